What follows belongs to an exercise in optimizing a design on an open flow for small area; a production flow would make more cautious choices. RTL that was checked went through simulation tests only; none was proved equivalent to the original. Runs are listed by start time; runs that overlapped did not see each other's results, and the first one shown may already differ from the original design. Some runs may be left out. An edit can pass the tests and still lose a function that they never use. Function not checked in runs 1 and 4: the RTL went through the layout flow alone.

**config.mk**
```make
export PLATFORM = sky130hd
export DESIGN_NAME = Pipeline
export DESIGN_NICKNAME = Pipeline
export VERILOG_FILES = /design/flow/design.v
export SDC_FILE = /design/flow/constraint.sdc
export NUM_CORES = 4
export LEC_CHECK = 0
export CAP_MARGIN = 20
export CORE_MARGIN = 2
export CORE_UTILIZATION = 45
export PLACE_DENSITY = 0.6
export SLEW_MARGIN = 20
```
**constraint.sdc**
```tcl
create_clock -name core_clock -period 8.0 [get_ports {clk}]
set_input_delay 1.6000 -clock core_clock [delete_from_list [all_inputs] [get_ports {clk}]]
set_output_delay 1.6000 -clock core_clock [all_outputs]
set_load 0.01 [all_outputs]
```
**design.v**
```verilog
module MUX_2#(parameter N = 1) (A,B,s,OUT);
	input[N - 1:0] A,B;
	input s;
	output[N - 1:0] OUT;
	assign OUT = (s)? A : B;
endmodule 
module MUX_4#(parameter N = 1) (A,B,C,D,s,OUT);
	input[N - 1:0] A,B,C,D;
	input [1:0]s;
	output[N - 1:0] OUT;
	assign OUT = (s == 2'b0)? A :
			(s == 2'b01) ? B:
			(s == 2'b10) ? C:
			(s == 2'b11) ? D:
			0;
endmodule 
module MUX_8#(parameter N = 1) (A,B,C,D,E,F,G,H,s,OUT);
	input[N - 1:0] A,B,C,D,E,F,G,H;
	input [2:0]s;
	output[N - 1:0] OUT;
	assign OUT = (s == 0)? A :
			(s == 1) ? B:
			(s == 2) ? C:
			(s == 3) ? D:
			(s == 4) ? E:
			(s == 5) ? F:
			(s == 6) ? G:
			(s == 7) ? H:
			0;
endmodule 
module Reg#(parameter N = 1)(input [N-1:0]D, input clk, enable, rst, output reg [N-1 : 0] Q);
	always@(posedge clk)begin
		if(rst) Q <= 0;
		else if(enable) Q <= D;
	end
endmodule
module RegFile(input clk, input rst, input [4:0] readReg1, readReg2, writeReg, input regwrite, input [31:0] writeData,
		output [31:0] readData1, readData2);
	reg [32*32-1:32] MemReg;
	wire wr = regwrite && writeReg != 0;
	integer index;
	always@(posedge clk)begin
		for (index=1; index < 32; index = index + 1)
			if(rst) MemReg[32*index +: 32] <= 0;
			else if(wr && writeReg == index) MemReg[32*index +: 32] <= writeData;
	end
	wire [32*32-1:0] regs = {MemReg, 32'd0};
	assign readData1 = (readReg1 == 0) ? 32'd0 : (wr && writeReg == readReg1) ? writeData : regs[32*readReg1 +: 32];
	assign readData2 = (readReg2 == 0) ? 32'd0 : (wr && writeReg == readReg2) ? writeData : regs[32*readReg2 +: 32];
endmodule
module SignExtend(A,B);
	input[15:0] A;
	output [31:0] B;
	assign B = { {16{A[15]}},A } ;
endmodule
module ALU (A, B, ALUcont, zero, out);
	input [3:0] ALUcont;
	input signed [31:0] A, B;
	output reg zero;
	output reg signed [63:0] out;
    always @(A, B, ALUcont)begin
     	out = 0;
	    zero = 0;
      	case(ALUcont)
         	4'b0000 : out = A + B;
         	4'b0001 : out = A - B;
         	4'b0010 : out = A & B;
         	4'b0011 : out = A | B;
         	4'b0100 : out = A ^ B;
		4'b0101 : out = (A < B) ? 1 : 0;
		4'b1000 : begin
			zero = ( A == B ) ? 1 : 0;
			out = 0;
		end
		4'b1001 : begin
			zero = ( A != B ) ? 1 : 0;
			out = 0;
		end
		default : out = 0;
       	endcase
     end
 endmodule
module CU(input [31:0] Inst,
		input clk,
		output reg pcwrite, RegWrite, branch, MemWrite, MemRead, j, jr, jal, 
		output reg [3:0] ALUcont,
		output reg [2:0] ALUSrc1, ALUSrc2, Mem2Reg, RegDst);
		always@(*)begin
			{pcwrite , RegWrite, branch, MemWrite, MemRead, j, jr, jal}<=8'b10000000;
   			ALUcont<=4'b0;
			ALUSrc1 <= 3'b0;
			ALUSrc2 <= 3'b0;
			Mem2Reg <= 3'b0;
			RegDst <= 3'b0;
			 case(Inst[31:26])
				6'b001000: begin 
					ALUSrc2 <= 3;
					RegWrite <= 1;
					Mem2Reg <= 1;
					RegDst <= 1;
				end
				6'b100000: begin 
					RegWrite <= 1;
					Mem2Reg <= 1;
					RegDst <= 2;
				end
				6'b100010: begin 
					ALUcont <= 4'b0001;
					RegWrite <= 1;
					Mem2Reg <= 1;
					RegDst <= 2;
				end
				6'b100100: begin 
					ALUcont <= 4'b0010;
					RegWrite <= 1;
					Mem2Reg <= 1;
					RegDst <= 2;
				end
				6'b100101: begin 
					ALUcont <= 4'b0011;
					RegWrite <= 1;
					Mem2Reg <= 1;
					RegDst <= 2;
				end
				6'b100110: begin 
					ALUcont <= 4'b0100;
					RegWrite <= 1;
					Mem2Reg <= 1;
					RegDst <= 2;
				end
				6'b101010: begin 
					RegWrite <= 1;
					Mem2Reg <= 1;
					RegDst <= 2;
					ALUcont <= 4'b0101;
				end
				6'b001010: begin 
					ALUSrc2 <= 3;
					RegWrite <= 1;
					Mem2Reg <= 1;
					RegDst <= 1;
					ALUcont <= 4'b0101;
				end
				6'b011000: begin 
				end
				6'b011010: begin 
				end
				6'b100011:begin 
					RegWrite <= 1;
					MemRead <= 1;
					ALUSrc2 <= 3;
					RegDst <= 1;
				end
				6'b101011:begin 
					MemWrite <= 1;
					ALUSrc2 <= 3;
				end
				6'b010000:begin 
					RegDst <= 0;
					RegWrite <= 1;
					Mem2Reg <= 5;
				end
				6'b010001:begin 
					RegDst <= 0;
					RegWrite <= 1;
					Mem2Reg <= 2;
				end
				6'b000010:begin 
					j <= 1;
				end
				6'b000011:begin 
					RegWrite <= 1;
					Mem2Reg <= 3;
					RegDst <= 3;
					jal <= 1;
				end
				6'b000111:begin 
					jr <= 1;
				end
				6'b000100:begin 
					branch <= 1;
					ALUcont <= 4'd8;
				end
				6'b000101:begin 
					branch <= 1;
					ALUcont <= 4'd9;
				end
				6'b001111:begin 
					RegDst <= 0;
					RegWrite <= 1;
					Mem2Reg <= 4;
				end
			endcase
		end
endmodule
module forwardUnit(input [4:0] EX_Mem_Rd, Mem_WB_Rd, ID_EX_Rs, ID_EX_Rt,
			 input EX_Mem_regwrite, Mem_WB_regwrite,
			input [1:0] ALUSrc1, ALUSrc2,
			output [1:0] ALUsrc1, ALUsrc2);
	assign ALUsrc1 = (Mem_WB_regwrite==1 && (Mem_WB_Rd==ID_EX_Rs  ) && Mem_WB_Rd != 0)?
			2'd2 : (EX_Mem_regwrite == 1 && (EX_Mem_Rd==ID_EX_Rs  ) && EX_Mem_Rd!=0)?
			2'd1 : ALUSrc1;
	assign ALUsrc2 = (Mem_WB_regwrite==1 && (  Mem_WB_Rd==ID_EX_Rt) && Mem_WB_Rd != 0)?
			2'd1 : (EX_Mem_regwrite == 1 && ( EX_Mem_Rd==ID_EX_Rt) && EX_Mem_Rd!=0)?
			2'd2 : ALUSrc2;
endmodule
module HazardDetec(input [31:0] readData1, readData2, input [5:0] IFout_opc,
			input ID_EX_memread,
			input [4:0] ID_EX_Rd, IF_ID_Rs, IF_ID_Rt,
			output IFflush,pcwrite,contsel,IFwrite );
	assign {pcwrite,contsel,IFwrite} = (ID_EX_memread==1 && (ID_EX_Rd==IF_ID_Rs || ID_EX_Rd==IF_ID_Rt))? 3'd0:3'd7;
	assign IFflush = ((IFout_opc == 6'b000100 && readData1 == readData2)||(IFout_opc == 6'b000101 && readData1 != readData2))?
		1 : 0;
endmodule
module DP(input clk, input rst, input [31:0] Inst, readData_Mem,
		input pcwrite, RegWrite, branch, MemWrite, MemRead, j, jr, jal,contsel, IFwrite, IFflush,
		input [3:0] ALUcont,
		input [2:0] ALUSrc1_CU, ALUSrc2_CU, ALUSrc1_FW, ALUSrc2_FW, Mem2Reg, RegDst,
		output [1:0] ALUsrc1, ALUsrc2,
		output [4:0] EX_Mem_Rd, Mem_WB_Rd, ID_EX_Rs, ID_EX_Rt,
		output EX_Mem_regwrite, Mem_WB_regwrite,
		output [31:0] readData1out, readData2out, 
		output [5:0] IFout_opc,
		output ID_EX_memread,
		output [4:0] ID_EX_Rd, IF_ID_Rs, IF_ID_Rt,
		output [31:0] adr_inst, adr_Mem, writeData_Mem ,Inst_CU,
		output memWrite, memRead);
	wire [31:0] hiout, lowout, jrout, plus4out, pcsrcout, jjalout,  plusbranchout, signexout, readData1, readData2,
		ALUSrc1out, ALUSrc2out, Mem2Regout;
	wire [63:0] IFout, ALUout;
	wire [22:0] contselout;
	wire [165:0] IDout;
	wire [161:0] EXout;
	wire [157:0] Memout;
	wire [4:0] RegDstout;
	wire zero, tmp, pcsrc;  
	Reg#(32) pc(jrout, clk, pcwrite, rst, adr_inst);
	Reg#(32) hi(Memout[121:90], clk, 1'b1, rst, hiout);
	Reg#(32) lo(Memout[57:26], clk, 1'b1, rst, lowout);
	Reg#(64) IF({plus4out, Inst}, clk, IFwrite, IFflush | rst, IFout); 
	Reg#(166) ID({contselout, IFout[63:32], readData1, readData2, signexout, IFout[25:21], IFout[20:16], IFout[15:11]},
			clk, 1'b1, rst, IDout);
	Reg#(162) EX({IDout[165:162], IDout[148:146], IDout[142:111], zero, ALUout, IDout[78:47], IDout[9:5], IDout[30:15],
			RegDstout}, clk, 1'b1, rst, EXout);
	Reg#(158) Mem({EXout[161], EXout[157:123], EXout[121:90], readData_Mem, EXout[89:58], EXout[25:5], EXout[4:0]},
			clk, 1'b1, rst, Memout);
	ALU EXE(ALUSrc1out, ALUSrc2out, IDout[158:155], zero, ALUout);
	MUX_2#(32) Pcsrc(plusbranchout, plus4out, pcsrc, pcsrcout);
	 MUX_2#(32) jjal( {IDout[142:139], IDout[25:0], 2'b0}, pcsrcout, (IDout[161] | IDout[159]), jjalout);
	 MUX_2#(32) Jr((IDout[110:79] << 2), jjalout, IDout[160], jrout);
	MUX_2#(23) Contsel({RegWrite, branch, MemWrite, MemRead, j, jr, jal, 
				ALUcont, ALUSrc1_CU, ALUSrc2_CU, Mem2Reg, RegDst}, 0, contsel, contselout);
	MUX_4#(32) src1(IDout[110:79],EXout[89:58],Mem2Regout, 0 , ALUSrc1_FW,ALUSrc1out);
	MUX_4#(32) src2(IDout[78:47],Mem2Regout,EXout[89:58],IDout[46:15], ALUSrc2_FW,ALUSrc2out);
	MUX_4#(5) regdst(IDout[14:10], IDout[9:5], IDout[4:0], 5'd31, IDout[144:143],RegDstout);
	MUX_8#(32) mem2reg(Memout[89:58],Memout[57:26], hiout,Memout[153:122],{{11{Memout[25]}},Memout[25:5]},lowout,0,0,Memout[156:154],Mem2Regout);
	SignExtend SE(IFout[15:0], signexout);
	RegFile RF(clk, rst, IFout[25:21], IFout[20:16], Memout[4:0], Memout[157], Mem2Regout,readData1,readData2);
	assign Inst_CU = IFout[31:0];
	assign memRead = EXout[158];
	assign memWrite = EXout[159];
	assign pcsrc = (IFout[31:26]==6'b000100)?(contselout[21] & (readData1==readData2)):
				(IFout[31:26]==6'b000101)?(contselout[21] & (readData1!=readData2)):0;
	assign plus4out = 4 + adr_inst;
	 assign plusbranchout = IFout[63:32] + (signexout << 2) ;
	assign adr_Mem = EXout[89:58];    
	assign writeData_Mem = EXout[57:26];  
	assign EX_Mem_Rd = EXout[4:0];
	assign Mem_WB_Rd = Memout[4:0];
	assign ID_EX_Rs = IDout[14:10];
	assign ID_EX_Rt = IDout[9:5];
	assign EX_Mem_regwrite = EXout[161];
	assign Mem_WB_regwrite = Memout[157];
	assign ALUsrc1 = IDout[153:152];
	assign ALUsrc2 = IDout[150:149];
	assign readData1out = readData1;
	assign readData2out = readData2;
	assign IFout_opc = IFout[31:26];
	assign ID_EX_memread = IDout[162];
	assign ID_EX_Rd = RegDstout;
	assign IF_ID_Rs = IFout[25:21]; 
	assign IF_ID_Rt = IFout[20:16];
endmodule
module Pipeline(input clk, input rst, input [31:0] Inst, readData_Mem,
		output [31:0] adr_inst, adr_Mem, writeData_Mem,
		output memWrite, memRead);
	wire pcwrite, RegWrite, branch, MemWrite, MemRead, j, jr, jal,contsel, IFwrite, IFflush ,Pcwrite;
	wire [3:0] ALUcont;
	wire [2:0] ALUSrc1_CU, ALUSrc2_CU, ALUSrc1_FW, ALUSrc2_FW, Mem2Reg, RegDst;
	wire [1:0] ALUsrc1, ALUsrc2;
	wire [4:0] EX_Mem_Rd, Mem_WB_Rd, ID_EX_Rs, ID_EX_Rt;
	wire EX_Mem_regwrite, Mem_WB_regwrite;
	wire [31:0] readData1out, readData2out, Inst_CU;
	wire [5:0] IFout_opc;
	wire ID_EX_memread;
	wire [4:0] ID_EX_Rd, IF_ID_Rs, IF_ID_Rt;
	DP dp(clk, rst, Inst, readData_Mem,
		pcwrite, RegWrite, branch, MemWrite, MemRead, j, jr, jal,contsel, IFwrite, IFflush,
		ALUcont,
		ALUSrc1_CU, ALUSrc2_CU, ALUSrc1_FW, ALUSrc2_FW, Mem2Reg, RegDst,
		ALUsrc1, ALUsrc2,
		EX_Mem_Rd, Mem_WB_Rd, ID_EX_Rs, ID_EX_Rt,
		EX_Mem_regwrite, Mem_WB_regwrite,
		readData1out, readData2out, 
		IFout_opc,
		ID_EX_memread,
		ID_EX_Rd, IF_ID_Rs, IF_ID_Rt,
		adr_inst, adr_Mem, writeData_Mem,Inst_CU,
		memWrite, memRead);
	CU cu(Inst_CU,
		clk,
		Pcwrite, RegWrite, branch, MemWrite, MemRead, j, jr, jal, 
		ALUcont,
		ALUSrc1_CU, ALUSrc2_CU, Mem2Reg, RegDst);
	forwardUnit FW(EX_Mem_Rd, Mem_WB_Rd, ID_EX_Rs, ID_EX_Rt,
			EX_Mem_regwrite, Mem_WB_regwrite,
			ALUsrc1, ALUsrc2,
			ALUSrc1_FW, ALUSrc2_FW);
	HazardDetec HD(readData1out, readData2out, IFout_opc,
			ID_EX_memread,
			ID_EX_Rd, IF_ID_Rs, IF_ID_Rt,
			IFflush,pcwrite,contsel,IFwrite );
endmodule
```
**run.sh**
```bash
#!/bin/bash
# synth_recipe.tcl (not shown) runs the flow's synth.tcl, then flattens the netlist and writes it again
# the make line also repeats each setting of config.mk as NAME=value (left out here)
make -C /OpenROAD-flow-scripts/flow DESIGN_CONFIG=/design/flow/config.mk WORK_HOME=/design/flow/orfs CLKGATE_MAP_FILE= SYNTH_SCRIPT=/design/flow/synth_recipe.tcl finish
```
==> results of run 1 <==
## routing by layer
layer  track usage  routed length, um  vias to the layer above
met3        0.0835              32800                      961
met1         0.437             117000                    32200
met2         0.526             135000                     3892
met5             0                126                        -
met4         0.207              21600                       18
li1              -                  -                    29100
## cells in the mapped netlist, drive strengths merged, types with 83 or more instances
| cell | number | area (um2) |
|---|---|---|
| clkbuf | 522 | 1960 |
| dfxtp | 1515 | 30300 |
| nor2 | 1171 | 4400 |
| a211oi | 807 | 6070 |
| inv | 133 | 499 |
| ha | 128 | 1600 |
| nor3 | 87 | 450 |
| nand2 | 833 | 3130 |
| mux2 | 83 | 935 |
| a21oi | 526 | 2640 |
| nand3 | 87 | 435 |
| mux2i | 257 | 2570 |
| nor2b | 345 | 2160 |
| buf | 338 | 2070 |
| o21ai | 177 | 886 |
| mux4 | 443 | 9980 |
## critical path, cell delays in order (launching register included)
cell and delay [ns]:
dfxtp_1 1.02, nor2_1 0.28, a21oi_1 0.53, a21o_1 0.89, a211oi_1 0.09, a211oi_1 0.56, xor2_1 0.14, nor4_1 0.59
o2111ai_1 0.32, nor4_4 0.72, a21o_1 0.30, nand2_2 0.59, or2_1 0.45, a311o_1 0.37, a311oi_2 0.23
## layout make-up
class,count,area [um2],share of cell area
Antenna cell,1,2.50,0.0000293
Sequential cell,1515,30400,0.356
Clock inverter,64,822,0.00964
Tap cell,2218,2780,0.0325
Multi-Input combinational cell,5795,42500,0.499
Inverter,136,510,0.00599
Clock buffer,238,4870,0.0571
Timing Repair Buffer,361,3410,0.0399
## stage by stage
| stage | util | setup slack, ns |
|---|---|---|
| floorplan | - | 2.87 |
| global placement | 0.469 | 1.26 |
| detailed placement | 0.469 | 1.12 |
| CTS | 0.503 | 1.13 |
| global route | 0.503 | 0.771 |
| finish | 0.503 | 0.776 |
## worst paths after layout
check             cells past startpoint  slack [ns]           end   startpoint
hold / removal                        1        0.43  dp.Mem.Q[14]  dp.EX.Q[14]
setup reg to reg                     14        0.78    dp.pc.Q[2]  dp.Mem.Q[2]
hold reg to reg                       1        0.43  dp.Mem.Q[14]  dp.EX.Q[14]
setup / recovery                     14        0.78    dp.pc.Q[2]  dp.Mem.Q[2]
## registers in the layout, indices dropped and copies added, names as in the netlist
register / count
dp.IF.Q: 64
dp.RF.MemReg: 992
dp.pc.Q: 32
dp.EX.Q: 129
dp.Mem.Q: 127
dp.lo.Q: 32
dp.ID.Q: 138
dp.hi.Q: 1
## cells in the final DEF (no fill, tap or decap), types with 83 or more instances in the layout
cell             instances
dfxtp_1               1504
nor2_1                1141
nand2_1                831
a211oi_1               804
a21oi_1                506
mux4_2                 443
nor2b_1                342
mux2i_1                257
buf_4                  176
o21ai_0                172
clkbuf_16              169
clkdlybuf4s50_1        162
inv_1                  128
ha_1                   128
nand3_1                 87
mux2_2                  83
## cells by family (layout without fill, tap and decap cells)
family          after synthesis  count (layout)
xor+xnor                    135             135
other cells                   0               1
compound gates             2008            2008
buf+inv                     996             799
fa+ha+maj                   131             131
simple gates               2738            2738
flops                      1515            1515
mux                         783             783
==> summary.txt, run 1 <==
Run status - timing/DRC/antenna clean
Crit path launch type - flop
Synthesized area - 76800 um2
Worst EP arrival - 7.95 ns
Average wire per standard cell - 29.6 um
Inst Count DP - 10000
Site row count - 151
Hold Fails Final Rpt - 0
CP Capture Type - flop
Largest family of logic cells by synthesized area - compound AO/OA/AOI/OAI gates
Port-buffer cells - 163
RSZ-0062 raised after global routing - false
Design area - 85300 um2
Clk latency of the worst-skew pair - 0.84 ns
Drt first pass iters - 9
Final setup TNS - 0 ns
Asr flop ratio synth - 0
Worst Max-Slew Pin Slew - 1.31 ns
GP Congestion - 0.999
Initial DRC Count - 8665
Worst EP required - 8.73 ns
Grt total ovfl - 0
Fillers - 15600
Placed cell area - 79600 um2
Gr usage total - 0.343
Io pins - 164
Final ANT Viol Nets - 0
Synth Area in Compound Gates - 0.177
Final setup vio count - 0
#FFs+latches synth - 1515
Largest net degree at the start of global routing - 219
Vias per std cell - 6.41
Critical path type - flop to flop
Share of post-route cells with drive strength above 1 - 0.140
EDFF count, synth - 0
Area grow syn2layout - 11.0%
F_max - 138 MHz
Register area share after synthesis - 0.395
First-pass GRT wire length - 441000 um
Multiplexer share of the synthesized area - 0.176
Crit Path Max Fanout - 40
PostCTS Resize Cnt - 0
Min Tclk post-route - 7.22 ns
Clock tree sinks - 1515
Hold slack - 0.427 ns
Vias in the first global route - 62200
Xor/xnor cell area share of the yosys netlist - 0.0154
YS warnings - 13
Fin Clk Skew - 0.0362 ns
Post-CTS Setup Bufs - 0
CTS tree - done
Syn Area/Cell - 9.25 um2
Nets - 8171
Syn Inst Count - 8306
CORE AREA - 169000 um2
Die ar. - 174000 um2
Fin crit share - 0.903
Starting Density - 0.453
Slew Limit Headroom - 0.124
Post-cts hold buffer count - 0
Adder-Cell Fraction of Synth Area - 0.0216
HPWL after detailed placement - 202000 um
Worst-path clk slew - 0.06 ns
Top_reg_cell synth - dfxtp_1
Worst Hold Class - flop to flop
Chip Height - 417 um
Distinct cells, synth - 91
Area share of and/or/nand/nor cells after synthesis - 0.156
Die Wd - 417 um
Non-filler cells, final - 10300
Clk root buf - clkbuf_16
Clock Path Buffers - 3
Via count - 66200
TritonCTS buffer count - 165
Htree depth - 4
Initial antenna violation count - 19
Max Cap Viol - 0
Final WL - 306000 um
# DRC - 0
Final slew viol count - 0
Power of run 1 is not shown: the default activity estimate is doubtful for this run.
==> run 2, diff against run 1 <==
==> design.v (replaced) <==
module aoi222(input a0, b0, a1, b1, a2, b2, output y);
	assign y = ~((a0 & b0) | (a1 & b1) | (a2 & b2));
endmodule
module oai21(input a0, a1, b, output y);
	assign y = ~((a0 | a1) & b);
endmodule
module invm(input a, output y);
	assign y = ~a;
endmodule
module nand2m(input a, b, output y);
	assign y = ~(a & b);
endmodule
module nand3m(input a, b, c, output y);
	assign y = ~(a & b & c);
endmodule
module nand4m(input a, b, c, d, output y);
	assign y = ~(a & b & c & d);
endmodule
module nor2m(input a, b, output y);
	assign y = ~(a | b);
endmodule
module or3m(input a, b, c, output y);
	assign y = a | b | c;
endmodule
module xor2m(input a, b, output y);
	assign y = a ^ b;
endmodule
module xnor2m(input a, b, output y);
	assign y = ~(a ^ b);
endmodule
module and2m(input a, b, output y);
	assign y = a & b;
endmodule
module or2m(input a, b, output y);
	assign y = a | b;
endmodule
module nand2bm(input an, b, output y);
	assign y = ~(~an & b);
endmodule
module oai22(input a0, a1, b0, b1, output y);
	assign y = ~((a0 | a1) & (b0 | b1));
endmodule
module ao21(input a0, a1, b, output y);
	assign y = (a0 & a1) | b;
endmodule
module rf_rdbit(input [31:1] s, input [31:1] d, output y);
	wire [10:0] n;
	genvar g;
	generate for (g = 0; g < 10; g = g + 1) begin : A
		aoi222 a(s[3*g+1], d[3*g+1], s[3*g+2], d[3*g+2], s[3*g+3], d[3*g+3], n[g]);
	end endgenerate
	nand2m a31(s[31], d[31], n[10]);
	wire p0, p1, p2;
	nand4m c0(n[0], n[1], n[2], n[3], p0);
	nand4m c1(n[4], n[5], n[6], n[7], p1);
	nand3m c2(n[8], n[9], n[10], p2);
	or3m c3(p0, p1, p2, y);
endmodule
module ALU(input [31:0] wbv, mema, rd1, rd2, input [15:0] imm,
		input sAw, sAm, sAr, sBw, sBm, sBi, sBr,
		input sub, selS, selXo, selAo, selSlt, selLg,
		output [31:0] lo, output hi);
	wire [32:0] c;       
	wire [31:0] px;      
	wire nselAo, nselXo;
	wire nImmHi;
	wire s32;
	invm ia(selAo, nselAo);
	invm ix(selXo, nselXo);
	nand2m ih(sBi, imm[15], nImmHi);
	assign c[0] = sub;
	genvar i;
	generate for (i = 0; i < 32; i = i + 1) begin : S
		wire nA, nB1, B;
		aoi222 ma(sAw, wbv[i], sAm, mema[i], sAr, rd1[i], nA);
		aoi222 mb(sBw, wbv[i], sBm, mema[i], sBr, rd2[i], nB1);
		if (i < 16) begin : LB
			wire nI;
			nand2m mi(sBi, imm[i], nI);
			nand2m mo(nB1, nI, B);
		end else begin : HB
			nand2m mo(nB1, nImmHi, B);
		end
		wire s;
		if (i % 2 == 0) begin : E
			wire nb, g, p, nL;
			xnor2m xb(B, sub, nb);           
			nor2m  gg(nA, nb, g);            
			nand2m pp(nA, nb, p);            
			xor2m  xx(nA, nb, px[i]);        
			oai21  cc(c[i], g, p, c[i+1]);   
			xor2m  ss(px[i], c[i], s);
			aoi222 ml(selS, s, selXo, px[i], selAo, g, nL);
			if (i == 0) begin : SLT
				wire nT;
				nand2m mt(selSlt, s32, nT);
				nand2m mo(nL, nT, lo[i]);
			end else begin : NS
				invm mo(nL, lo[i]);
			end
		end else begin : O
			wire a, b, ng, np, t;
			invm   ia(nA, a);
			xor2m  xb(B, sub, b);
			nand2m gg(a, b, ng);             
			nor2m  pp(a, b, np);             
			nand2bm xx(np, ng, px[i]);       
			oai21  cc(np, c[i], ng, c[i+1]); 
			xor2m  ss(px[i], c[i], s);
			oai22  ml(nselAo, ng, nselXo, px[i], t);
			ao21   mo(selS, s, t, lo[i]);
		end
	end endgenerate
	xnor2m sg(c[32], px[31], s32);
	assign hi = (selS & s32) | (selLg & lo[31]);
endmodule
module inc30(input [29:0] a, output [29:0] y);
	wire [30:0] t;       
	invm i0(a[0], y[0]);
	assign t[1] = a[0];
	genvar k;
	generate for (k = 1; k < 30; k = k + 1) begin : B
		if (k % 2 == 1) begin : O
			nand2m cc(t[k], a[k], t[k+1]);
			xor2m  ss(a[k], t[k], y[k]);
		end else begin : E
			wire an;
			invm   ia(a[k], an);
			nor2m  cc(t[k], an, t[k+1]);
			xnor2m ss(a[k], t[k], y[k]);
		end
	end endgenerate
endmodule
module badd30(input [29:0] a, input [15:0] imm, output [29:0] y);
	wire [16:0] c;       
	xor2m  s0(a[0], imm[0], y[0]);
	nand2m c0(a[0], imm[0], c[1]);
	genvar k;
	generate for (k = 1; k < 16; k = k + 1) begin : L
		if (k % 2 == 1) begin : O
			wire ng, np, npx;
			nand2m  gg(a[k], imm[k], ng);
			nor2m   pp(a[k], imm[k], np);
			nand2bm xx(np, ng, npx);
			oai21   cc(np, c[k], ng, c[k+1]);
			xor2m   ss(npx, c[k], y[k]);
		end else begin : E
			wire g, p, npx;
			and2m   gg(a[k], imm[k], g);
			or2m    pp(a[k], imm[k], p);
			nand2bm xx(g, p, npx);
			oai21   cc(c[k], g, p, c[k+1]);
			xnor2m  ss(npx, c[k], y[k]);
		end
	end endgenerate
	wire [30:16] t;      
	xor2m t16(imm[15], c[16], t[16]);
	generate for (k = 16; k < 30; k = k + 1) begin : H
		wire x;
		if (k % 2 == 0) begin : E
			xor2m  xs(a[k], imm[15], x);
			nand2m cc(x, t[k], t[k+1]);
			xor2m  ss(a[k], t[k], y[k]);
		end else begin : O
			xnor2m xs(a[k], imm[15], x);
			nor2m  cc(x, t[k], t[k+1]);
			xnor2m ss(a[k], t[k], y[k]);
		end
	end endgenerate
endmodule
module pcmux(input [29:0] r, j, b, n, input sr, sj, sb, sn, output [29:0] y);
	genvar k;
	generate for (k = 0; k < 30; k = k + 1) begin : B
		wire n1, n2;
		aoi222 m1(sr, r[k], sj, j[k], sn, n[k], n1);
		nand2m m2(sb, b[k], n2);
		nand2m m3(n1, n2, y[k]);
	end endgenerate
endmodule
module auxmux(input [29:0] pc4, input [4:0] rt, input [15:0] imm, input [31:0] lo, rd2,
		input sjal, slui, smflo, srd2, hbit, output [31:0] y);
	wire nh = ~hbit;
	wire nhh = ~((slui & rt[4]) | hbit);
	wire [20:0] lv = {rt, imm};
	genvar k;
	generate for (k = 0; k < 32; k = k + 1) begin : B
		wire n1, n2;
		if (k < 2) begin : L
			aoi222 m1(slui, lv[k], smflo, lo[k], srd2, rd2[k], n1);
			nand2m m3(n1, nh, y[k]);
		end else if (k < 21) begin : M
			aoi222 m1(sjal, pc4[k-2], smflo, lo[k], srd2, rd2[k], n1);
			nand2m m2(slui, lv[k], n2);
			nand3m m3(n1, n2, nh, y[k]);
		end else begin : H
			aoi222 m1(sjal, pc4[k-2], smflo, lo[k], srd2, rd2[k], n1);
			nand2m m3(n1, nhh, y[k]);
		end
	end endgenerate
endmodule
module wbmux(input [31:0] a, b, c, input sa, sb, sc, output [31:0] y);
	genvar k;
	generate for (k = 0; k < 32; k = k + 1) begin : B
		wire n1;
		aoi222 m1(sa, a[k], sb, b[k], sc, c[k], n1);
		invm m2(n1, y[k]);
	end endgenerate
endmodule
module Pipeline(input clk, input rst, input [31:0] Inst, readData_Mem,
		output [31:0] adr_inst, adr_Mem, writeData_Mem,
		output memWrite, memRead);
	localparam OP_ADDI = 6'b001000, OP_ADD = 6'b100000, OP_SUB = 6'b100010, OP_AND = 6'b100100,
		OP_OR = 6'b100101, OP_XOR = 6'b100110, OP_SLT = 6'b101010, OP_SLTI = 6'b001010,
		OP_LW = 6'b100011, OP_SW = 6'b101011, OP_MFLO = 6'b010000, OP_MFHI = 6'b010001,
		OP_J = 6'b000010, OP_JAL = 6'b000011, OP_JR = 6'b000111, OP_BEQ = 6'b000100,
		OP_BNE = 6'b000101, OP_LUI = 6'b001111;
	reg [31:2] pc;
	reg [31:0] id_inst;
	reg [31:2] id_pc4;
	reg [5:0] ex_op;
	reg [4:0] ex_rs, ex_rt;
	reg [15:0] ex_imm;
	reg [31:0] ex_rd1, ex_rd2;
	reg [31:2] ex_pc4;
	reg ex_sAw, ex_sAm, ex_sAr, ex_sBw, ex_sBm, ex_sBi, ex_sBr;
	reg [31:0] mem_alu, mem_aux;
	reg mem_hi;
	reg [4:0] mem_dest;
	reg mem_wr, mem_rd, mem_we, mem_isalu;
	reg [31:0] wb_val;
	wire e_addi = ex_op == OP_ADDI, e_add = ex_op == OP_ADD, e_sub = ex_op == OP_SUB,
		e_and = ex_op == OP_AND, e_or = ex_op == OP_OR, e_xor = ex_op == OP_XOR,
		e_slt = ex_op == OP_SLT, e_slti = ex_op == OP_SLTI, e_lw = ex_op == OP_LW,
		e_sw = ex_op == OP_SW, e_mflo = ex_op == OP_MFLO, e_mfhi = ex_op == OP_MFHI,
		e_j = ex_op == OP_J, e_jal = ex_op == OP_JAL, e_jr = ex_op == OP_JR,
		e_beq = ex_op == OP_BEQ, e_bne = ex_op == OP_BNE, e_lui = ex_op == OP_LUI;
	wire e_rtype = e_add | e_sub | e_and | e_or | e_xor | e_slt;
	wire e_itype = e_addi | e_slti | e_lw;
	wire e_alu = e_rtype | e_addi | e_slti;
	wire e_rw = e_alu | e_lw | e_mflo | e_mfhi | e_jal | e_lui;
	wire [4:0] e_dest = e_itype ? ex_rt : e_rtype ? ex_imm[15:11] : e_jal ? 5'd31 : ex_rs;
	wire e_wr = e_rw && e_dest != 5'd0;
	wire e_jmp = e_j | e_jal;
	wire [5:0] id_op = id_inst[31:26];
	wire [4:0] id_rs = id_inst[25:21];
	wire [4:0] id_rt = id_inst[20:16];
	wire [31:0] rd1, rd2;
	wire [31:0] mem_val;
	reg [32*32-1:32] rf;
	reg [31:1] rf_valid;
	wire [31:1] sel1, sel2, rf_we;
	genvar gi, gb;
	generate
		for (gi = 1; gi < 32; gi = gi + 1) begin : RSEL
			assign sel1[gi] = rf_valid[gi] && id_rs == gi;
			assign sel2[gi] = rf_valid[gi] && id_rt == gi;
			assign rf_we[gi] = mem_wr && mem_dest == gi;
			always @(posedge clk) begin
				if (rf_we[gi]) rf[32*gi +: 32] <= mem_val;
				if (rst) rf_valid[gi] <= 1'b0;
				else if (rf_we[gi]) rf_valid[gi] <= 1'b1;
			end
		end
		for (gb = 0; gb < 32; gb = gb + 1) begin : RBIT
			wire [31:1] col;
			for (gi = 1; gi < 32; gi = gi + 1) begin : C
				assign col[gi] = rf[32*gi + gb];
			end
			rf_rdbit r1(sel1, col, rd1[gb]);
			rf_rdbit r2(sel2, col, rd2[gb]);
		end
	endgenerate
	wire stall = e_lw && (ex_rt == id_rs || ex_rt == id_rt);
	wire eq = (rd1 == rd2);
	wire flush = ((id_op == OP_BEQ) && eq) || ((id_op == OP_BNE) && !eq);
	wire take = flush && !stall;
	wire [31:2] btarget;
	badd30 BA(id_pc4, id_inst[15:0], btarget);
	wire fa_wb = mem_wr && mem_dest == id_rs;
	wire fa_mem = e_wr && e_dest == id_rs;
	wire fb_wb = mem_wr && mem_dest == id_rt;
	wire fb_mem = e_wr && e_dest == id_rt;
	wire id_imm = !stall && (id_op == OP_ADDI || id_op == OP_SLTI || id_op == OP_LW || id_op == OP_SW);
	wire e_lg = e_and | e_or | e_xor;
	wire e_slts = e_slt | e_slti;
	wire [31:0] alu_lo;
	wire alu_hi;
	ALU EXE(wb_val, mem_alu, ex_rd1, ex_rd2, ex_imm,
		ex_sAw, ex_sAm, ex_sAr, ex_sBw, ex_sBm, ex_sBi, ex_sBr,
		e_sub | e_slts, !(e_lg | e_slts | e_beq | e_bne), e_xor | e_or, e_and | e_or, e_slts, e_lg,
		alu_lo, alu_hi);
	wire [31:0] aux;
	auxmux AX(ex_pc4, ex_rt, ex_imm, mem_alu, ex_rd2,
		e_jal, e_lui, e_mflo, !(e_jal | e_lui | e_mflo | e_mfhi), e_mfhi & mem_hi, aux);
	wire [31:2] pc_inc;
	inc30 PI(pc, pc_inc);
	wire [31:2] pc_next;
	pcmux PM(ex_rd1[29:0], {ex_pc4[31:28], ex_imm[10:0], ex_rs, ex_rt, ex_imm[15:11]}, btarget, pc_inc,
		!rst && e_jr, !rst && e_jmp, !rst && take && !e_jr && !e_jmp, !rst && !take && !e_jr && !e_jmp,
		pc_next);
	wbmux WM(readData_Mem, mem_alu, mem_aux, mem_rd, mem_isalu, !(mem_rd | mem_isalu), mem_val);
	always @(posedge clk) begin
		if (rst || !stall) pc <= pc_next;
		if (rst || flush) id_inst <= 32'd0;
		else if (!stall) id_inst <= Inst;
		if (!stall) id_pc4 <= pc_inc;
		ex_op <= (rst || stall) ? 6'd0 : id_op;
		ex_rs <= id_rs;
		ex_rt <= id_rt;
		ex_imm <= id_inst[15:0];
		ex_rd1 <= rd1;
		ex_rd2 <= rd2;
		ex_pc4 <= id_pc4;
		ex_sAw <= fa_wb;
		ex_sAm <= !fa_wb && fa_mem;
		ex_sAr <= !fa_wb && !fa_mem;
		ex_sBw <= fb_wb;
		ex_sBm <= !fb_wb && fb_mem;
		ex_sBi <= !fb_wb && !fb_mem && id_imm;
		ex_sBr <= !fb_wb && !fb_mem && !id_imm;
		mem_alu <= alu_lo;
		mem_hi <= alu_hi;
		mem_aux <= aux;
		mem_dest <= e_dest;
		mem_wr <= !rst && e_wr;
		mem_rd <= !rst && e_lw;
		mem_we <= !rst && e_sw;
		mem_isalu <= e_alu;
		wb_val <= mem_val;
	end
	assign adr_inst = {pc, 2'b00};
	assign adr_Mem = mem_alu;
	assign writeData_Mem = mem_aux;
	assign memRead = mem_rd;
	assign memWrite = mem_we;
endmodule
==> flow/run.sh (new file) <==
#!/bin/bash
# Layout flow: the standard synthesis unchanged, then the standard ORFS
# steps with these changes:
#  - port buffers are buf_1 instead of the resizer's default choice
#  - clock tree synthesis without dummy loads
#  - power recovery (downsizing of gates off the critical paths), with cells
#    free to change footprint
# Each step's full output goes to the ORFS logs under orfs/logs, and the
# output of each make call to a log file here.
set -uo pipefail
bash standard.sh synth > make_synth.log 2>&1 || exit 1
export BUFFER_PORTS_ARGS="-buffer_cell sky130_fd_sc_hd__buf_1"
export CTS_ARGS="-sink_clustering_enable -repair_clock_nets -dont_use_dummy_load"
export RECOVER_POWER=100
bash standard.sh MATCH_CELL_FOOTPRINT=0 finish > make_layout.log 2>&1 || exit 1
==> standard.sh (new file) <==
#!/bin/bash
# synth_recipe.tcl (not shown) runs the flow's synth.tcl, then flattens the netlist and writes it again
# the make line also repeats each setting of config.mk as NAME=value (left out here)
make -C /OpenROAD-flow-scripts/flow DESIGN_CONFIG=/design/flow/config.mk WORK_HOME=/design/flow/orfs CLKGATE_MAP_FILE= SYNTH_SCRIPT=/design/flow/synth_recipe.tcl "${@:-finish}"
--- a/config.mk
+++ b/config.mk
@@ -12 +12,3 @@
 export SLEW_MARGIN = 20
+export SYNTH_HIERARCHICAL = 1
+export SYNTH_MINIMUM_KEEP_SIZE = 0
removed: run.sh
==> summary.txt, run 2 <==
#FFs+latches synth - 1354 (-11%)
Via count - 41500 (-37%)
Clk latency of the worst-skew pair - 0.77 ns (-0.07 ns)
YS warnings - 7 (-6)
EDFF count, synth - 1052 (+1052)
Worst Max-Slew Pin Slew - 3.24 ns (+1.93 ns)
Final ANT Viol Nets - 0 (unchanged)
Share of post-route cells with drive strength above 1 - 0.0761 (-0.0640)
Synthesized area - 54300 um2 (-29%)
Worst-path clk slew - 0.06 ns (about the same)
Syn Area/Cell - 14.8 um2 (+60%)
Run status - failed layout checks
Top_reg_cell synth - edfxtp_1
Initial antenna violation count - 13 (-6)
Slew Limit Headroom - -1.16 (-1.29)
Clk root buf - clkbuf_16
GP Congestion - 0.947 (-5.1%)
Max Cap Viol - 62 (+62)
Io pins - 164 (unchanged)
Syn Inst Count - 3674 (-56%)
Average wire per standard cell - 36.3 um (+23%)
Clock Path Buffers - 3 (unchanged)
HPWL after detailed placement - 134000 um (-34%)
Fin util - 0.515 (+0.0122)
Commonest non-fill, non-tap cell in the layout - edfxtp_1
Vias per std cell - 7.21 (+12%)
Top post-synthesis cells by count - edfxtp_1 (1052), a222oi_1 (814), dfxtp_1 (302), nand2_1 (290), nor2_1 (212)
GRT busiest layer - met2
Reg2reg setup slack - 0.32 ns (-0.46 ns)
Initial DRC Count - 9731 (+12%)
RSZ-0062 raised after global routing - false
Die Wd - 351 um (-16%)
# DRC - 0 (unchanged)
Top cell type's share of synthesized area - 0.582 (+0.187)
Area grow syn2layout - 13.8%
Max reg flops - 992 (unchanged)
Nets - 4207 (-49%)
Crit path launch type - flop
Area leader, netlist - edfxtp_1
Met2 Use GR - 0.503 (-0.0227)
Min Tclk post-route - 7.68 ns (+0.457 ns)
Fillers - 10100 (-35%)
Worst EP arrival - 8.25 ns (+0.30 ns)
Worst EP required - 8.57 ns (-0.16 ns)
Grt total ovfl - 0 (unchanged)
Htree depth - 4 (unchanged)
CTS tree - done
Crit Path Max Fanout - 17 (-57%)
Die ar. - 123000 um2 (-29%)
Vias in the first global route - 39300 (-37%)
Top-count cell post-synth - edfxtp_1
First-pass GRT wire length - 289000 um (-34%)
Clock tree sinks - 1354 (-11%)
Gr usage total - 0.331 (-0.0115)
Site row count - 127 (-16%)
Hold Fails Final Rpt - 0 (unchanged)
Fin Clk Skew - 0.0766 ns (+0.0405 ns)
Drt first pass iters - 13 (+4)
Synth top area cells - edfxtp_1 (58%), a222oi_1 (15%), dfxtp_1 (11%)
Port-buffer cells - 161 (-1.2%)
Register area share after synthesis - 0.693 (+0.298)
Most frequent cells in the layout - edfxtp_1 (1052), a222oi_1 (814), dfxtp_1 (302)
Final setup vio count - 0 (unchanged)
Final setup TNS - 0 ns (unchanged)
Chip Height - 351 um (-16%)
Starting Density - 0.453 (about the same)
Final WL - 209000 um (-32%)
Critical path type - flop to flop
Asr flop ratio synth - 0 (unchanged)
Largest net degree at the start of global routing - 44 (-80%)
F_max - 130 MHz (-5.9%)
CORE AREA - 120000 um2 (-29%)
CP Capture Type - flop
Worst Hold Class - flop to flop
Most flops, register - rf
TritonCTS buffer count - 142 (-14%)
Fin crit share - 0.960 (+0.0571)
Final slew viol count - 2010 (+2010)
Grt met3 use - 0.0785 (-0.00499)
SO Faults - max-capacitance violations, max-slew violations
Distinct cells, synth - 71 (-22%)
Met1 Use GR - 0.423 (-0.0137)
==> run 2: cell types whose count changed after synthesis, sizes merged, moves of 128 or more <==
cell,change
nor2,-959
a211oi,-801
mux4,-443
buf,-326
a222oi,+814
ha,-128
dfxtp,-1213
mux2i,-227
clkbuf,-496
nand2,-543
nor2b,-330
a21oi,-514
edfxtp,+1052
==> run 2: cell families (layout without fill, tap and decap cells) <==
| logic type | after synthesis | count (layout) | synth area share |
|---|---|---|---|
| AND/OR/NAND/NOR | 995 | 995 | 0.0905 |
| XOR/XNOR | 208 | 208 | 0.0336 |
| other | 1 | 6 | 0.0000691 |
| AO/OA/AOI/OAI | 961 | 961 | 0.168 |
| multiplexers | 30 | 30 | 0.00553 |
| flip-flops | 1354 | 1354 | 0.693 |
| buffers and inverters | 125 | 589 | 0.00915 |
==> run 2: worst max-delay path: stages (launching register included) <==
cell	delay [ns]
dfxtp_1	0.69
nor2b_1	0.45
nor2b_1	0.40
and3_1	1.03
clkbuf_1	0.71
clkbuf_1	0.68
a222oi_1	0.14
nand4_1	0.26
or3_1	0.28
xor2_1	0.13
nor4_1	0.36
nand4_1	0.51
nor2_1	0.35
xnor2_1	0.13
o21bai_2	0.71
clkbuf_2	0.52
nor2_1	0.10
==> run 2: cell type report <==
class | instances | area (um2) | area share
diodes | 4 | 10.0 | 0.000162
clock buffers | 142 | 3550 | 0.0575
inverters | 87 | 327 | 0.00529
multi-input cells | 2196 | 16400 | 0.266
flip-flops and latches | 1354 | 37600 | 0.609
well taps | 1612 | 2020 | 0.0327
repair buffers | 360 | 1780 | 0.0288
==> run 2: worst paths after layout <==
check | from | to | cells past startpoint
setup / recovery | id_inst[24] | id_inst[15] | 16
hold reg to reg | id_inst[14] | ex_imm[14] | 0
setup reg to reg | id_inst[24] | id_inst[15] | 16
hold / removal | id_inst[14] | ex_imm[14] | 0
==> run 2: per-module statistics from Yosys, one instance, submodules excluded, a selection <==
| module | flip-flops and latches | times used | area, um2 |
|---|---|---|---|
| oai21 | 0 | 47 | 5.00 |
| xnor2m | 0 | 51 | 8.76 |
| xor2m | 0 | 103 | 8.76 |
| or3m | 0 | 64 | 6.26 |
| nand3m | 0 | 83 | 5.00 |
| nand4m | 0 | 128 | 6.26 |
| invm | 0 | 80 | 3.75 |
| ALU | 0 | 1 | 8.76 |
| nand2m | 0 | 269 | 3.75 |
| and2m | 0 | 7 | 6.26 |
==> run 2: metal layers <==
layer / vias to the layer above / wire length, um
li1: 17100 / -
met2: 3380 / 91200
met3: 639 / 27700
met1: 20400 / 73600
met5: - / 40
met4: 6 / 16700
==> run 2: stage by stage <==
stage | instance area, um2 | hold WS [ns] | cells | worst slack (ns)
2_1_floorplan | 54300 | 0.329 | 3675 | 0.0662
3_3_place_gp | 58500 | 0.375 | 5600 | 0.182
3_5_place_dp | 58600 | 0.364 | 5605 | 0.115
4_1_cts | 62200 | 0.372 | 5747 | 0.121
5_1_grt | 61800 | 0.374 | 5753 | 0.0461
6_report | 61800 | 0.360 | 5755 | 0.319
==> run 2: what timing repair did <==
action,4_1_cts,5_1_grt
setup endpoints to repair,0,4
hold buffers,0,0
gates resized for setup,0,12
setup buffers,0,3
Power of run 2 is not shown: the default activity estimate is doubtful for this run.
==> run 3, diff against run 2 <==
==> run.sh (new file) <==
#!/bin/bash
# synth_recipe.tcl (not shown) runs the flow's synth.tcl, then flattens the netlist and writes it again
# the make line also repeats each setting of config.mk as NAME=value (left out here)
make -C /OpenROAD-flow-scripts/flow DESIGN_CONFIG=/design/flow/config.mk WORK_HOME=/design/flow/orfs CLKGATE_MAP_FILE= SYNTH_SCRIPT=/design/flow/synth_recipe.tcl finish
removed: flow/run.sh
removed: standard.sh
==> summary.txt, run 3 <==
Starting Density - 0.453 (unchanged)
Min Tclk post-route - 7.34 ns (-0.338 ns)
Htree depth - 4 (unchanged)
Area grow syn2layout - 18.4%
Clock Path Buffers - 3 (unchanged)
Worst Hold Class - flop to flop
Crit-path most repeated cell - o21ai_1
Final ANT Viol Nets - 0 (unchanged)
Site row count - 127 (unchanged)
Most frequent cells in the layout - edfxtp_1 (1052), a222oi_1 (814), dfxtp_1 (301)
Most flops, register - rf
Fin crit share - 0.918 (-0.0422)
TritonCTS buffer count - 145 (+2.1%)
Clk root buf - clkbuf_16
RSZ-0062 raised after global routing - false
Syn Inst Count - 3674 (unchanged)
Drt first pass iters - 14 (+1)
Io pins - 164 (unchanged)
Vias in the first global route - 39600 (+0.67%)
YS warnings - 7 (unchanged)
Final slew viol count - 0 (-100%)
Worst EP required - 8.64 ns (+0.07 ns)
Largest net degree at the start of global routing - 51 (+16%)
GP Congestion - 0.971 (+2.5%)
Syn Area/Cell - 14.8 um2 (unchanged)
# DRC - 0 (unchanged)
Vias per std cell - 7.16 (-0.66%)
Clk latency of the worst-skew pair - 0.77 ns (about the same)
F_max - 136 MHz (+4.6%)
Port-buffer cells - 161 (unchanged)
Fin Clk Skew - 0.0317 ns (-0.0449 ns)
Area leader, netlist - edfxtp_1
Crit Path Max Fanout - 11 (-6)
Worst EP arrival - 7.98 ns (-0.27 ns)
Synthesized area - 54300 um2 (unchanged)
Chip Height - 351 um (unchanged)
Initial antenna violation count - 12 (-1)
Final WL - 211000 um (+1.1%)
Hold Fails Final Rpt - 0 (unchanged)
Average wire per standard cell - 36.0 um (-0.82%)
CTS tree - done
Critical path type - flop to flop
Max reg flops - 992 (unchanged)
First-pass GRT wire length - 293000 um (+1.5%)
EDFF count, synth - 1052 (unchanged)
Top cell type's share of synthesized area - 0.582 (unchanged)
Distinct cells, synth - 71 (unchanged)
CORE AREA - 120000 um2 (unchanged)
Final setup TNS - 0 ns (unchanged)
Grt total ovfl - 0 (unchanged)
Top-count cell post-synth - edfxtp_1
CP Capture Type - flop
Share of post-route cells with drive strength above 1 - 0.113 (+0.0368)
HPWL after detailed placement - 133000 um (-0.39%)
CP max stage cell - dfxtp_2
Die Wd - 351 um (unchanged)
#FFs+latches synth - 1354 (unchanged)
Commonest non-fill, non-tap cell in the layout - edfxtp_1
Asr flop ratio synth - 0 (unchanged)
Max incr delay on CP - 0.37 ns (-0.66 ns)
Gr usage total - 0.335 (+0.00377)
Top_reg_cell synth - edfxtp_1
Max Cap Viol - 0 (-100%)
Worst-path clk slew - 0.06 ns (about the same)
Via count - 42000 (+1.2%)
Final setup vio count - 0 (unchanged)
Register area share after synthesis - 0.693 (unchanged)
Crit path launch type - flop
Top post-synthesis cells by count - edfxtp_1 (1052), a222oi_1 (814), dfxtp_1 (302), nand2_1 (290), nor2_1 (212)
Run status - timing/DRC/antenna clean
Slew Limit Headroom - 0.221 (+1.38)
Nets - 4192 (-0.36%)
Clock tree sinks - 1354 (unchanged)
Worst Max-Slew Pin Slew - 1.16 ns (-2.08 ns)
Synth top area cells - edfxtp_1 (58%), a222oi_1 (15%), dfxtp_1 (11%)
Die ar. - 123000 um2 (unchanged)
Initial DRC Count - 9794 (+0.65%)
[run 3: cell counts after synthesis]
No cell type changed its count.
[run 3: repair_timing]
| action | in CTS | in global routing |
|---|---|---|
| hold buffers | 0 | 0 |
| endpoints found under the hold margin | 0 | 0 |
| buffers inserted | 0 | 1 |
| resized for setup | 0 | 17 |
| endpoints found under the setup margin | 0 | 4 |
[run 3: layout make-up]
type | instances | area [um2]
inverters | 87 | 327
diodes | 9 | 22.5
clock inverters | 70 | 552
flip-flops and latches | 1354 | 37600
multi-input cells | 2196 | 16500
fillers | 9943 | 55500
repair buffers | 342 | 3070
well taps | 1612 | 2020
clock buffers | 194 | 4110
[run 3: through the flow]
step / std cells / instance area (um2) / setup slack, ns / util / hold WS, ns
2_1_floorplan: 3675 / 54300 / 0.0662 / - / 0.329
3_3_place_gp: 5588 / 59500 / 0.249 / 0.496 / 0.361
3_5_place_dp: 5590 / 59500 / 0.102 / 0.497 / 0.373
4_1_cts: 5854 / 64200 / 0.0516 / 0.536 / 0.383
5_1_grt: 5857 / 64300 / 0.0114 / 0.536 / 0.397
6_report: 5864 / 64300 / 0.657 / 0.536 / 0.385
[run 3: routing by layer]
metal,track usage,up-vias,share of wire
met2,0.509,3523,0.43
met3,0.0804,591,0.14
met4,0.208,2,0.074
met5,0,-,0.000062
li1,-,17200,-
met1,0.435,20700,0.35
[run 3: critical path, delay by kind of cell (launching register included)]
kind	cells	cell delay [ns]
and+or+nand+nor	3	0.50
AOI/OAI and AO/OA	32	5.51
xor gates and xnor gates	2	0.35
buffers and inverters	3	0.49
DFF	1	0.37
[run 3: cell families after synthesis]
group           Yosys count  synth area share
xor+xnor                208            0.0336
buf+inv                 125           0.00915
compound gates          961             0.168
other cells               1         0.0000691
flops                  1354             0.693
simple gates            995            0.0905
mux                      30           0.00553
[run 3: per-module statistics from Yosys (local to each module, per instance), a selection]
module,cell area [um2],cells,copies in the design
and2m,6.26,1,7
ao21,7.51,1,16
aoi222,10.0,1,814
auxmux,12.5,2,1
invm,3.75,1,80
nand2m,3.75,1,269
nand3m,5.00,1,83
nand4m,6.26,1,128
oai21,5.00,1,47
oai22,6.26,1,16
xor2m,8.76,1,103
[run 3: final timing paths]
check	slack (ns)	depth (start not counted)	start	end
min	0.38	0	id_pc4[14]	ex_pc4[14]
max reg2reg	0.66	40	ex_op[4]	mem_hi
max	0.66	40	ex_op[4]	mem_hi
min reg2reg	0.38	0	id_pc4[14]	ex_pc4[14]
Power of run 3 is not shown: the default activity estimate is doubtful for this run.
==> run 4, diff against run 3 <==
--- a/design.v
+++ b/design.v
@@ -225,2 +225,3 @@
 	reg ex_sAw, ex_sAm, ex_sAr, ex_sBw, ex_sBm, ex_sBi, ex_sBr;
+	reg ex_sub;          
 	reg [31:0] mem_alu, mem_aux;
@@ -289,3 +290,3 @@
 		ex_sAw, ex_sAm, ex_sAr, ex_sBw, ex_sBm, ex_sBi, ex_sBr,
-		e_sub | e_slts, !(e_lg | e_slts | e_beq | e_bne), e_xor | e_or, e_and | e_or, e_slts, e_lg,
+		ex_sub, !(e_lg | e_slts | e_beq | e_bne), e_xor | e_or, e_and | e_or, e_slts, e_lg,
 		alu_lo, alu_hi);
@@ -320,2 +321,3 @@
 		ex_sBr <= !fb_wb && !fb_mem && !id_imm;
+		ex_sub <= !stall && (id_op == OP_SUB || id_op == OP_SLT || id_op == OP_SLTI);
 		mem_alu <= alu_lo;
==> flow/run.sh (new file) <==
#!/bin/bash
# Layout flow: the standard synthesis unchanged, then the standard ORFS
# steps with these changes:
#  - port buffers are buf_1 instead of the resizer's default choice
#  - clock tree from clkbuf_8 buffers, without dummy loads


# Each step's full output goes to the ORFS logs under orfs/logs, and the
# output of each make call to a log file here.
set -uo pipefail
bash standard.sh synth > make_synth.log 2>&1 || exit 1
export BUFFER_PORTS_ARGS="-buffer_cell sky130_fd_sc_hd__buf_1"
export CTS_ARGS="-sink_clustering_enable -repair_clock_nets -dont_use_dummy_load -buf_list sky130_fd_sc_hd__clkbuf_8 -sink_clustering_size 16 -sink_clustering_max_diameter 80"

bash standard.sh MATCH_CELL_FOOTPRINT=0 finish > make_layout.log 2>&1 || exit 1
==> standard.sh (new file) <==
#!/bin/bash
# synth_recipe.tcl (not shown) runs the flow's synth.tcl, then flattens the netlist and writes it again
# the make line also repeats each setting of config.mk as NAME=value (left out here)
make -C /OpenROAD-flow-scripts/flow DESIGN_CONFIG=/design/flow/config.mk WORK_HOME=/design/flow/orfs CLKGATE_MAP_FILE= SYNTH_SCRIPT=/design/flow/synth_recipe.tcl "${@:-finish}"
--- a/config.mk
+++ b/config.mk
@@ -7,7 +7,7 @@
 export LEC_CHECK = 0
-export CAP_MARGIN = 20
+export CAP_MARGIN = 10
 export CORE_MARGIN = 2
-export CORE_UTILIZATION = 45
+export CORE_UTILIZATION = 40
 export PLACE_DENSITY = 0.6
-export SLEW_MARGIN = 20
+export SLEW_MARGIN = 10
 export SYNTH_HIERARCHICAL = 1
removed: run.sh
==> summary.txt, run 4 <==
RSZ-0062 raised after global routing - false
#FFs+latches synth - 1355 (+0.074%)
Starting Density - 0.402 (-0.0512)
Average wire per standard cell - 36.3 um (+0.63%)
Critical path type - flop to flop
Crit Path Max Fanout - 31 (+20)
CP Capture Type - flop
Xor/xnor cell area share of the yosys netlist - 0.0342 (+0.000634)
Clk latency of the worst-skew pair - 0.85 ns (+0.08 ns)
Worst Hold Launch - id_pc4[14]
Gr usage total - 0.294 (-0.0414)
Top-count cell post-synth - edfxtp_1
Site row count - 135 (+6.3%)
R2R depth - 39 (-2.5%)
Fin crit share - 0.911 (-0.00655)
CP max stage cell - a222oi_1
Worst Max-Slew Pin Slew - 1.23 ns (+0.0710 ns)
Run status - timing/DRC/antenna clean
Worst setup path startpoint - ex_sBw
Worst EP required - 8.73 ns (+0.09 ns)
Area share of and/or/nand/nor cells after synthesis - 0.0902 (-0.000283)
CTS tree - done
Die ar. - 139000 um2 (+12%)
Htree depth - 3 (-1)
Drt first pass iters - 15 (+1)
Syn Inst Count - 3673 (-0.027%)
HPWL after detailed placement - 128000 um (-4.2%)
Post-cts hold buffer count - 0 (unchanged)
Max incr delay on CP - 0.39 ns (+0.02 ns)
F_max - 137 MHz (+0.72%)
Vias in the first global route - 39100 (-1.3%)
Synth top area cells - edfxtp_1 (58%), a222oi_1 (15%), dfxtp_1 (11%)
EDFF count, synth - 1052 (unchanged)
Clock tree sinks - 1355 (+0.074%)
Adder-Cell Fraction of Synth Area - 0 (unchanged)
Critical Path Stages - 39 (-2.5%)
Final ANT Viol Nets - 0 (unchanged)
Final WL - 211000 um (-0.11%)
Reg2reg end - mem_hi
CORE AREA - 135000 um2 (+13%)
Area grow syn2layout - 9.99%
Via count - 41200 (-2.0%)
Max reg flops - 992 (unchanged)
CP top delay family - compound AO/OA/AOI/OAI gates
First-pass GRT wire length - 289000 um (-1.4%)
Worst Hold Depth - 0 (unchanged)
Min Tclk post-route - 7.29 ns (-0.0524 ns)
Most frequent cells in the layout - edfxtp_1 (1052), a222oi_1 (814), dfxtp_1 (302)
Grt met3 use - 0.0809 (+0.000438)
Crit-path most repeated cell - o21ai_1
Fin Clk Skew - 0.120 ns (+0.0882 ns)
Min-Delay Endpoint - ex_pc4[14]
Final slew viol count - 0 (unchanged)
Top_reg_cell synth - edfxtp_1
Slew Limit Headroom - 0.178 (-0.0423)
Largest net degree at the start of global routing - 43 (-16%)
WP buf/inv - 2 (-1)
Worst Hold Class - flop to flop
Crit path launch type - flop
TritonCTS buffer count - 95 (-34%)
Hold Fails Final Rpt - 0 (unchanged)
Top post-synthesis cells by count - edfxtp_1 (1052), a222oi_1 (814), dfxtp_1 (303), nand2_1 (286), nor2_1 (208)
Reg2reg setup slack - 0.71 ns (+0.05 ns)
GP Congestion - 0.946 (-2.5%)
Largest family of logic cells by synthesized area - compound AO/OA/AOI/OAI gates
Met2 Use GR - 0.445 (-0.0641)
Multiplexer share of the synthesized area - 0.00631 (+0.000782)
Synth Area in Compound Gates - 0.166 (-0.00243)
YS warnings - 7 (unchanged)
Worst-path clk slew - 0.12 ns (+0.06 ns)
Top cell type's share of synthesized area - 0.582 (about the same)
Nets - 4104 (-2.1%)
Initial DRC Count - 10300 (+5.2%)
Reg-to-Reg Start - ex_sBw
Vias per std cell - 7.07 (-1.3%)
Met1 Use GR - 0.370 (-0.0650)
Syn Area/Cell - 14.8 um2 (about the same)
Commonest non-fill, non-tap cell in the layout - edfxtp_1
Die Wd - 372 um (+6.0%)
Register area share after synthesis - 0.693 (about the same)
Design area - 59700 um2 (-7.1%)
Synthesized area - 54300 um2 (about the same)
Area leader, netlist - edfxtp_1
Max Cap Viol - 0 (unchanged)
Asr flop ratio synth - 0 (unchanged)
Grt total ovfl - 0 (unchanged)
Share of post-route cells with drive strength above 1 - 0.0845 (-0.0284)
Clk root buf - clkbuf_8
Final setup TNS - 0 ns (unchanged)
Clock Path Buffers - 3 (unchanged)
GRT busiest layer - met2
Placed cell area - 58400 um2 (-2.0%)
Most flops, register - rf
Io pins - 164 (unchanged)
Final setup vio count - 0 (unchanged)
Chip Height - 372 um (+6.0%)
Distinct cells, synth - 59 (-17%)
# DRC - 0 (unchanged)
Worst EP arrival - 8.02 ns (+0.04 ns)
Port-buffer cells - 161 (unchanged)
Initial antenna violation count - 17 (+5)
[run 4: cell count changes in the layout (fill, tap and decap cells not counted), moves of 28 or more]
cell and delta:
buf_1 +160, clkdlybuf4s50_1 -161, clkinv_2 -28, clkbuf_16 -154, clkbuf_8 +85, clkbuf_1 -28
[run 4: per-module statistics from Yosys (local to each module, per instance), a selection]
| module | area [um2] | cells inside | copies in the design |
|---|---|---|---|
| Pipeline | 40900 | 1894 | 1 |
| aoi222 | 10.0 | 1 | 814 |
| xor2m | 8.76 | 1 | 103 |
| ALU | 8.76 | 1 | 1 |
| nand4m | 6.26 | 1 | 128 |
| or3m | 6.26 | 1 | 64 |
| or2m | 6.26 | 1 | 7 |
| nand3m | 5.00 | 1 | 83 |
| oai21 | 5.00 | 1 | 47 |
| nand2m | 3.75 | 1 | 269 |
| nor2m | 3.75 | 1 | 60 |
[run 4: logic make-up after synthesis]
| family | Yosys count |
|---|---|
| xor gates and xnor gates | 212 |
| muxes | 34 |
| buffers and inverters | 131 |
| DFF | 1355 |
| AOI/OAI and AO/OA | 944 |
| and+or+nand+nor | 996 |
| other | 1 |
[run 4: worst max-delay path by stage]
stage,slack [ns],end
2_1_floorplan,1.07,mem_hi
3_3_place_gp,0.42,mem_hi
3_5_place_dp,0.33,mem_hi
4_1_cts,0.34,mem_hi
5_1_grt,0.01,mem_hi
6_report,0.71,mem_hi
[run 4: final cells by class]
type | count | area (um2)
sequential | 1355 | 37700
multi-input combinational | 2188 | 16500
clock buffer | 95 | 1310
fill | 12100 | 75400
tap | 1781 | 2230
antenna | 4 | 10.0
inverter | 88 | 330
timing repair buffer | 310 | 1730
[run 4: through the flow]
stage          worst slack (ns)  hold WS [ns]  cells   util
6_report                  0.709         0.391   5821  0.442
5_1_grt                  0.0143         0.406   5819  0.442
4_1_cts                   0.341         0.392   5816  0.441
3_5_place_dp              0.333         0.372   5721  0.432
3_3_place_gp              0.418         0.364   5721  0.432
2_1_floorplan              1.07         0.326   3674      -
[run 4: layer usage]
layer | vias up | routed length, um
met1 | 20400 | 72800
met2 | 3360 | 91800
met3 | 628 | 30200
met4 | 6 | 16300
li1 | 16800 | -
met5 | - | 37
[run 4: repair_timing]
action | in CTS | in global routing
gates resized for setup | 0 | 11
buffers inserted | 0 | 0
setup endpoints to repair | 0 | 4
endpoints found under the hold margin | 0 | 0
Power of run 4 is not shown: the default activity estimate is doubtful for this run.
==> run 5, diff against run 4 <==
--- a/design.v
+++ b/design.v
@@ -250,3 +250,2 @@
 	reg [32*32-1:32] rf;
-	reg [31:1] rf_valid;
 	wire [31:1] sel1, sel2, rf_we;
@@ -255,10 +254,7 @@
 		for (gi = 1; gi < 32; gi = gi + 1) begin : RSEL
-			assign sel1[gi] = rf_valid[gi] && id_rs == gi;
-			assign sel2[gi] = rf_valid[gi] && id_rt == gi;
-			assign rf_we[gi] = mem_wr && mem_dest == gi;
-			always @(posedge clk) begin
+			assign sel1[gi] = id_rs == gi;
+			assign sel2[gi] = id_rt == gi;
+			assign rf_we[gi] = rst || (mem_wr && mem_dest == gi);
+			always @(posedge clk)
 				if (rf_we[gi]) rf[32*gi +: 32] <= mem_val;
-				if (rst) rf_valid[gi] <= 1'b0;
-				else if (rf_we[gi]) rf_valid[gi] <= 1'b1;
-			end
 		end
@@ -301,3 +297,3 @@
 		pc_next);
-	wbmux WM(readData_Mem, mem_alu, mem_aux, mem_rd, mem_isalu, !(mem_rd | mem_isalu), mem_val);
+	wbmux WM(readData_Mem, mem_alu, mem_aux, !rst && mem_rd, !rst && mem_isalu, !rst && !(mem_rd | mem_isalu), mem_val);
 	always @(posedge clk) begin
--- a/flow/run.sh
+++ b/flow/run.sh
@@ -5,4 +5,2 @@
 #  - clock tree from clkbuf_8 buffers, without dummy loads
-
-
 # Each step's full output goes to the ORFS logs under orfs/logs, and the
@@ -13,3 +11,2 @@
 export CTS_ARGS="-sink_clustering_enable -repair_clock_nets -dont_use_dummy_load -buf_list sky130_fd_sc_hd__clkbuf_8 -sink_clustering_size 16 -sink_clustering_max_diameter 80"
-
 bash standard.sh MATCH_CELL_FOOTPRINT=0 finish > make_layout.log 2>&1 || exit 1
==> summary.txt, run 5 <==
Top cell type's share of synthesized area - 0.591 (+0.00980)
Synthesized area - 53400 um2 (-1.7%)
Nets - 4108 (+0.097%)
Max Cap Viol - 0 (unchanged)
Crit-path most repeated cell - o21ai_1
Grt met3 use - 0.0813 (+0.000418)
Die ar. - 136000 um2 (-1.6%)
Crit path launch type - flop
Max incr delay on CP - 0.35 ns (-0.04 ns)
Fin crit share - 0.919 (+0.00752)
Area grow syn2layout - 11.4%
Max reg flops - 992 (unchanged)
Inst Count DP - 5712 (-0.16%)
Worst Max-Slew Pin Slew - 1.31 ns (+0.0780 ns)
Min Tclk post-route - 7.35 ns (+0.0602 ns)
CP max stage cell - dfxtp_1
Final slew viol count - 0 (unchanged)
Critical path type - flop to flop
Non-filler cells, final - 5813 (-0.14%)
EDFF count, synth - 1052 (unchanged)
Commonest non-fill, non-tap cell in the layout - edfxtp_1
Distinct cells, synth - 70 (+19%)
Vias per std cell - 7.18 (+1.5%)
Reg2reg end - mem_hi
Worst-path clk slew - 0.11 ns (about the same)
Io pins - 164 (unchanged)
Run status - timing/DRC/antenna clean
Gr usage total - 0.304 (+0.0106)
First-pass GRT wire length - 295000 um (+2.1%)
Fin Clk Skew - 0.0981 ns (-0.0218 ns)
Share of post-route cells with drive strength above 1 - 0.100 (+0.0158)
Post-CTS Setup Bufs - 0 (unchanged)
Via count - 41700 (+1.4%)
R2R depth - 38 (-2.6%)
Top_reg_cell synth - edfxtp_1
Reg2reg setup slack - 0.65 ns (-0.06 ns)
Clock tree sinks - 1324 (-2.3%)
Worst EP arrival - 8.05 ns (+0.03 ns)
Clock Path Buffers - 3 (unchanged)
Reg-to-Reg Start - ex_sBw
Area leader, netlist - edfxtp_1
Min-Delay Endpoint - ex_imm[12]
Clk root buf - clkbuf_8
GP Congestion - 0.938 (-0.83%)
Register area share after synthesis - 0.693 (about the same)
Vias in the first global route - 39500 (+1.0%)
Drt first pass iters - 13 (-2)
Synth top area cells - edfxtp_1 (59%), a222oi_1 (15%), dfxtp_1 (10%)
Syn Inst Count - 3645 (-0.76%)
Crit Path Max Fanout - 4 (-87%)
GRT busiest layer - met2
Grt total ovfl - 0 (unchanged)
Met1 Use GR - 0.382 (+0.0119)
Final setup vio count - 0 (unchanged)
Asr flop ratio synth - 0 (unchanged)
Initial antenna violation count - 13 (-4)
HPWL after detailed placement - 135000 um (+6.2%)
Final WL - 216000 um (+2.2%)
Htree depth - 3 (unchanged)
Site row count - 134 (-0.74%)
YS warnings - 7 (unchanged)
#FFs+latches synth - 1324 (-2.3%)
CP Capture Type - flop
Chip Height - 369 um (-0.82%)
Average wire per standard cell - 37.1 um (+2.3%)
Initial DRC Count - 10300 (+0.18%)
Worst Hold Class - flop to flop
Die Wd - 369 um (-0.82%)
Top-count cell post-synth - edfxtp_1
Worst Hold Depth - 0 (unchanged)
Most flops, register - rf
F_max - 136 MHz (-0.82%)
Port-buffer cells - 161 (unchanged)
Clk latency of the worst-skew pair - 0.84 ns (about the same)
Placed cell area - 58100 um2 (-0.42%)
CTS tree - done
Top post-synthesis cells by count - edfxtp_1 (1052), a222oi_1 (814), nand2_1 (382), dfxtp_1 (272), xor2_1 (153)
CORE AREA - 133000 um2 (-1.6%)
Final ANT Viol Nets - 0 (unchanged)
Starting Density - 0.402 (about the same)
TritonCTS buffer count - 94 (-1.1%)
Syn Area/Cell - 14.7 um2 (-0.90%)
Worst EP required - 8.70 ns (-0.03 ns)
Largest net degree at the start of global routing - 50 (+16%)
Fillers - 11800 (-2.8%)
Worst Hold Launch - id_inst[12]
# DRC - 0 (unchanged)
Design area - 59500 um2 (-0.39%)
Met2 Use GR - 0.459 (+0.0144)
Hold Fails Final Rpt - 0 (unchanged)
Slew Limit Headroom - 0.126 (-0.0521)
Most frequent cells in the layout - edfxtp_1 (1052), a222oi_1 (814), nand2_1 (373)
## run 5: area by class of cell
cell class	count	area, um2	area share
inverters	92	345	0.00580
clock buffers	94	1290	0.0217
diodes	5	12.5	0.000210
flip-flops and latches	1324	37000	0.622
well taps	1768	2210	0.0372
multi-input cells	2183	16500	0.278
repair buffers	347	2070	0.0347
## run 5: how the worst max path moves through the flow
| stage | from | end | cells after the start |
|---|---|---|---|
| 2_1_floorplan | ex_sub | mem_hi | 36 |
| 3_3_place_gp | ex_sBw | mem_hi | 38 |
| 3_5_place_dp | ex_sBw | mem_hi | 38 |
| 4_1_cts | ex_sBw | mem_hi | 38 |
| 5_1_grt | ex_sBw | mem_hi | 38 |
| 6_report | ex_sBw | mem_hi | 38 |
## run 5: cells by family after synthesis
kind of cell	after synthesis	share of synthesized area
AO/OA/AOI/OAI	1007	0.175
XOR/XNOR	207	0.0339
buffers and inverters	139	0.0101
flip-flops	1324	0.693
multiplexers	1	0.000187
other	1	0.0000702
AND/OR/NAND/NOR	966	0.0869
## run 5: layer usage
| layer | part of all wire | wire length [um] | vias to the layer above |
|---|---|---|---|
| li1 | - | - | 16800 |
| met4 | 0.078 | 16800 | 8 |
| met1 | 0.34 | 74000 | 20600 |
| met3 | 0.14 | 30600 | 675 |
| met2 | 0.44 | 94300 | 3671 |
| met5 | 0.00061 | 131 | - |
## run 5: modules after synthesis (local to each module, per instance), a selection
module | times used | area (um2)
xor2m | 103 | 8.76
or3m | 64 | 6.26
xnor2m | 51 | 8.76
and2m | 7 | 6.26
nor2m | 60 | 3.75
or2m | 7 | 6.26
oai22 | 16 | 6.26
nand4m | 128 | 6.26
nand2m | 269 | 3.75
nand2bm | 31 | 6.26
invm | 80 | 3.75
aoi222 | 814 | 10.0
auxmux | 1 | 12.5
ALU | 1 | 8.76
ao21 | 16 | 7.51
nand3m | 83 | 5.00
## run 5: critical path, delay by kind of cell (launching register included)
| kind | cells | cell delay [ns] |
|---|---|---|
| AO/OA/AOI/OAI | 34 | 6.30 |
| XOR/XNOR | 2 | 0.31 |
| flip-flops | 1 | 0.35 |
| AND/OR/NAND/NOR | 2 | 0.29 |
## run 5: per-stage QoR
| stage | utilization | setup TNS (ns) | hold slack [ns] | setup slack [ns] |
|---|---|---|---|---|
| CTS | 0.447 | 0 | 0.317 | 0.301 |
| detailed placement | 0.437 | 0 | 0.369 | 0.405 |
| global route | 0.447 | -0.0188 | 0.342 | -0.0188 |
| finish | 0.448 | 0 | 0.323 | 0.649 |
| global placement | 0.437 | 0 | 0.361 | 0.308 |
| floorplan | - | 0 | 0.326 | 1.06 |
## run 5: what timing repair did
| item | CTS | global route |
|---|---|---|
| gates resized for setup | 0 | 7 |
| hold buffers | 0 | 0 |
| hold endpoints to repair | 0 | 0 |
| setup endpoints to repair | 0 | 4 |
Power of run 5 is not shown: the default activity estimate is doubtful for this run.
==> run 6, diff against run 5 <==
--- a/config.mk
+++ b/config.mk
@@ -9,4 +9,4 @@
 export CORE_MARGIN = 2
-export CORE_UTILIZATION = 40
-export PLACE_DENSITY = 0.6
+export CORE_UTILIZATION = 55
+export PLACE_DENSITY = 0.7
 export SLEW_MARGIN = 10
==> summary.txt, run 6 <==
Starting Density - 0.554 (+0.152)
Asr flop ratio synth - 0 (unchanged)
Worst Max-Slew Pin Slew - 1.34 ns (+0.0310 ns)
EDFF count, synth - 1052 (unchanged)
Reg2reg end - mem_hi
Design area - 58400 um2 (-1.8%)
Post-cts hold buffer count - 0 (unchanged)
F_max - 137 MHz (+0.39%)
Fin Clk Skew - 0.0524 ns (-0.0457 ns)
Chip Height - 316 um (-15%)
# DRC - 0 (unchanged)
WP buf/inv - 1 (+1)
Final WL - 198000 um (-8.0%)
Drt first pass iters - 13 (unchanged)
Htree depth - 3 (unchanged)
Max incr delay on CP - 0.37 ns (+0.02 ns)
Clk root buf - clkbuf_8
CP max stage cell - a222oi_1
Syn Area/Cell - 14.7 um2 (unchanged)
Port-buffer cells - 161 (unchanged)
Distinct cells, synth - 70 (unchanged)
Area grow syn2layout - 9.39%
Commonest non-fill, non-tap cell in the layout - edfxtp_1
Final ANT Viol Nets - 0 (unchanged)
Top_reg_cell synth - edfxtp_1
Syn Inst Count - 3645 (unchanged)
Run status - timing/DRC/antenna clean
Top-count cell post-synth - edfxtp_1
Gr usage total - 0.388 (+0.0832)
Largest net degree at the start of global routing - 47 (-6.0%)
Die ar. - 99600 um2 (-27%)
Share of post-route cells with drive strength above 1 - 0.0900 (-0.0102)
Vias in the first global route - 39000 (-1.2%)
Worst EP required - 8.69 ns (about the same)
#FFs+latches synth - 1324 (unchanged)
Nets - 4066 (-1.0%)
Via count - 41400 (-0.72%)
R2R depth - 38 (unchanged)
Max reg flops - 992 (unchanged)
Io pins - 164 (unchanged)
Die Wd - 316 um (-15%)
Final setup vio count - 0 (unchanged)
Max Cap Viol - 0 (unchanged)
Worst Hold Depth - 0 (unchanged)
Fin crit share - 0.915 (-0.00359)
Final setup TNS - 0 ns (unchanged)
Most flops, register - rf
HPWL after detailed placement - 122000 um (-10%)
Critical path type - flop to flop
Worst Hold Launch - id_pc4[4]
Reg2reg setup slack - 0.68 ns (+0.03 ns)
Clk latency of the worst-skew pair - 0.80 ns (-0.04 ns)
Register area share after synthesis - 0.693 (unchanged)
Synth top area cells - edfxtp_1 (59%), a222oi_1 (15%), dfxtp_1 (10%)
Top post-synthesis cells by count - edfxtp_1 (1052), a222oi_1 (814), nand2_1 (382), dfxtp_1 (272), xor2_1 (153)
Reg-to-Reg Start - ex_sBw
CORE AREA - 96400 um2 (-27%)
PostCTS Resize Cnt - 0 (unchanged)
Worst Hold Class - flop to flop
CP top delay family - compound AO/OA/AOI/OAI gates
Critical Path Stages - 38 (unchanged)
Worst-path clk slew - 0.12 ns (about the same)
Crit Path Max Fanout - 31 (+27)
Grt total ovfl - 0 (unchanged)
Post-CTS Setup Bufs - 0 (unchanged)
Site row count - 114 (-15%)
Crit path launch type - flop
Worst EP arrival - 8.02 ns (-0.03 ns)
Initial antenna violation count - 12 (-1)
Min-Delay Endpoint - ex_pc4[4]
Slew Limit Headroom - 0.107 (-0.0197)
Most frequent cells in the layout - edfxtp_1 (1052), a222oi_1 (814), nand2_1 (373)
Placed cell area - 57100 um2 (-1.8%)
TritonCTS buffer count - 92 (-2.1%)
Clock tree sinks - 1324 (unchanged)
Initial DRC Count - 10800 (+4.3%)
CTS tree - done
Final slew viol count - 0 (unchanged)
Min Tclk post-route - 7.32 ns (-0.0287 ns)
CP Capture Type - flop
Crit-path most repeated cell - o21ai_1
Average wire per standard cell - 37.6 um (+1.2%)
GP Congestion - 0.961 (+2.4%)
Clock Path Buffers - 3 (unchanged)
Hold Fails Final Rpt - 0 (unchanged)
Area leader, netlist - edfxtp_1
YS warnings - 7 (unchanged)
Top cell type's share of synthesized area - 0.591 (unchanged)
Synthesized area - 53400 um2 (unchanged)
First-pass GRT wire length - 275000 um (-7.1%)
Fillers - 7363 (-38%)
Vias per std cell - 7.84 (+9.3%)
run 6: cell count changes in the layout (fill, tap and decap cells not counted), moves of 3 or more:
cell / delta
buf_4: -39
nor2_4: -18
nor2_2: +17
clkinv_1: +3
inv_1: -3
run 6: kinds of logic (layout without fill, tap and decap cells):
group,count (synthesis),in the layout,share of synthesized area
AOI/OAI and AO/OA,1007,1007,0.175
xor gates and xnor gates,207,207,0.0339
buffers and inverters,139,491,0.0101
DFF,1324,1324,0.693
muxes,1,1,0.000187
other,1,9,0.0000702
and+or+nand+nor,966,966,0.0869
run 6: worst max path at each step:
stage,slack (ns),startpoint,endpoint
after CTS,0.49,ex_sBw,mem_hi
after detailed placement,0.55,ex_sBw,mem_hi
final,0.68,ex_sBw,mem_hi
after floorplan,1.06,ex_sub,mem_hi
after global routing,-0.008,ex_sBw,mem_hi
after global placement,0.62,ex_sBw,mem_hi
run 6: worst reg2reg max path, delay by kind of cell, from the launching register on:
kind,cells,cell delay (ns)
AO/OA/AOI/OAI,33,6.10
flip-flops,1,0.33
XOR/XNOR,2,0.32
buffers and inverters,1,0.25
AND/OR/NAND/NOR,2,0.20
run 6: modules after synthesis, one instance, submodules excluded, a selection:
module  flops+latches  copies in the design
aoi222              0                   814
ao21                0                    16
oai22               0                    16
or3m                0                    64
or2m                0                     7
nand3m              0                    83
nor2m               0                    60
run 6: per-layer routing:
metal  vias up  GRT usage  wire [um]
met4         8      0.268      16200
met3       716      0.118      33300
met1     19900      0.488      63400
li1      16700          -          -
met5         -          0         47
met2      4105      0.578      85600
run 6: cell type report:
type,count,area [um2],area share
Inverter,92,345,0.00591
Sequential cell,1324,37000,0.634
Multi-Input combinational cell,2183,16400,0.281
Timing Repair Buffer,307,1740,0.0297
Tap cell,1276,1600,0.0273
Clock buffer,92,1270,0.0217
Antenna cell,7,17.5,0.000300
run 6: per-stage QoR:
stage,util,hold slack (ns),setup slack [ns],std cells
floorplan,-,0.326,1.06,3646
CTS,0.605,0.372,0.487,5271
global route,0.606,0.381,-0.00776,5276
global placement,0.592,0.363,0.616,5179
detailed placement,0.592,0.367,0.549,5179
finish,0.606,0.383,0.678,5281
Power of run 6 is not shown: the default activity estimate is doubtful for this run.
==> run 7, diff against run 6 <==
--- a/flow/run.sh
+++ b/flow/run.sh
@@ -10,3 +10,3 @@
 export BUFFER_PORTS_ARGS="-buffer_cell sky130_fd_sc_hd__buf_1"
-export CTS_ARGS="-sink_clustering_enable -repair_clock_nets -dont_use_dummy_load -buf_list sky130_fd_sc_hd__clkbuf_8 -sink_clustering_size 16 -sink_clustering_max_diameter 80"
+export CTS_ARGS="-sink_clustering_enable -repair_clock_nets -dont_use_dummy_load -buf_list sky130_fd_sc_hd__clkbuf_8 -sink_clustering_size 14 -sink_clustering_max_diameter 60"
 bash standard.sh MATCH_CELL_FOOTPRINT=0 finish > make_layout.log 2>&1 || exit 1
==> summary.txt, run 7 <==
Synth Area in Compound Gates - 0.175 (unchanged)
Via count - 41600 (+0.53%)
Clk root buf - clkbuf_8
Critical path type - flop to flop
First-pass GRT wire length - 275000 um (about the same)
CP top delay family - compound AO/OA/AOI/OAI gates
Adder-Cell Fraction of Synth Area - 0 (unchanged)
Multiplexer share of the synthesized area - 0.000187 (unchanged)
Clk latency of the worst-skew pair - 0.84 ns (+0.04 ns)
# DRC - 0 (unchanged)
Crit-path most repeated cell - o21ai_1
Die Wd - 316 um (unchanged)
Top cell type's share of synthesized area - 0.591 (unchanged)
Final ANT Viol Nets - 0 (unchanged)
Gr usage total - 0.387 (about the same)
Die ar. - 99600 um2 (unchanged)
Distinct cells, synth - 70 (unchanged)
CORE AREA - 96400 um2 (unchanged)
Share of post-route cells with drive strength above 1 - 0.0946 (+0.00455)
Clock tree sinks - 1324 (unchanged)
Post-CTS Setup Bufs - 0 (unchanged)
Post-cts hold buffer count - 0 (unchanged)
Io pins - 164 (unchanged)
Worst EP arrival - 7.96 ns (-0.06 ns)
Reg2reg end - mem_hi
Htree depth - 3 (unchanged)
Area share of and/or/nand/nor cells after synthesis - 0.0869 (unchanged)
Max Cap Viol - 0 (unchanged)
Most frequent cells in the layout - edfxtp_1 (1052), a222oi_1 (814), nand2_1 (373)
CP Capture Type - flop
Worst EP required - 8.69 ns (about the same)
Slew Limit Headroom - 0.113 (+0.00630)
Largest net degree at the start of global routing - 47 (unchanged)
Run status - timing/DRC/antenna clean
Worst Hold Launch - id_pc4[4]
F_max - 137 MHz (+0.67%)
Reg-to-Reg Start - ex_sBw
Final slew viol count - 0 (unchanged)
Final setup TNS - 0 ns (unchanged)
Final setup vio count - 0 (unchanged)
Worst Max-Slew Pin Slew - 1.33 ns (-0.00944 ns)
Asr flop ratio synth - 0 (unchanged)
Grt total ovfl - 0 (unchanged)
Final WL - 199000 um (+0.15%)
Syn Area/Cell - 14.7 um2 (unchanged)
PostCTS Resize Cnt - 0 (unchanged)
Top post-synthesis cells by count - edfxtp_1 (1052), a222oi_1 (814), nand2_1 (382), dfxtp_1 (272), xor2_1 (153)
Worst Hold Class - flop to flop
Chip Height - 316 um (unchanged)
Top_reg_cell synth - edfxtp_1
Synth top area cells - edfxtp_1 (59%), a222oi_1 (15%), dfxtp_1 (10%)
Met2 Use GR - 0.581 (+0.00349)
HPWL after detailed placement - 122000 um (unchanged)
Max reg flops - 992 (unchanged)
Drt first pass iters - 14 (+1)
Syn Inst Count - 3645 (unchanged)
Min-Delay Endpoint - ex_pc4[4]
Commonest non-fill, non-tap cell in the layout - edfxtp_1
Average wire per standard cell - 37.5 um (-0.14%)
TritonCTS buffer count - 110 (+20%)
Worst-path clk slew - 0.09 ns (-0.03 ns)
Crit Path Max Fanout - 31 (unchanged)
Port-buffer cells - 161 (unchanged)
Initial DRC Count - 10500 (-2.4%)
Fin crit share - 0.909 (-0.00605)
Largest family of logic cells by synthesized area - compound AO/OA/AOI/OAI gates
Site row count - 114 (unchanged)
R2R depth - 38 (unchanged)
Grt met3 use - 0.117 (-0.000394)
Vias per std cell - 7.86 (+0.24%)
Synthesized area - 53400 um2 (unchanged)
Max incr delay on CP - 0.38 ns (about the same)
Top-count cell post-synth - edfxtp_1
GRT busiest layer - met2
GP Congestion - 0.961 (unchanged)
Fin Clk Skew - 0.0786 ns (+0.0262 ns)
Met1 Use GR - 0.487 (-0.000767)
YS warnings - 7 (unchanged)
Nets - 4085 (+0.47%)
#FFs+latches synth - 1324 (unchanged)
Initial antenna violation count - 15 (+3)
Reg2reg setup slack - 0.73 ns (+0.05 ns)
Most flops, register - rf
CTS tree - done
WP buf/inv - 1 (unchanged)
Xor/xnor cell area share of the yosys netlist - 0.0339 (unchanged)
Min Tclk post-route - 7.27 ns (-0.0484 ns)
EDFF count, synth - 1052 (unchanged)
Crit path launch type - flop
Register area share after synthesis - 0.693 (unchanged)
Hold Fails Final Rpt - 0 (unchanged)
Starting Density - 0.554 (unchanged)
Vias in the first global route - 39200 (+0.40%)
Clock Path Buffers - 3 (unchanged)
Area grow syn2layout - 9.94%
CP max stage cell - a222oi_1
Area leader, netlist - edfxtp_1
RSZ-0062 raised after global routing - false
Worst Hold Depth - 0 (unchanged)
-- run 7: how the worst max path moves through the flow --
stage,startpoint,end,slack [ns],cells after the start
6_report,ex_sBw,mem_hi,0.73,38
5_1_grt,ex_sBw,mem_hi,0.01,38
4_1_cts,ex_sBw,mem_alu[0],0.49,39
3_5_place_dp,ex_sBw,mem_hi,0.55,38
3_3_place_gp,ex_sBw,mem_hi,0.62,38
2_1_floorplan,ex_sub,mem_hi,1.06,36
-- run 7: modules after synthesis, one instance, submodules excluded, a selection --
module / copies in the design / cell area (um2) / flip-flops and latches / cells inside
nor2m: 60 / 3.75 / 0 / 1
nand3m: 83 / 5.00 / 0 / 1
ALU: 1 / 8.76 / 0 / 1
oai21: 47 / 5.00 / 0 / 1
aoi222: 814 / 10.0 / 0 / 1
ao21: 16 / 7.51 / 0 / 1
xnor2m: 51 / 8.76 / 0 / 1
nand2m: 269 / 3.75 / 0 / 1
-- run 7: layout make-up --
cell class	count	area (um2)
Clock buffer	110	1510
Tap cell	1276	1600
Fill cell	7353	37700
Sequential cell	1324	37000
Timing Repair Buffer	308	1790
Multi-Input combinational cell	2183	16400
Antenna cell	3	7.51
Inverter	92	345
-- run 7: per-layer routing --
layer / share of wire / vias to the layer above
met5: 0.00050 / -
met4: 0.080 / 14
met3: 0.16 / 731
met2: 0.43 / 4131
met1: 0.32 / 20100
li1: - / 16700
-- run 7: worst reg2reg max path, delay by kind of cell, from the launching register on --
kind / cells / cell delay (ns)
AOI/OAI and AO/OA: 33 / 6.00
xor gates and xnor gates: 2 / 0.35
DFF: 1 / 0.32
and+or+nand+nor: 2 / 0.26
buffers and inverters: 1 / 0.25
-- run 7: cell families after synthesis --
group | after synthesis
xor+xnor | 207
other cells | 1
buf+inv | 139
flops | 1324
mux | 1
simple gates | 966
compound gates | 1007
-- run 7: stage by stage --
step	cell area [um2]	util	worst slack (ns)	hold slack, ns	instances
after floorplan	53400	-	1.06	0.326	3646
after global placement	57100	0.592	0.616	0.363	5179
after detailed placement	57100	0.592	0.549	0.367	5179
after CTS	58600	0.607	0.489	0.372	5289
after global routing	58700	0.609	0.0117	0.376	5294
final	58700	0.609	0.726	0.381	5296
Power of run 7 is not shown: the default activity estimate is doubtful for this run.
==> run 8, diff against run 7 <==
--- a/design.v
+++ b/design.v
@@ -58,2 +58,42 @@
 endmodule
+module rdec(input [4:0] a, output [31:1] y);
+	wire [4:0] an;
+	wire [3:0] ph;       
+	wire [7:0] pl;       
+	genvar i;
+	generate for (i = 0; i < 5; i = i + 1) begin : I
+		invm iv(a[i], an[i]);
+	end endgenerate
+	nand2m h0(an[4], an[3], ph[0]);
+	nand2m h1(an[4], a[3], ph[1]);
+	nand2m h2(a[4], an[3], ph[2]);
+	nand2m h3(a[4], a[3], ph[3]);
+	generate for (i = 0; i < 8; i = i + 1) begin : L
+		nand3m l(((i >> 2) & 1) ? a[2] : an[2], ((i >> 1) & 1) ? a[1] : an[1], (i & 1) ? a[0] : an[0], pl[i]);
+	end endgenerate
+	generate for (i = 1; i < 32; i = i + 1) begin : Y
+		nor2m g(ph[i >> 3], pl[i & 7], y[i]);
+	end endgenerate
+endmodule
+module wdec(input [4:0] a, input we, rst, output [31:1] y);
+	wire [4:0] an;
+	wire rn;
+	wire [3:0] ph;       
+	wire [7:0] pl;       
+	genvar i;
+	generate for (i = 0; i < 5; i = i + 1) begin : I
+		invm iv(a[i], an[i]);
+	end endgenerate
+	invm ir(rst, rn);
+	nand3m h0(we, an[4], an[3], ph[0]);
+	nand3m h1(we, an[4], a[3], ph[1]);
+	nand3m h2(we, a[4], an[3], ph[2]);
+	nand3m h3(we, a[4], a[3], ph[3]);
+	generate for (i = 0; i < 8; i = i + 1) begin : L
+		nand3m l(((i >> 2) & 1) ? a[2] : an[2], ((i >> 1) & 1) ? a[1] : an[1], (i & 1) ? a[0] : an[0], pl[i]);
+	end endgenerate
+	generate for (i = 1; i < 32; i = i + 1) begin : Y
+		oai21 g(ph[i >> 3], pl[i & 7], rn, y[i]);
+	end endgenerate
+endmodule
 module ALU(input [31:0] wbv, mema, rd1, rd2, input [15:0] imm,
@@ -251,2 +291,5 @@
 	wire [31:1] sel1, sel2, rf_we;
+	rdec D1(id_rs, sel1);
+	rdec D2(id_rt, sel2);
+	wdec DW(mem_dest, mem_wr, rst, rf_we);
 	genvar gi, gb;
@@ -254,5 +297,2 @@
 		for (gi = 1; gi < 32; gi = gi + 1) begin : RSEL
-			assign sel1[gi] = id_rs == gi;
-			assign sel2[gi] = id_rt == gi;
-			assign rf_we[gi] = rst || (mem_wr && mem_dest == gi);
 			always @(posedge clk)
==> summary.txt, run 8 <==
GRT busiest layer - met2
Clock Path Buffers - 3 (unchanged)
TritonCTS buffer count - 110 (unchanged)
Reg2reg end - mem_hi
R2R depth - 38 (unchanged)
Grt total ovfl - 0 (unchanged)
Grt met3 use - 0.132 (+0.0144)
Hold Fails Final Rpt - 0 (unchanged)
Worst Hold Depth - 0 (unchanged)
Drt first pass iters - 14 (unchanged)
Top cell type's share of synthesized area - 0.595 (+0.00382)
EDFF count, synth - 1052 (unchanged)
Htree depth - 3 (unchanged)
Crit path launch type - flop
Vias per std cell - 7.89 (+0.34%)
Max incr delay on CP - 0.42 ns (+0.04 ns)
Max Cap Viol - 0 (unchanged)
Run status - timing/DRC/antenna clean
Met1 Use GR - 0.473 (-0.0137)
CP max stage cell - dfxtp_1
Syn Inst Count - 3548 (-2.7%)
Nets - 4022 (-1.5%)
Min-Delay Endpoint - ex_imm[12]
Largest net degree at the start of global routing - 45 (-4.3%)
Met2 Use GR - 0.581 (about the same)
Clock tree sinks - 1324 (unchanged)
Worst Hold Class - flop to flop
Worst-path clk slew - 0.10 ns (about the same)
CP Capture Type - flop
Clk latency of the worst-skew pair - 0.82 ns (-0.02 ns)
Commonest non-fill, non-tap cell in the layout - edfxtp_1
CTS tree - done
Final setup vio count - 0 (unchanged)
First-pass GRT wire length - 274000 um (-0.30%)
Share of post-route cells with drive strength above 1 - 0.0989 (+0.00429)
Crit-path most repeated cell - o21ai_1
Critical path type - flop to flop
CORE AREA - 95300 um2 (-1.2%)
CP top delay family - compound AO/OA/AOI/OAI gates
Most frequent cells in the layout - edfxtp_1 (1052), a222oi_1 (814), nand2_1 (296)
HPWL after detailed placement - 121000 um (-0.81%)
Gr usage total - 0.386 (-0.000882)
Area leader, netlist - edfxtp_1
Register area share after synthesis - 0.698 (+0.00448)
Chip Height - 315 um (-0.32%)
Reg-to-Reg Start - ex_sBm
Crit Path Max Fanout - 9 (-71%)
WP buf/inv - 0 (-1)
Post-cts hold buffer count - 0 (unchanged)
Fillers - 7209 (-2.0%)
# DRC - 0 (unchanged)
Final slew viol count - 0 (unchanged)
Die Wd - 315 um (-0.32%)
Vias in the first global route - 39000 (-0.36%)
Most flops, register - rf
Initial antenna violation count - 16 (+1)
Final WL - 196000 um (-1.3%)
Asr flop ratio synth - 0 (unchanged)
Die ar. - 99000 um2 (-0.64%)
Worst Max-Slew Pin Slew - 1.31 ns (-0.0248 ns)
Worst EP required - 8.68 ns (about the same)
Average wire per standard cell - 37.5 um (about the same)
Initial DRC Count - 10800 (+3.1%)
Distinct cells, synth - 57 (-19%)
Min Tclk post-route - 7.45 ns (+0.174 ns)
GP Congestion - 0.978 (+1.7%)
Fin Clk Skew - 0.105 ns (+0.0264 ns)
Worst Hold Launch - id_inst[12]
Final setup TNS - 0 ns (unchanged)
Synthesized area - 53100 um2 (-0.64%)
Slew Limit Headroom - 0.129 (+0.0166)
Area grow syn2layout - 10.4%
Fin crit share - 0.931 (+0.0218)
Top_reg_cell synth - edfxtp_1
Via count - 41300 (-0.95%)
Top-count cell post-synth - edfxtp_1
Synth top area cells - edfxtp_1 (60%), a222oi_1 (15%), dfxtp_1 (10%)
Max reg flops - 992 (unchanged)
Port-buffer cells - 161 (unchanged)
Worst EP arrival - 8.13 ns (+0.17 ns)
#FFs+latches synth - 1324 (unchanged)
Clk root buf - clkbuf_8
Hold slack - 0.366 ns (-0.0150 ns)
Site row count - 113 (-0.88%)
YS warnings - 7 (unchanged)
Starting Density - 0.557 (+0.00296)
Syn Area/Cell - 15.0 um2 (+2.1%)
Top post-synthesis cells by count - edfxtp_1 (1052), a222oi_1 (814), nand2_1 (297), dfxtp_1 (272), nor2_1 (170)
Io pins - 164 (unchanged)
Final ANT Viol Nets - 0 (unchanged)
Reg2reg setup slack - 0.55 ns (-0.17 ns)
F_max - 134 MHz (-2.3%)
-- run 8: cell types whose count changed in the layout (fill, tap and decap cells not counted), moves of 19 or more --
cell     delta
xnor2_1    +37
o21ai_4    +22
xor2_1     -36
nand3_1    +25
nor2_1     +19
a21oi_1    -32
mux2i_1    +31
nand2_1    -77
nor3_2     -21
-- run 8: what timing repair did --
action	CTS	global route
buffers inserted	0	0
gates resized for setup	0	11
endpoints found under the setup margin	0	5
-- run 8: worst max-delay path by stage --
stage | start | to | cells past startpoint
final | ex_sBm | mem_hi | 38
after global routing | ex_sBm | mem_hi | 38
after CTS | ex_sBm | mem_hi | 38
after detailed placement | ex_sBm | mem_hi | 38
after global placement | ex_sBm | mem_hi | 38
after floorplan | ex_sub | mem_hi | 36
-- run 8: per-module statistics from Yosys, one instance, submodules excluded, a selection --
module   cell area (um2)  copies in the design  flops+latches  cells
aoi222              10.0                   814              0      1
or2m                6.26                     7              0      1
invm                3.75                    96              0      1
nand2bm             6.26                    31              0      1
nand3m              5.00                   111              0      1
xnor2m              8.76                    51              0      1
oai21               5.00                    78              0      1
-- run 8: layout make-up --
| cell class | count | area [um2] | share of cell area |
|---|---|---|---|
| Antenna cell | 9 | 22.5 | 0.000384 |
| Inverter | 100 | 375 | 0.00641 |
| Sequential cell | 1324 | 37000 | 0.632 |
| Timing Repair Buffer | 312 | 1760 | 0.0300 |
| Clock buffer | 110 | 1510 | 0.0258 |
| Tap cell | 1265 | 1580 | 0.0270 |
| Multi-Input combinational cell | 2108 | 16300 | 0.278 |
-- run 8: cell families after synthesis --
logic type / synth area share
buffers and inverters: 0.00861
AO/OA/AOI/OAI: 0.172
AND/OR/NAND/NOR: 0.0810
flip-flops: 0.698
multiplexers: 0.00604
other: 0.0000707
XOR/XNOR: 0.0343
-- run 8: per-stage QoR --
step	area [um2]	cells	worst slack [ns]	util
final	58600	5228	0.552	0.615
after global routing	58600	5220	-0.0283	0.615
after CTS	58500	5218	0.152	0.614
after detailed placement	57000	5108	0.232	0.598
after global placement	57000	5108	0.438	0.598
after floorplan	53100	3549	1.07	-
-- run 8: layer usage --
metal	up-vias	routed length (um)
li1	16500	-
met1	19900	62400
met2	4089	85400
met3	776	32500
met4	12	15800
met5	-	73
Power of run 8 is not shown: the default activity estimate is doubtful for this run.
==> run 9, diff against run 8 <==
--- a/flow/run.sh
+++ b/flow/run.sh
@@ -10,3 +10,3 @@
 export BUFFER_PORTS_ARGS="-buffer_cell sky130_fd_sc_hd__buf_1"
-export CTS_ARGS="-sink_clustering_enable -repair_clock_nets -dont_use_dummy_load -buf_list sky130_fd_sc_hd__clkbuf_8 -sink_clustering_size 14 -sink_clustering_max_diameter 60"
+export CTS_ARGS="-sink_clustering_enable -repair_clock_nets -dont_use_dummy_load -buf_list sky130_fd_sc_hd__clkbuf_8 -sink_clustering_size 16 -sink_clustering_max_diameter 60"
 bash standard.sh MATCH_CELL_FOOTPRINT=0 finish > make_layout.log 2>&1 || exit 1
==> summary.txt, run 9 <==
YS warnings - 7 (unchanged)
Commonest non-fill, non-tap cell in the layout - edfxtp_1
Vias per std cell - 7.88 (-0.10%)
Top_reg_cell synth - edfxtp_1
Asr flop ratio synth - 0 (unchanged)
Starting Density - 0.557 (unchanged)
Max Cap Viol - 0 (unchanged)
Distinct cells, synth - 57 (unchanged)
Syn Area/Cell - 15.0 um2 (unchanged)
Worst EP required - 8.69 ns (about the same)
Synth top area cells - edfxtp_1 (60%), a222oi_1 (15%), dfxtp_1 (10%)
Post-CTS Setup Bufs - 0 (unchanged)
Worst Hold Class - flop to flop
Drt first pass iters - 11 (-3)
Multiplexer share of the synthesized area - 0.00604 (unchanged)
Worst-path clk slew - 0.11 ns (about the same)
Top-count cell post-synth - edfxtp_1
Clock Path Buffers - 3 (unchanged)
Area share of and/or/nand/nor cells after synthesis - 0.0810 (unchanged)
GP Congestion - 0.978 (unchanged)
Final WL - 196000 um (about the same)
Htree depth - 3 (unchanged)
F_max - 134 MHz (-0.19%)
Worst Hold Launch - id_pc4[12]
Largest family of logic cells by synthesized area - compound AO/OA/AOI/OAI gates
WP buf/inv - 0 (unchanged)
Clock tree sinks - 1324 (unchanged)
CORE AREA - 95300 um2 (unchanged)
Crit path launch type - flop
Initial antenna violation count - 16 (unchanged)
Io pins - 164 (unchanged)
Nets - 4012 (-0.25%)
# DRC - 0 (unchanged)
Grt total ovfl - 0 (unchanged)
Final slew viol count - 0 (unchanged)
Port-buffer cells - 161 (unchanged)
Most frequent cells in the layout - edfxtp_1 (1052), a222oi_1 (814), nand2_1 (296)
Worst Max-Slew Pin Slew - 1.28 ns (-0.0279 ns)
Synth Area in Compound Gates - 0.172 (unchanged)
Final ANT Viol Nets - 0 (unchanged)
Register area share after synthesis - 0.698 (unchanged)
Share of post-route cells with drive strength above 1 - 0.0966 (-0.00228)
Vias in the first global route - 39000 (-0.21%)
PostCTS Resize Cnt - 0 (unchanged)
Crit-path most repeated cell - o21ai_1
Syn Inst Count - 3548 (unchanged)
EDFF count, synth - 1052 (unchanged)
Area leader, netlist - edfxtp_1
Synthesized area - 53100 um2 (unchanged)
Largest net degree at the start of global routing - 45 (unchanged)
Average wire per standard cell - 37.6 um (+0.27%)
Worst setup path startpoint - ex_sBm
Top post-synthesis cells by count - edfxtp_1 (1052), a222oi_1 (814), nand2_1 (297), dfxtp_1 (272), nor2_1 (170)
Critical path type - flop to flop
CP max stage cell - dfxtp_1
Reg-to-Reg Start - ex_sBm
Top cell type's share of synthesized area - 0.595 (unchanged)
TritonCTS buffer count - 99 (-10%)
Crit Path Max Fanout - 9 (unchanged)
First-pass GRT wire length - 275000 um (+0.26%)
Chip Height - 315 um (unchanged)
Hold Fails Final Rpt - 0 (unchanged)
Fin Clk Skew - 0.0953 ns (-0.00977 ns)
Fillers - 7235 (+0.36%)
Xor/xnor cell area share of the yosys netlist - 0.0343 (unchanged)
Most flops, register - rf
Max incr delay on CP - 0.44 ns (+0.02 ns)
Clk latency of the worst-skew pair - 0.85 ns (+0.03 ns)
CTS tree - done
Area grow syn2layout - 10.1%
HPWL after detailed placement - 121000 um (unchanged)
Adder-Cell Fraction of Synth Area - 0 (unchanged)
Die ar. - 99000 um2 (unchanged)
Final setup vio count - 0 (unchanged)
Via count - 41100 (-0.31%)
Clk root buf - clkbuf_8
Post-cts hold buffer count - 0 (unchanged)
#FFs+latches synth - 1324 (unchanged)
Site row count - 113 (unchanged)
Run status - timing/DRC/antenna clean
Max reg flops - 992 (unchanged)
Worst Setup Slack, final - 0.538 ns (-0.0141 ns)
Slew Limit Headroom - 0.147 (+0.0177)
Worst EP arrival - 8.15 ns (+0.02 ns)
Min Tclk post-route - 7.46 ns (+0.0141 ns)
Gr usage total - 0.387 (+0.000924)
Fin crit share - 0.933 (+0.00176)
Reg2reg setup slack - 0.54 ns (about the same)
DP Worst Slack - 0.232 ns (unchanged)
CP Capture Type - flop
Die Wd - 315 um (unchanged)
CP top delay family - compound AO/OA/AOI/OAI gates
Initial DRC Count - 10900 (+0.23%)
run 9: final cells by class:
cell class | instances | area [um2] | share of cell area
well taps | 1265 | 1580 | 0.0271
flip-flops and latches | 1324 | 37000 | 0.634
repair buffers | 313 | 1770 | 0.0303
multi-input cells | 2108 | 16300 | 0.279
diodes | 8 | 20.0 | 0.000343
inverters | 100 | 375 | 0.00642
clock buffers | 99 | 1360 | 0.0233
run 9: through the flow:
| stage | util | hold WS (ns) | TNS, ns | instances | area [um2] |
|---|---|---|---|---|---|
| detailed placement | 0.598 | 0.369 | 0 | 5108 | 57000 |
| finish | 0.613 | 0.366 | 0 | 5217 | 58400 |
| CTS | 0.612 | 0.358 | 0 | 5207 | 58300 |
| floorplan | - | 0.354 | 0 | 3549 | 53100 |
| global placement | 0.598 | 0.365 | 0 | 5108 | 57000 |
| global route | 0.613 | 0.367 | -0.176 | 5210 | 58400 |
run 9: final timing paths:
check / to / cells after the start
worst max-delay path: mem_hi / 38
worst min-delay path: ex_pc4[12] / 0
worst max register to register: mem_hi / 38
worst min register to register: ex_pc4[12] / 0
run 9: worst reg2reg max path: cells and delay by family, from the launching register on:
| kind | cells | cell delay [ns] |
|---|---|---|
| XOR/XNOR | 2 | 0.36 |
| AND/OR/NAND/NOR | 2 | 0.31 |
| flip-flops | 1 | 0.44 |
| AO/OA/AOI/OAI | 34 | 6.23 |
run 9: cell families after synthesis:
logic type,count (synthesis)
AND/OR/NAND/NOR,893
XOR/XNOR,208
buffers and inverters,117
other,1
AO/OA/AOI/OAI,973
multiplexers,32
flip-flops,1324
run 9: per-module statistics from Yosys, one instance, submodules excluded, a selection:
module / flip-flops and latches / cells inside
ALU: 0 / 1
and2m: 0 / 1
ao21: 0 / 1
aoi222: 0 / 1
invm: 0 / 1
nand2bm: 0 / 1
nand2m: 0 / 1
nand3m: 0 / 1
nor2m: 0 / 1
oai21: 0 / 1
oai22: 0 / 1
or3m: 0 / 1
run 9: metal layers:
layer | share of wire | vias to the layer above | wire length [um] | GRT usage
met5 | 0.00036 | - | 71 | 0
met4 | 0.080 | 12 | 15600 | 0.255
met3 | 0.17 | 753 | 33200 | 0.134
met2 | 0.43 | 4005 | 85100 | 0.582
met1 | 0.32 | 19900 | 62300 | 0.477
li1 | - | 16400 | - | -
Power of run 9 is not shown: the default activity estimate is doubtful for this run.

==> separate check: timing with driven ports <==
In the flow no input, the clock included, has a driving cell. The finished layouts below were timed again as built, in two steps. Step 1 sets driving cells, clkbuf_16 on the clock port and buf_2 on the other inputs (assumed; they add their load-dependent delay and slew). Step 2 also shifts input and output timing later by t, the mid clock arrival at the registers, as if the neighbouring blocks saw the same clock. a / b / c = ideal / step 1 / step 2; a / b = the first two.
| run | t, ns | setup slack, ns | hold slack, ns |
|---|---|---|---|
| run 1 | 0.909 | 0.776 / 0.776 / 0.776 | 0.427 / 0.427 / 0.427 |
| run 2 | 0.807 | 0.319 / 0.319 / 0.319 | 0.360 / 0.360 / 0.360 |
| run 3 | 0.825 | 0.657 / 0.657 / 0.657 | 0.385 / 0.385 / 0.385 |
| run 4 | 0.861 | 0.709 / 0.709 / 0.709 | 0.391 / 0.391 / 0.391 |
| run 5 | 0.856 | 0.649 / 0.649 / 0.649 | 0.323 / 0.323 / 0.323 |
| run 6 | 0.849 | 0.678 / 0.678 / 0.678 | 0.383 / 0.383 / 0.383 |
| run 7 | 0.857 | 0.726 / 0.726 / 0.726 | 0.381 / 0.381 / 0.381 |
| run 8 | 0.832 | 0.552 / 0.552 / 0.552 | 0.366 / 0.366 / 0.366 |
| run 9 | 0.855 | 0.538 / 0.538 / 0.538 | 0.366 / 0.366 / 0.366 |
